Context: an optimization exercise on an open-source flow, tuned for small area, a short achievable clock period and few clock cycles. The choices shown serve that exercise and are no tape-out recipe. The RTL was checked by simulation tests, not by an equivalence proof against the original design. Order is by start time. A run may have started before the one above it ended, and the first run may already hold edits. The series may have gaps, and a smaller design here may also do less where the tests do not look. Power and IR drop assume default switching activity.

==> design.v <==
module rv32 (clk,clrn,pc,inst,m_addr,d_f_mem,d_t_mem,write,
                                 io_rdn,io_wrn,rvram,wvram,read);
    input         clk, clrn;                                  
    input  [31:0] inst;                                       
    input  [31:0] d_f_mem;                                    
    output [31:0] pc;                                         
    output [31:0] m_addr;                                     
    output [31:0] d_t_mem;                                    
    output  [3:0] write;                                      
    output        read;                                       
    output  [3:0] wvram;                                      
    output        rvram;                                      
    output   reg  io_wrn;                                     
    output   reg  io_rdn;                                     
    reg           wreg;                                       
    reg     [3:0] wmem;                                       
    reg           rmem;                                       
    reg    [31:0] alu_out;                                    
    reg    [31:0] mem_out;                                    
    reg    [31:0] m_addr;                                     
    reg    [31:0] next_pc;                                    
    reg    [31:0] d_t_mem;
    wire   [31:0] pc_plus_4 = pc + 4;                         
    wire    [6:0] opcode = inst[6:0];   
    wire    [2:0] func3  = inst[14:12]; 
    wire    [6:0] func7  = inst[31:25]; 
    wire    [4:0] rd     = inst[11:7];  
    wire    [4:0] rs     = inst[19:15];  
    wire    [4:0] rt     = inst[24:20];  
    wire    [4:0] shamt  = inst[24:20];  
    wire          sign   = inst[31];
    wire   [11:0] imm    = inst[31:20];
    wire   [31:0] broffset  = {{19{sign}},inst[31],inst[7],inst[30:25],inst[11:8],1'b0};    
    wire   [31:0] simm      = {{20{sign}},inst[31:20]};                                     
    wire   [31:0] stimm     = {{20{sign}},inst[31:25],inst[11:7]};                          
    wire   [31:0] uimm      = {inst[31:12],12'h0};                                          
    wire   [31:0] jaloffset = {{11{sign}},inst[31],inst[19:12],inst[20],inst[30:21],1'b0};  
    wire i_auipc = (opcode == 7'b0010111);
    wire i_lui   = (opcode == 7'b0110111);
    wire i_jal   = (opcode == 7'b1101111);
    wire i_jalr  = (opcode == 7'b1100111) & (func3 == 3'b000);
    wire i_beq   = (opcode == 7'b1100011) & (func3 == 3'b000);
    wire i_bne   = (opcode == 7'b1100011) & (func3 == 3'b001);
    wire i_blt   = (opcode == 7'b1100011) & (func3 == 3'b100);
    wire i_bge   = (opcode == 7'b1100011) & (func3 == 3'b101);
    wire i_bltu  = (opcode == 7'b1100011) & (func3 == 3'b110);
    wire i_bgeu  = (opcode == 7'b1100011) & (func3 == 3'b111);
    wire i_lb    = (opcode == 7'b0000011) & (func3 == 3'b000);
    wire i_lh    = (opcode == 7'b0000011) & (func3 == 3'b001);
    wire i_lw    = (opcode == 7'b0000011) & (func3 == 3'b010);
    wire i_lbu   = (opcode == 7'b0000011) & (func3 == 3'b100);
    wire i_lhu   = (opcode == 7'b0000011) & (func3 == 3'b101);
    wire i_sb    = (opcode == 7'b0100011) & (func3 == 3'b000);
    wire i_sh    = (opcode == 7'b0100011) & (func3 == 3'b001);
    wire i_sw    = (opcode == 7'b0100011) & (func3 == 3'b010);
    wire i_addi  = (opcode == 7'b0010011) & (func3 == 3'b000);
    wire i_slti  = (opcode == 7'b0010011) & (func3 == 3'b010);
    wire i_sltiu = (opcode == 7'b0010011) & (func3 == 3'b011);
    wire i_xori  = (opcode == 7'b0010011) & (func3 == 3'b100);
    wire i_ori   = (opcode == 7'b0010011) & (func3 == 3'b110);
    wire i_andi  = (opcode == 7'b0010011) & (func3 == 3'b111);
    wire i_csrrw = (opcode == 7'b1110011) & (func3 == 3'b001);  
    wire i_slli  = (opcode == 7'b0010011) & (func3 == 3'b001) & (func7 == 7'b0000000);
    wire i_srli  = (opcode == 7'b0010011) & (func3 == 3'b101) & (func7 == 7'b0000000);
    wire i_srai  = (opcode == 7'b0010011) & (func3 == 3'b101) & (func7 == 7'b0100000);
    wire i_add   = (opcode == 7'b0110011) & (func3 == 3'b000) & (func7 == 7'b0000000);
    wire i_sub   = (opcode == 7'b0110011) & (func3 == 3'b000) & (func7 == 7'b0100000);
    wire i_sll   = (opcode == 7'b0110011) & (func3 == 3'b001) & (func7 == 7'b0000000);
    wire i_slt   = (opcode == 7'b0110011) & (func3 == 3'b010) & (func7 == 7'b0000000);
    wire i_sltu  = (opcode == 7'b0110011) & (func3 == 3'b011) & (func7 == 7'b0000000);
    wire i_xor   = (opcode == 7'b0110011) & (func3 == 3'b100) & (func7 == 7'b0000000);
    wire i_srl   = (opcode == 7'b0110011) & (func3 == 3'b101) & (func7 == 7'b0000000);
    wire i_sra   = (opcode == 7'b0110011) & (func3 == 3'b101) & (func7 == 7'b0100000);
    wire i_or    = (opcode == 7'b0110011) & (func3 == 3'b110) & (func7 == 7'b0000000);
    wire i_and   = (opcode == 7'b0110011) & (func3 == 3'b111) & (func7 == 7'b0000000);
    reg    [31:0]  pc;
    always @ (posedge clk or negedge clrn) begin
        if (!clrn) pc <= 0;
        else       pc <= next_pc;
    end
    wire        i_load = i_lw | i_lb | i_lbu | i_lh | i_lhu | i_csrrw;
    wire [31:0] data_2_rf = i_load ? mem_out : alu_out;
    reg    [31:0] regfile [1:31];                           
    wire   [31:0] a = (rs==0) ? 0 : regfile[rs];            
    wire   [31:0] b = (rt==0) ? 0 : regfile[rt];            
    always @ (posedge clk) begin
        if (wreg && (rd != 0)) begin
            regfile[rd] <= data_2_rf;                       
        end
    end
    wire  vr_space =                                        
          alu_out[31] &  
          alu_out[30] &  
         ~alu_out[29];   
    assign write   =    wmem & {4{~vr_space}};              
    assign read    =    rmem &    ~vr_space;                
    assign wvram   =    wmem & {4{vr_space}};               
    assign rvram   =    rmem & vr_space;                    
    always @(*) begin                                       
        alu_out = 0;                                        
        mem_out = 0;                                        
        m_addr  = 0;                                        
        wreg    = 0;                                        
        wmem    = 4'b0000;                                  
        rmem    = 0;                                        
        io_rdn  = 1;
        io_wrn  = 1;
        d_t_mem = b;
        next_pc = pc_plus_4;
        case (1'b1)
            i_add: begin                                    
                alu_out = a + b;
                wreg    = 1; end
            i_sub: begin                                    
                alu_out = a - b;
                wreg    = 1; end
            i_and: begin                                    
                alu_out = a & b;
                wreg    = 1; end
            i_or: begin                                     
                alu_out = a | b;
                wreg    = 1; end
            i_xor: begin                                    
                alu_out = a ^ b;
                wreg    = 1; end
            i_sll: begin                                    
                alu_out = a << b[4:0];
                wreg    = 1; end
            i_srl: begin                                    
                alu_out = a >> b[4:0];
                wreg    = 1; end
            i_sra: begin                                    
                alu_out = $signed(a) >>> b[4:0];
                wreg    = 1; end
            i_slli: begin                                   
                alu_out = a << shamt;
                wreg    = 1; end
            i_srli: begin                                   
                alu_out = a >> shamt;
                wreg    = 1; end
            i_srai: begin                                   
                alu_out = $signed(a) >>> shamt;
                wreg    = 1; end
            i_slt: begin                                    
                if ($signed(a) < $signed(b)) 
                  alu_out = 1;
                wreg    = 1; end
            i_sltu: begin                                   
                if ({1'b0,a} < {1'b0,b}) 
                  alu_out = 1;
                wreg    = 1; end
            i_addi: begin                                   
                alu_out = a + simm;
                wreg    = 1; end
            i_andi: begin                                   
                alu_out = a & simm;
                wreg    = 1; end
            i_ori: begin                                    
                alu_out = a | simm;
                wreg    = 1; end
            i_xori: begin                                   
                alu_out = a ^ simm;
                wreg    = 1; end
            i_slti: begin                                   
                if ($signed(a) < $signed(simm)) 
                  alu_out = 1;
                wreg    = 1; end
            i_sltiu: begin                                  
                if ({1'b0,a} < {1'b0,simm}) 
                  alu_out = 1;
                wreg    = 1; end
            i_lw: begin                                     
                alu_out = a + simm;
                m_addr  = {alu_out[31:2],2'b00};            
                rmem    = 1;
                mem_out = d_f_mem;
                wreg    = 1; end
            i_lbu: begin                                    
                alu_out = a + simm;
                m_addr  = alu_out;
                rmem    = 1;
                case(m_addr[1:0])
                  2'b00: mem_out = {24'h0,d_f_mem[ 7: 0]};
                  2'b01: mem_out = {24'h0,d_f_mem[15: 8]};
                  2'b10: mem_out = {24'h0,d_f_mem[23:16]};
                  2'b11: mem_out = {24'h0,d_f_mem[31:24]};
                endcase
                wreg    = 1; end
            i_lb: begin                                     
                alu_out = a + simm;
                m_addr  = alu_out;
                rmem    = 1;
                case(m_addr[1:0])
                  2'b00: mem_out = {{24{d_f_mem[ 7]}},d_f_mem[ 7: 0]};
                  2'b01: mem_out = {{24{d_f_mem[15]}},d_f_mem[15: 8]};
                  2'b10: mem_out = {{24{d_f_mem[23]}},d_f_mem[23:16]};
                  2'b11: mem_out = {{24{d_f_mem[31]}},d_f_mem[31:24]};
                endcase
                wreg    = 1; end
            i_lhu: begin                                    
                alu_out = a + simm;
                m_addr  = {alu_out[31:1],1'b0};             
                rmem    = 1;
                       case(m_addr[1])
                  1'b0: mem_out = {16'h0,d_f_mem[15: 0]};
                  1'b1: mem_out = {16'h0,d_f_mem[31:16]};
                endcase
                wreg    = 1; end
            i_lh: begin                                     
                alu_out = a + simm;
                m_addr  = {alu_out[31:1],1'b0};             
                rmem    = 1;
                case(m_addr[1])
                  1'b0: mem_out = {{16{d_f_mem[15]}},d_f_mem[15: 0]};
                  1'b1: mem_out = {{16{d_f_mem[31]}},d_f_mem[31:16]};
                endcase
                wreg    = 1; end
            i_sb: begin                                     
                alu_out = a + stimm;
                m_addr  = alu_out;
                wmem    = 4'b0001 << alu_out[1:0];
                d_t_mem = {4{b[7:0]}}; end
            i_sh: begin                                     
                alu_out = a + stimm;
                m_addr  = {alu_out[31:1],1'b0};             
                wmem    = 4'b0011 << {alu_out[1],1'b0};
                d_t_mem = {2{b[15:0]}}; end
            i_sw: begin                                     
                alu_out = a + stimm;
                m_addr  = {alu_out[31:2],2'b00};            
                wmem    = 4'b1111; end
            i_beq: begin                                    
                if (a == b) 
                  next_pc = pc + broffset; end
            i_bne: begin                                    
                if (a != b) 
                  next_pc = pc + broffset; end
            i_blt: begin                                    
                if ($signed(a) < $signed(b)) 
                  next_pc = pc + broffset; end
            i_bge: begin                                    
                if ($signed(a) >= $signed(b)) 
                  next_pc = pc + broffset; end
            i_bltu: begin                                   
                if ({1'b0,a} < {1'b0,b}) 
                  next_pc = pc + broffset; end
            i_bgeu: begin                                   
                if ({1'b0,a} >= {1'b0,b}) 
                  next_pc = pc + broffset; end
            i_auipc: begin                                  
                alu_out = pc + uimm;
                wreg    = 1; end
            i_lui: begin                                    
                alu_out = uimm;
                wreg    = 1; end
            i_jal: begin                                    
                alu_out = pc_plus_4;
                wreg    = 1;
                next_pc = pc + jaloffset; end
            i_jalr: begin                                   
                alu_out = pc_plus_4;
                wreg    = 1;
                next_pc = (a + simm) & 32'hfffffffe; end
            i_csrrw: begin                                  
                m_addr  = {20'h0,imm};
                if (rd != 0) begin
                    io_rdn  = 0;  
                    mem_out = d_f_mem;
                    wreg    = 1;
                end
                if (rs != 0) begin
                    io_wrn  = 0;  
                    d_t_mem = a;
                end
            end
            default: ;
        endcase
    end
endmodule
==> run.sh <==
#!/bin/bash
# synth_recipe.tcl (not shown) runs the flow's synth.tcl, then flattens the netlist and writes it again
# the make line also repeats each setting of config.mk as NAME=value (left out here)
make -C /OpenROAD-flow-scripts/flow DESIGN_CONFIG=/design/flow/config.mk WORK_HOME=/design/flow/orfs CLKGATE_MAP_FILE= SYNTH_SCRIPT=/design/flow/synth_recipe.tcl finish
==> config.mk <==
export PLATFORM = sky130hd
export DESIGN_NAME = rv32
export DESIGN_NICKNAME = rv32
export VERILOG_FILES = /design/flow/design.v
export SDC_FILE = /design/flow/constraint.sdc
export NUM_CORES = 4
export LEC_CHECK = 0
export CAP_MARGIN = 20
export CORE_MARGIN = 2
export CORE_UTILIZATION = 35
export SLEW_MARGIN = 20
==> constraint.sdc <==
create_clock -name core_clock -period 14.5 [get_ports {clk}]
set_input_delay 2.9000 -clock core_clock [delete_from_list [all_inputs] [get_ports {clk}]]
set_output_delay 2.9000 -clock core_clock [all_outputs]
set_load 0.01 [all_outputs]
==> reports/metrics.csv, run 1 <==
metric,value,unit
Seq cells post-synth,1023,
CP Capture Type,primary output,
remaining global-route overflow,0,
Worst path depth,24,
# clock sinks,1023,
initial antenna violation count,43,
max-capacitance violation count,0,
post-route clock period utilization,97.8,%
fmax,70.5,MHz
Worst-Skew Late Latency,780,ps
Most used DFF post-synth,edfxtp_1,
# port buffers,172,
asr flop ratio synth,3.03,%
Starting Density,35.1,%
full die area,219000,um2
Post-synth EDFFs,992,
Via density,6.99,
Post-route DRC,0,
Layout area overhead,14.7,%
final slew viol count,0,
Final Hold Fails,0,
Post-Synthesis Cells,7092,
"reg-to-reg slack, setup",5960,ps
# hold bufs at CTS,0,
final std cells w/o fill,10289,
layout cells sized above 1,16.7,%
sequential fraction of the synthesis area,40.6,%
final setup fails,0,
first-pass GRT wire length,598000,um
number of CTS-inserted buffers,107,
CP Launch Point,inst[15],
pin count of the biggest net entering global routing,87,
routability cong.,1.11,
leakage,31.0,nW
CTS HTree Levels,3,
WP data required,11600,ps
worst stage delay on the critical path,790,ps
Top Ports,174,
Clock Pin Slew Worst Setup and Hold Paths,60,ps
ANT nets after route,0,
CP endpoint,write[2],
worst reg2reg path startpoint,regfile[21][2],
crit-path leading delay family,simple AND/OR/NAND/NOR gates,
crit path max fanout,27,
total negative slack,0,ps
Post-CTS Setup Inserts,0,
Mapped Nets,7449,
Pwr Density,120,nW/um2
crit-path most repeated cell,buf_4,
Nets,7688,
Tmin final,14180,ps
status,finished clean,
startpoint type of the worst setup path,input pin,
core area,214000,um2
Post-Syn Area per Cell,10.6,um2
Starting DRT DRC Count,11321,
Placed Cells incl. Taps,10055,
CTS resizes,0,
vias in the first global route,67318,
clock root cell,clkbuf_16,
Yosys cell types,106,
Worst Path Arrival,11280,ps
post-synth design cell area,75400,um2
reg2reg path depth,20,
drt wl/cell,43.6,um
Pre-antenna DRT Iters,9,
Detail Placement HPWL,334000,um
Critical-path top delay cell,ha_1,
CTS tree,done,
Chip Height,468,um
VDD IR max,0.000106,V
Hold Path Class,reg2reg,
worst slew pin tran,1340,ps
YS warnings,1,
critical-path cell list,clkbuf_8 -> nand3b_2 -> buf_4 -> o221ai_1 -> nor4_1 -> nor3_1 -> nand2_1 -> ha_1 -> nand4_1 -> nor4_1 -> a21boi_0 -> or3_1 -> and3_1 -> o21ai_0 -> o2111a_1 -> nor3_1 -> buf_4 -> or2_1 -> nand3_1 -> buf_4 -> nor4_2 -> buf_4 -> nor2_1 -> clkdlybuf4s50_1,
vias,71910,
DIE WIDTH,468,um
Bufs and invs on worst path,6,
total track usage,39.8,%
Finished Core Util,40.3,%
CP Class,in2out,
total wire length,449000,um
RSZ-0062 raised after global routing,no,
num rows,170,
worst hold slack,747,ps
maximum root-to-sink buffer count,3,
headroom to the max-slew limit,10.7,%
RR Endpoint,regfile[11][20],
Max Clock Skew,79.3,ps
-- tightest hold or removal path: cells and delay by family (launching register included) --
family / cells / cell delay, ps
AO/OA/AOI/OAI: 2 / 200
flip-flops: 1 / 500
-- kinds of logic (layout without fill, tap and decap cells) --
group / after synthesis / in the layout / share of synthesized area (%)
fa+ha+maj: 291 / 291 / 4.90
xor+xnor: 174 / 174 / 2.02
buf+inv: 693 / 1024 / 4.13
compound gates: 2266 / 2266 / 19.9
flops: 1023 / 1023 / 40.6
other cells: 1 / 29 / 0.00498
simple gates: 1777 / 1777 / 10.9
mux: 867 / 867 / 17.5
-- cell usage after synthesis (45+ instances only) --
library cell / instances / share of area (%)
buf_1: 76 / 0.38
o221ai_1: 75 / 0.87
xor2_1: 67 / 0.78
inv_1: 152 / 0.76
clkbuf_1: 302 / 1.5
nor3_1: 135 / 0.90
nand2_1: 544 / 2.7
o211ai_1: 84 / 0.84
mux4_2: 337 / 10
mux2i_1: 472 / 6.3
o22ai_1: 69 / 0.57
nor4_1: 45 / 0.37
a221oi_1: 78 / 0.91
nor2_1: 544 / 2.7
a22oi_1: 205 / 2.0
o21ai_0: 392 / 2.6
nand3_1: 184 / 1.2
edfxtp_1: 992 / 40
a21o_1: 68 / 0.68
a31oi_1: 61 / 0.51
xnor2_1: 107 / 1.2
ha_1: 284 / 4.7
a21oi_1: 625 / 4.2
a211oi_1: 227 / 2.3
buf_2: 96 / 0.64
-- placed cells by master, fill, tap and decap left out, drive strengths merged, types with 43 or more instances in the layout --
cell type / Yosys / layout
a211oi: 239 / 239
a21o: 68 / 68
a21oi: 626 / 626
a221oi: 78 / 78
a22oi: 205 / 205
a31oi: 61 / 61
buf: 232 / 502
clkbuf: 303 / 128
clkdlybuf4s50: 0 / 160
clkinv: 3 / 54
edfxtp: 992 / 992
ha: 284 / 284
inv: 155 / 156
mux2i: 473 / 473
mux4: 353 / 353
nand2: 546 / 546
nand3: 186 / 186
nor2: 544 / 544
nor3: 136 / 136
nor4: 57 / 57
o211ai: 84 / 84
o21ai: 397 / 397
o21bai: 43 / 43
o221ai: 75 / 75
o22ai: 69 / 69
xnor2: 107 / 107
xor2: 67 / 67
-- layer usage --
metal  vias up  share of wire, %  track usage [%]
met1     36514                38             50.4
met5         -             0.033                0
met2      5588                43             59.1
met3      1309                11             10.8
met4        22               8.4             27.1
li1      28477                 -                -
-- flip-flops by register name (all words and copies together) (netlist names) --
| signal | count |
|---|---|
| regfile | 992 |
| pc | 31 |
-- final cells by class --
type	count	area [um2]
fillers	20685	128000
well taps	2838	3550
multi-input cells	5376	42300
diodes	28	70.1
flip-flops and latches	1023	30600
inverters	158	598
clock inverters	76	910
repair buffers	665	5650
clock buffers	125	2760
-- worst min-delay path by stage --
stage / startpoint / depth (start not counted) / endpoint / slack (ps)
after floorplan: pc[1] / 2 / pc[1] / 590
after global placement: pc[1] / 2 / pc[1] / 690
after detailed placement: pc[1] / 2 / pc[1] / 720
after CTS: pc[1] / 2 / pc[1] / 730
after global routing: pc[1] / 2 / pc[1] / 770
final: pc[1] / 2 / pc[1] / 750
-- where the power goes --
group	total, mW	leakage (nW)	internal, mW	switching, mW
Combinational	4.01	19.7	1.26	2.76
Clock	2.86	1.75	1.64	1.22
Sequential	3.48	9.56	3.36	0.123
Total	10.4	31.0	6.25	4.10
-- metrics by stage --
step	cell area (um2)	setup WS, ps	total power, mW
2_1_floorplan	75400	2200	5.61
3_3_place_gp	82500	427	7.35
3_5_place_dp	82600	673	7.34
4_1_cts	86200	652	10.2
5_1_grt	86400	151	10.6
6_report	86400	316	10.4
Testbench counts, summed over its fixed seeds: cycles 41,292.
==> inputs of run 2 (changes only) <==
==> design.v (replaced) <==
module rv32 (clk,clrn,pc,inst,m_addr,d_f_mem,d_t_mem,write,
                                 io_rdn,io_wrn,rvram,wvram,read);
    input         clk, clrn;                                  
    input  [31:0] inst;                                       
    input  [31:0] d_f_mem;                                    
    output [31:0] pc;                                         
    output [31:0] m_addr;                                     
    output [31:0] d_t_mem;                                    
    output  [3:0] write;                                      
    output        read;                                       
    output  [3:0] wvram;                                      
    output        rvram;                                      
    output        io_wrn;                                     
    output        io_rdn;                                     
    reg    [31:0] pc;                                         
    reg    [31:0] ir, ir_pc;                                  
    reg           ir_v;
    reg    [31:0] ex_a, ex_b, ex_i;                           
    reg     [4:0] ex_rd;
    reg           ex_wen, ex_ld, ex_st, ex_br, ex_jalr, ex_csr, ex_iow;
    reg           ex_fam, ex_faw, ex_fbm, ex_fbw;             
    reg           ex_useimm, ex_sub, ex_pred;
    reg           ex_add, ex_slt, ex_sll, ex_sr, ex_xor, ex_or, ex_and, ex_passi, ex_link;
    reg     [2:0] ex_f3;
    reg    [31:0] m_addr, d_t_mem;                            
    reg     [3:0] write, wvram;
    reg           read, rvram, io_wrn, io_rdn;
    reg     [4:0] m_rd;
    reg           m_wen, m_ld;
    reg     [2:0] m_f3;
    reg    [31:0] w_data;                                     
    reg     [4:0] w_rd;
    reg           w_wen, w_ld;
    reg     [2:0] w_f3;
    reg     [1:0] w_a;
    reg    [31:0] w_ldv;
    always @(*) begin
        case (w_f3[1:0])
            2'b00: begin                                        
                case (w_a)
                    2'b00: w_ldv[7:0] = w_data[ 7: 0];
                    2'b01: w_ldv[7:0] = w_data[15: 8];
                    2'b10: w_ldv[7:0] = w_data[23:16];
                    default: w_ldv[7:0] = w_data[31:24];
                endcase
                w_ldv[31:8] = {24{~w_f3[2] & w_ldv[7]}};
            end
            2'b01: begin                                        
                w_ldv[15:0] = w_a[1] ? w_data[31:16] : w_data[15:0];
                w_ldv[31:16] = {16{~w_f3[2] & w_ldv[15]}};
            end
            default: w_ldv = w_data;                            
        endcase
    end
    wire   [31:0] w_val = w_ld ? w_ldv : w_data;
    reg    [31:0] regfile [1:31];
    always @ (posedge clk) begin
        if (w_wen) regfile[w_rd] <= w_val;
    end
    wire    [6:0] opcode = ir[6:0];
    wire    [2:0] func3  = ir[14:12];
    wire    [4:0] rd     = ir[11:7];
    wire    [4:0] rs     = ir[19:15];
    wire    [4:0] rt     = ir[24:20];
    wire          sign   = ir[31];
    wire   [31:0] broffset  = {{19{sign}},ir[31],ir[7],ir[30:25],ir[11:8],1'b0};
    wire   [31:0] simm      = {{20{sign}},ir[31:20]};
    wire   [31:0] stimm     = {{20{sign}},ir[31:25],ir[11:7]};
    wire   [31:0] uimm      = {ir[31:12],12'h0};
    wire   [31:0] jaloffset = {{11{sign}},ir[31],ir[19:12],ir[20],ir[30:21],1'b0};
    wire d_lui   = (opcode == 7'b0110111);
    wire d_auipc = (opcode == 7'b0010111);
    wire d_jal   = (opcode == 7'b1101111);
    wire d_jalr  = (opcode == 7'b1100111);
    wire d_br    = (opcode == 7'b1100011);
    wire d_ld    = (opcode == 7'b0000011);
    wire d_st    = (opcode == 7'b0100011);
    wire d_opi   = (opcode == 7'b0010011);
    wire d_opr   = (opcode == 7'b0110011);
    wire d_csr   = (opcode == 7'b1110011) & (func3 == 3'b001);
    wire d_alu   = d_opi | d_opr;
    wire d_use1  = ~(d_lui | d_auipc | d_jal);
    wire d_use2  = d_opr | d_st | d_br;
    wire d_wr    = (d_lui | d_auipc | d_jal | d_jalr | d_ld | d_alu | d_csr) & (rd != 5'd0);
    wire d_rdm   = d_ld | d_csr;                                
    wire   [31:0] rf_a = (rs == 5'd0) ? 32'd0 : regfile[rs];
    wire   [31:0] rf_b = (rt == 5'd0) ? 32'd0 : regfile[rt];
    wire   [31:0] id_a = (w_wen && (w_rd == rs)) ? w_val : rf_a;
    wire   [31:0] id_b = (w_wen && (w_rd == rt)) ? w_val : rf_b;
    wire hz1 = d_use1 & (rs != 5'd0) & ((ex_ld & ex_wen & (ex_rd == rs)) | (m_ld & m_wen & (m_rd == rs)));
    wire hz2 = d_use2 & (rt != 5'd0) & ((ex_ld & ex_wen & (ex_rd == rt)) | (m_ld & m_wen & (m_rd == rt)));
    wire stall = ir_v & (hz1 | hz2);
    wire          d_pred   = d_br & sign;
    wire   [31:0] id_tgt   = ir_pc + (d_jal ? jaloffset : broffset);
    wire   [31:0] id_pc4   = ir_pc + 32'd4;
    wire   [31:0] fa = ex_fam ? m_addr : ex_faw ? w_data : ex_a;
    wire   [31:0] fb = ex_fbm ? m_addr : ex_fbw ? w_data : ex_b;
    wire   [31:0] op2 = ex_useimm ? ex_i : fb;
    wire   [32:0] sum = {1'b0, fa} + {1'b0, op2 ^ {32{ex_sub}}} + {32'd0, ex_sub};
    wire          ltu = ~sum[32];                               
    wire          lts = (fa[31] ^ op2[31]) ? fa[31] : sum[31];
    wire          lt  = ex_f3[0] ? ltu : lts;
    wire          eq  = (fa == fb);
    reg           cond;
    always @(*) begin
        case (ex_f3)
            3'b000: cond = eq;
            3'b001: cond = ~eq;
            3'b100: cond = lts;
            3'b101: cond = ~lts;
            3'b110: cond = ltu;
            default: cond = ~ltu;
        endcase
    end
    wire   [31:0] shl = fa << op2[4:0];
    wire   [31:0] shr = $signed({ex_f3[2] & ex_i[10] & fa[31], fa}) >>> op2[4:0];
    wire   [31:0] res = ({32{ex_add}}   & sum[31:0])
                      | ({32{ex_slt}}   & {31'd0, lt})
                      | ({32{ex_sll}}   & shl)
                      | ({32{ex_sr}}    & shr)
                      | ({32{ex_xor}}   & (fa ^ op2))
                      | ({32{ex_or}}    & (fa | op2))
                      | ({32{ex_and}}   & (fa & op2))
                      | ({32{ex_passi}} & ex_i)
                      | ({32{ex_link}}  & ex_b);
    wire ex_redirect = (ex_br & (cond ^ ex_pred)) | ex_jalr;
    wire [31:0] ex_tgt = ex_jalr ? {sum[31:1], 1'b0} : ex_i;
    wire vr_space = sum[31] & sum[30] & ~sum[29];
    reg   [3:0] be;
    always @(*) begin
        case (ex_f3[1:0])
            2'b00:   be = 4'b0001 << sum[1:0];
            2'b01:   be = sum[1] ? 4'b1100 : 4'b0011;
            default: be = 4'b1111;
        endcase
    end
    reg  [31:0] st_data;
    always @(*) begin
        case (ex_f3[1:0])
            2'b00:   st_data = {4{fb[7:0]}};
            2'b01:   st_data = {2{fb[15:0]}};
            default: st_data = fb;
        endcase
    end
    wire id_go   = ir_v & ~stall & ~ex_redirect;                
    wire id_jump = id_go & (d_jal | d_pred);
    always @ (posedge clk or negedge clrn) begin
        if (!clrn) begin
            pc      <= 0;
            ir_v    <= 0;
            ex_wen  <= 0; ex_ld <= 0; ex_st <= 0; ex_br <= 0; ex_jalr <= 0;
            ex_csr  <= 0; ex_iow <= 0;
            write   <= 0; wvram <= 0; read <= 0; rvram <= 0;
            io_wrn  <= 1; io_rdn <= 1;
            m_wen   <= 0; m_ld <= 0;
            w_wen   <= 0; w_ld <= 0;
        end else begin
            if (ex_redirect)      pc <= ex_tgt;
            else if (stall)       pc <= pc;
            else if (id_jump)     pc <= id_tgt;
            else                  pc <= pc + 32'd4;
            if (ex_redirect | id_jump) ir_v <= 0;
            else if (!stall)           ir_v <= 1;
            ex_wen  <= id_go & d_wr;
            ex_ld   <= id_go & d_rdm;
            ex_st   <= id_go & d_st;
            ex_br   <= id_go & d_br;
            ex_jalr <= id_go & d_jalr;
            ex_csr  <= id_go & d_csr;
            ex_iow  <= id_go & d_csr & (rs != 5'd0);
            write   <= {4{ex_st & ~vr_space}} & be;
            wvram   <= {4{ex_st &  vr_space}} & be;
            read    <= ex_ld & ~ex_csr & ~vr_space;
            rvram   <= ex_ld & ~ex_csr &  vr_space;
            io_rdn  <= ~(ex_csr & ex_wen);
            io_wrn  <= ~ex_iow;
            m_wen   <= ex_wen;
            m_ld    <= ex_ld;
            w_wen   <= m_wen;
            w_ld    <= m_ld;
        end
    end
    always @ (posedge clk) begin
        if (!stall) begin
            ir    <= inst;
            ir_pc <= pc;
        end
        ex_a      <= d_auipc ? ir_pc : id_a;
        ex_b      <= (d_jal | d_jalr) ? id_pc4 : id_b;
        ex_i      <= d_br  ? (d_pred ? id_pc4 : id_tgt) :
                     d_st  ? stimm :
                     (d_lui | d_auipc) ? uimm :
                     d_csr ? {20'd0, ir[31:20]} : simm;
        ex_rd     <= rd;
        ex_f3     <= d_csr ? 3'b010 : func3;
        ex_pred   <= d_pred;
        ex_fam    <= d_use1 & (rs != 5'd0) & ex_wen & (ex_rd == rs);
        ex_faw    <= d_use1 & (rs != 5'd0) & m_wen  & (m_rd  == rs);
        ex_fbm    <= d_use2 & (rt != 5'd0) & ex_wen & (ex_rd == rt);
        ex_fbw    <= d_use2 & (rt != 5'd0) & m_wen  & (m_rd  == rt);
        ex_useimm <= ~(d_opr | d_br);
        ex_sub    <= (d_opr & ir[30] & (func3 == 3'b000)) | d_br |
                     (d_alu & (func3[2:1] == 2'b01));
        ex_add    <= ((d_alu & (func3 == 3'b000)) | d_auipc | d_ld | d_st);
        ex_slt    <= d_alu & (func3[2:1] == 2'b01);
        ex_sll    <= d_alu & (func3 == 3'b001);
        ex_sr     <= d_alu & (func3 == 3'b101);
        ex_xor    <= d_alu & (func3 == 3'b100);
        ex_or     <= d_alu & (func3 == 3'b110);
        ex_and    <= d_alu & (func3 == 3'b111);
        ex_passi  <= d_lui | d_csr;
        ex_link   <= d_jal | d_jalr;
        m_addr    <= res;
        d_t_mem   <= ex_csr ? fa : st_data;
        m_rd      <= ex_rd;
        m_f3      <= ex_f3;
        w_data    <= m_ld ? d_f_mem : m_addr;
        w_rd      <= m_rd;
        w_f3      <= m_f3;
        w_a       <= m_addr[1:0];
    end
endmodule
==> run 2 against run 1 <==
Still clean. Count of clock-buffer cells in the layout is 66 higher. Global-route usage is 13 points lower. Clock skew is 29 ps lower. Critical path type is now reg2reg. Largest power group is now sequential cells. Highest routed layer unchanged.
==> reports/metrics.csv, run 2 <==
metric,value,unit
Synth area leader,edfxtp_1,
maximum root-to-sink buffer count,3,
overall power,10.9,mW
worst stage delay on the critical path,720,ps
startpoint type of the worst setup path,flop,
status,finished clean,
# clock sinks,1356,
Post-route DRC,0,
Bufs and invs on worst path,4,
leakage,27.6,nW
busiest grt layer,met2,
"commonest non-fill, non-tap cell in the layout",edfxtp_1,
total track usage,27.3,%
met1 usage,34.1,%
# port buffers,173,
core area,203000,um2
vias,50145,
Internal Power,7.41,mW
first-pass GRT wire length,398000,um
CP Class,reg2reg,
# hold bufs at CTS,0,
sequential fraction of the synthesis area,53.2,%
Clock Pin Slew Worst Setup and Hold Paths,60,ps
critical-path cell list,buf_4 -> mux2_1 -> mux2i_1 -> o21a_2 -> buf_4 -> xnor2_1 -> inv_1 -> fa_1 -> nor2b_1 -> o31ai_1 -> a211oi_1 -> nor3_1 -> o211ai_1 -> xnor2_1 -> o211ai_2 -> a211oi_4 -> mux2i_4 -> buf_4 -> or2_0 -> o221ai_1 -> a21o_1,
most instantiated cells after synthesis,"edfxtp_1, mux4_2, nor2_1",
Pre-antenna DRT Iters,6,
ANT nets after route,0,
full die area,208000,um2
Final Hold Fails,0,
routability cong.,0.997,
CP Capture Type,flop,
crit path max fanout,51,
Largest register FFs,992,
Post-Syn Area per Cell,13.7,um2
clock root cell,clkbuf_16,
pin count of the biggest net entering global routing,134,
Most used DFF post-synth,edfxtp_1,
final setup fails,0,
top-count cell post-synth,edfxtp_1,
Placed Cells incl. Taps,7840,
met3 Usage GRT,5.84,%
crit-path leading delay family,compound AO/OA/AOI/OAI gates,
Comb pwr share,20.5,%
Via density,6.17,
drt wl/cell,35.5,um
final std cells w/o fill,8130,
Finished Core Util,40.4,%
vias in the first global route,49678,
Seq cells post-synth,1356,
Max Clock Skew,50.1,ps
fmax,138,MHz
num rows,165,
Post-Synthesis Cells,5229,
crit-path most repeated cell,buf_4,
synth top area cells,"edfxtp_1, mux4_2, dfxtp_1",
layout cells sized above 1,21.2,%
Critical-path top delay cell,or2_0,
Sequential Power Share,43.5,%
Post-CTS Setup Inserts,0,
post-synth design cell area,71500,um2
Pwr Density,134,nW/um2
Starting DRT DRC Count,6933,
Net Switching,3.54,mW
post-route clock period utilization,50.0,%
Tmin final,7240,ps
Layout area overhead,14.4,%
Worst-Skew Late Latency,830,ps
Yosys cell types,95,
Detail Placement HPWL,194000,um
asr flop ratio synth,4.13,%
Worst Path Arrival,7950,ps
DIE WIDTH,456,um
CTS resizes,0,
headroom to the max-slew limit,14.5,%
worst hold slack,335,ps
Mapped Nets,5425,
remaining global-route overflow,0,
Switching Share,32.4,%
Chip Height,456,um
Post-synth EDFFs,1056,
Top reg by flops,regfile,
most frequent cells in the layout,"edfxtp_1, mux4_2, nor2_1",
total negative slack,0,ps
total wire length,289000,um
Starting Density,35.3,%
worst slew pin tran,1280,ps
Hold Path Class,reg2reg,
Nets,5522,
Top Ports,174,
WP data required,15200,ps
number of CTS-inserted buffers,155,
VDD IR max,0.000126,V
clock share of power,36.0,%
filler instances,18628,
RSZ-0062 raised after global routing,no,
YS warnings,1,
met2 usage,42.4,%
CTS tree,done,
initial antenna violation count,17,
Synth top area share,44.4,%
final slew viol count,0,
max-capacitance violation count,0,
CTS HTree Levels,4,
## run 2: changes by cell type after synthesis, sizes merged, moves of 68 or more
cell and delta:
a211oi -141, a21oi -302, a221oi -68, a22oi -182, buf -107, dfxtp +244
ha -156, mux2i -152, mux4 +200, nand2 -232, nand3 -105, nor2 -168
nor3 -76, o21ai -145
## run 2: power by group through the flow
stage          sequential [mW]  combinational, mW  clock [mW]
2_1_floorplan             4.57               1.24           0
3_3_place_gp              4.80               2.17           0
3_5_place_dp              4.79               2.17           0
4_1_cts                   4.72               2.18        3.99
5_1_grt                   4.75               2.33        4.14
6_report                  4.76               2.25        3.94
## run 2: per-layer routing
metal | vias up | wire length [um]
met2 | 2820 | 131000
met3 | 620 | 25300
met1 | 25886 | 109000
li1 | 20803 | -
met5 | - | 102
met4 | 16 | 22900
## run 2: final timing paths
| kind | startpoint | slack, ps | endpoint | cells after the start |
|---|---|---|---|---|
| max | ex_fbw | 7260 | pc[31] | 21 |
| min | m_f3[0] | 340 | w_f3[0] | 0 |
| max reg2reg | ex_fbw | 7260 | pc[31] | 21 |
| min reg2reg | m_f3[0] | 340 | w_f3[0] | 0 |
| max in group asynchronous | clrn | 11570 | ex_csr | 2 |
| min in group asynchronous | clrn | 2280 | pc[16] | 2 |
## run 2: kinds of logic (layout without fill, tap and decap cells)
logic type	Yosys count	after routing	share of synthesized area [%]
xor gates and xnor gates	193	193	2.37
adders and majority gates	130	130	2.30
muxes	978	978	23.7
other	0	7	0
DFF	1356	1356	53.2
buffers and inverters	517	739	2.83
AOI/OAI and AO/OA	1053	1053	9.42
and+or+nand+nor	1002	1002	6.26
## run 2: through the flow
| step | instance area (um2) | setup WS (ps) |
|---|---|---|
| after floorplan | 71500 | 8740 |
| after global placement | 76600 | 7470 |
| after detailed placement | 76600 | 7390 |
| after CTS | 81700 | 7390 |
| after global routing | 81700 | 6880 |
| final | 81700 | 7260 |
## run 2: cell type report
| cell class | instances | area [um2] | area share, % |
|---|---|---|---|
| flip-flops and latches | 1356 | 38000 | 46.5 |
| inverters | 132 | 495 | 0.606 |
| repair buffers | 325 | 2910 | 3.56 |
| diodes | 7 | 17.5 | 0.0214 |
| multi-input cells | 3356 | 31800 | 39.0 |
| well taps | 2672 | 3340 | 4.09 |
| clock inverters | 91 | 955 | 1.17 |
| clock buffers | 191 | 4130 | 5.05 |
Testbench counts for the RTL of run 2, summed over its fixed seeds: cycles 50,141.
==> inputs of run 3 (changes only) <==
==> design.v (replaced) <==
module rv32 (clk,clrn,pc,inst,m_addr,d_f_mem,d_t_mem,write,
                                 io_rdn,io_wrn,rvram,wvram,read);
    input         clk, clrn;                                  
    input  [31:0] inst;                                       
    input  [31:0] d_f_mem;                                    
    output [31:0] pc;                                         
    output [31:0] m_addr;                                     
    output [31:0] d_t_mem;                                    
    output  [3:0] write;                                      
    output        read;                                       
    output  [3:0] wvram;                                      
    output        rvram;                                      
    output        io_wrn;                                     
    output        io_rdn;                                     
    reg    [31:0] pc;                                         
    reg    [31:0] ex_a, ex_b, ex_i;                           
    reg    [31:0] ex_c;                                       
    reg           ex_fc;
    reg     [4:0] ex_rd;
    reg           ex_wen, ex_ld, ex_st, ex_jalr, ex_csr, ex_iow;
    reg     [5:0] ex_rb;                                    
    reg           ex_fa, ex_fb;                               
    reg           ex_sub;
    reg           ex_si, ex_smp, ex_smn, ex_sbp, ex_sbn;      
    reg           ex_add, ex_slt, ex_sll, ex_sr, ex_xor, ex_or, ex_and, ex_passi, ex_link;
    reg     [2:0] ex_f3;
    reg    [31:0] m_addr, d_t_mem;                            
    reg     [3:0] write, wvram;
    reg           read, rvram, io_wrn, io_rdn;
    reg     [4:0] m_rd;
    reg           m_wen, m_ld;
    reg     [2:0] m_f3;
    reg    [31:0] w_val;                                      
    reg     [4:0] w_rd;
    reg           w_wen;
    reg    [31:0] m_ldv;
    always @(*) begin
        case (m_f3[1:0])
            2'b00: begin                                        
                case (m_addr[1:0])
                    2'b00: m_ldv[7:0] = d_f_mem[ 7: 0];
                    2'b01: m_ldv[7:0] = d_f_mem[15: 8];
                    2'b10: m_ldv[7:0] = d_f_mem[23:16];
                    default: m_ldv[7:0] = d_f_mem[31:24];
                endcase
                m_ldv[31:8] = {24{~m_f3[2] & m_ldv[7]}};
            end
            2'b01: begin                                        
                m_ldv[15:0] = m_addr[1] ? d_f_mem[31:16] : d_f_mem[15:0];
                m_ldv[31:16] = {16{~m_f3[2] & m_ldv[15]}};
            end
            default: m_ldv = d_f_mem;                           
        endcase
    end
    wire   [31:0] m_val = m_ld ? m_ldv : m_addr;
    reg    [31:0] regfile [1:31];
    always @ (posedge clk) begin
        if (w_wen) regfile[w_rd] <= w_val;
    end
    wire    [6:0] opcode = inst[6:0];
    wire    [2:0] func3  = inst[14:12];
    wire    [4:0] rd     = inst[11:7];
    wire    [4:0] rs     = inst[19:15];
    wire    [4:0] rt     = inst[24:20];
    wire          sign   = inst[31];
    wire   [31:0] broffset  = {{19{sign}},inst[31],inst[7],inst[30:25],inst[11:8],1'b0};
    wire   [31:0] simm      = {{20{sign}},inst[31:20]};
    wire   [31:0] stimm     = {{20{sign}},inst[31:25],inst[11:7]};
    wire   [31:0] uimm      = {inst[31:12],12'h0};
    wire   [31:0] jaloffset = {{11{sign}},inst[31],inst[19:12],inst[20],inst[30:21],1'b0};
    wire d_lui   = (opcode == 7'b0110111);
    wire d_auipc = (opcode == 7'b0010111);
    wire d_jal   = (opcode == 7'b1101111);
    wire d_jalr  = (opcode == 7'b1100111);
    wire d_br    = (opcode == 7'b1100011);
    wire d_ld    = (opcode == 7'b0000011);
    wire d_st    = (opcode == 7'b0100011);
    wire d_opi   = (opcode == 7'b0010011);
    wire d_opr   = (opcode == 7'b0110011);
    wire d_csr   = (opcode == 7'b1110011) & (func3 == 3'b001);
    wire d_alu   = d_opi | d_opr;
    wire d_use1  = ~(d_lui | d_auipc | d_jal);
    wire d_use2  = d_opr | d_st | d_br;
    wire d_wr    = (d_lui | d_auipc | d_jal | d_jalr | d_ld | d_alu | d_csr) & (rd != 5'd0);
    wire d_rdm   = d_ld | d_csr;                                
    reg    [31:0] rf_a, rf_b;
    integer k;
    always @(*) begin
        rf_a = 32'd0;
        rf_b = 32'd0;
        for (k = 1; k < 32; k = k + 1) begin
            rf_a = rf_a | ({32{rs == k}} & regfile[k]);
            rf_b = rf_b | ({32{rt == k}} & regfile[k]);
        end
    end
    wire   [31:0] fd_a = (m_wen && (m_rd == rs)) ? m_val : (w_wen && (w_rd == rs)) ? w_val : rf_a;
    wire   [31:0] fd_b = (m_wen && (m_rd == rt)) ? m_val : (w_wen && (w_rd == rt)) ? w_val : rf_b;
    wire hz1 = d_use1 & ex_ld & ex_wen & (ex_rd == rs);
    wire hz2 = d_use2 & ex_ld & ex_wen & (ex_rd == rt);
    wire stall = hz1 | hz2;
    wire   [14:0] lo_b     = {1'b0, pc[13:0]} + {1'b0, broffset[13:0]};
    wire   [14:0] lo_j     = {1'b0, pc[13:0]} + {1'b0, jaloffset[13:0]};
    wire          dz_b     = (lo_b[14] == sign);
    wire          dz_j     = lo_j[14] ? (&{inst[31], inst[19:14]}) : ~(|{inst[31], inst[19:14]});
    wire          d_pred   = d_br & sign & dz_b;
    wire          fd_jump  = (d_jal & dz_j) | d_pred;
    wire   [13:0] fd_tgt   = ({14{d_jal}} & lo_j[13:0]) | ({14{~d_jal}} & lo_b[13:0]);
    wire   [31:0] pc4      = pc + 32'd4;
    wire   [31:0] fa = ex_fa ? m_addr : ex_a;
    wire   [31:0] fb = ex_fb ? m_addr : ex_b;
    wire   [31:0] op2 = ({32{ex_si}}  & ex_i)   |
                        ({32{ex_smp}} & m_addr) | ({32{ex_smn}} & ~m_addr) |
                        ({32{ex_sbp}} & ex_b)   | ({32{ex_sbn}} & ~ex_b);
    wire   [33:0] sum_c = {1'b0, fa, 1'b1} + {1'b0, op2, ex_sub};
    wire   [32:0] sum = sum_c[33:1];
    wire          ltu = ~sum[32];                               
    wire          lts = (fa[31] ^ ~op2[31]) ? fa[31] : sum[31];
    wire          lt  = ex_f3[0] ? ltu : lts;
    wire   [31:0] fc   = ex_fc ? m_addr : ex_c;
    wire          eq   = (fc == fb);
    wire          bltu = fc < fb;
    wire          blts = (fc[31] ^ fb[31]) ? fc[31] : bltu;
    wire    [4:0] shamt = ex_si ? ex_i[4:0] : fb[4:0];
    wire   [31:0] shl = fa << shamt;
    wire   [31:0] shr = $signed({ex_f3[2] & ex_i[10] & fa[31], fa}) >>> shamt;
    wire   [31:0] res = ({32{ex_add}}   & sum[31:0])
                      | ({32{ex_slt}}   & {31'd0, lt})
                      | ({32{ex_sll}}   & shl)
                      | ({32{ex_sr}}    & shr)
                      | ({32{ex_xor}}   & (fa ^ op2))
                      | ({32{ex_or}}    & (fa | op2))
                      | ({32{ex_and}}   & (fa & op2))
                      | ({32{ex_passi}} & ex_i)
                      | ({32{ex_link}}  & ex_b);
    wire ex_redirect = (ex_rb[0] & eq)   | (ex_rb[1] & ~eq)  |
                       (ex_rb[2] & blts) | (ex_rb[3] & ~blts) |
                       (ex_rb[4] & bltu) | (ex_rb[5] & ~bltu) | ex_jalr;
    wire [31:0] ex_tgt = {sum[31:1], 1'b0};
    wire vr_space = sum[31] & sum[30] & ~sum[29];
    reg   [3:0] be;
    always @(*) begin
        case (ex_f3[1:0])
            2'b00:   be = 4'b0001 << sum[1:0];
            2'b01:   be = sum[1] ? 4'b1100 : 4'b0011;
            default: be = 4'b1111;
        endcase
    end
    reg  [31:0] st_data;
    always @(*) begin
        case (ex_f3[1:0])
            2'b00:   st_data = {4{fb[7:0]}};
            2'b01:   st_data = {2{fb[15:0]}};
            default: st_data = fb;
        endcase
    end
    wire fwd_b   = d_use2 & (rt != 5'd0) & ex_wen & (ex_rd == rt);
    wire d_sub   = (d_opr & inst[30] & (func3 == 3'b000)) | (d_alu & (func3[2:1] == 2'b01));
    wire fd_go   = ~stall & ~ex_redirect;                       
    always @ (posedge clk or negedge clrn) begin
        if (!clrn) begin
            pc      <= 0;
            ex_wen  <= 0; ex_ld <= 0; ex_st <= 0; ex_rb <= 0; ex_jalr <= 0;
            ex_csr  <= 0; ex_iow <= 0;
            write   <= 0; wvram <= 0; read <= 0; rvram <= 0;
            io_wrn  <= 1; io_rdn <= 1;
            m_wen   <= 0; m_ld <= 0;
            w_wen   <= 0;
        end else begin
            if (ex_redirect)      pc <= ex_tgt;
            else if (stall)       pc <= pc;
            else if (fd_jump)     pc <= {pc[31:14], fd_tgt};
            else                  pc <= pc4;
            ex_wen  <= fd_go & d_wr;
            ex_ld   <= fd_go & d_rdm;
            ex_st   <= fd_go & d_st;
            ex_rb   <= {6{fd_go & d_br}} & (
                       (func3 == 3'b000) ? (d_pred ? 6'b000010 : 6'b000001) :
                       (func3 == 3'b001) ? (d_pred ? 6'b000001 : 6'b000010) :
                       (func3 == 3'b100) ? (d_pred ? 6'b001000 : 6'b000100) :
                       (func3 == 3'b101) ? (d_pred ? 6'b000100 : 6'b001000) :
                       (func3 == 3'b110) ? (d_pred ? 6'b100000 : 6'b010000) :
                       (func3 == 3'b111) ? (d_pred ? 6'b010000 : 6'b100000) : 6'b000000);
            ex_jalr <= fd_go & (d_jalr | (d_jal & ~dz_j));
            ex_csr  <= fd_go & d_csr;
            ex_iow  <= fd_go & d_csr & (rs != 5'd0);
            write   <= {4{ex_st & ~vr_space}} & be;
            wvram   <= {4{ex_st &  vr_space}} & be;
            read    <= ex_ld & ~ex_csr & ~vr_space;
            rvram   <= ex_ld & ~ex_csr &  vr_space;
            io_rdn  <= ~(ex_csr & ex_wen);
            io_wrn  <= ~ex_iow;
            m_wen   <= ex_wen;
            m_ld    <= ex_ld;
            w_wen   <= m_wen;
        end
    end
    always @ (posedge clk) begin
        ex_a      <= (d_auipc | d_jal | d_br) ? pc : fd_a;
        ex_c      <= fd_a;
        ex_fc     <= d_br & (rs != 5'd0) & ex_wen & (ex_rd == rs);
        ex_b      <= (d_jal | d_jalr) ? pc4 : fd_b;
        ex_i      <= d_br  ? (d_pred ? 32'd4 : broffset) :
                     d_jal ? jaloffset :
                     d_st  ? stimm :
                     (d_lui | d_auipc) ? uimm :
                     d_csr ? {20'd0, inst[31:20]} :
                     (d_opi & (func3[2:1] == 2'b01)) ? ~simm : simm;
        ex_rd     <= rd;
        ex_f3     <= d_csr ? 3'b010 : func3;
        ex_fa     <= d_use1 & ~d_br & (rs != 5'd0) & ex_wen & (ex_rd == rs);
        ex_fb     <= fwd_b;
        ex_sub    <= d_sub;
        ex_si     <= ~d_opr;
        ex_smp    <= d_opr &  fwd_b & ~d_sub;
        ex_smn    <= d_opr &  fwd_b &  d_sub;
        ex_sbp    <= d_opr & ~fwd_b & ~d_sub;
        ex_sbn    <= d_opr & ~fwd_b &  d_sub;
        ex_add    <= ((d_alu & (func3 == 3'b000)) | d_auipc | d_ld | d_st);
        ex_slt    <= d_alu & (func3[2:1] == 2'b01);
        ex_sll    <= d_alu & (func3 == 3'b001);
        ex_sr     <= d_alu & (func3 == 3'b101);
        ex_xor    <= d_alu & (func3 == 3'b100);
        ex_or     <= d_alu & (func3 == 3'b110);
        ex_and    <= d_alu & (func3 == 3'b111);
        ex_passi  <= d_lui | d_csr;
        ex_link   <= d_jal | d_jalr;
        m_addr    <= res;
        d_t_mem   <= ex_csr ? fa : st_data;
        m_rd      <= ex_rd;
        m_f3      <= ex_f3;
        w_val     <= m_val;
        w_rd      <= m_rd;
    end
endmodule
==> flow/run.sh (new file) <==
#!/bin/bash
set -uo pipefail
M=$(cat flow/margin.txt)
B="BUFFER_PORTS_ARGS=-buffer_cell sky130_fd_sc_hd__buf_4"
bash standard.sh synth > synth.log 2>&1 || exit 1
for step in floorplan place cts; do
  bash standard.sh SETUP_SLACK_MARGIN=$M "$B" $step > $step.log 2>&1 || exit 1
done
for step in route finish; do
  bash standard.sh SETUP_SLACK_MARGIN=0 "$B" $step > $step.log 2>&1 || exit 1
done
==> flow/margin.txt (new file) <==
10.2
==> standard.sh (new file) <==
#!/bin/bash
# synth_recipe.tcl (not shown) runs the flow's synth.tcl, then flattens the netlist and writes it again
# the make line also repeats each setting of config.mk as NAME=value (left out here)
make -C /OpenROAD-flow-scripts/flow DESIGN_CONFIG=/design/flow/config.mk WORK_HOME=/design/flow/orfs CLKGATE_MAP_FILE= SYNTH_SCRIPT=/design/flow/synth_recipe.tcl "${@:-finish}"
--- a/config.mk
+++ b/config.mk
@@ -6,6 +6,8 @@
 export NUM_CORES = 4
 export LEC_CHECK = 0
 export CAP_MARGIN = 20
+export CELL_PAD_IN_SITES_DETAIL_PLACEMENT = 1
 export CORE_MARGIN = 2
 export CORE_UTILIZATION = 35
 export SLEW_MARGIN = 20
+export TNS_END_PERCENT = 5
removed: run.sh
==> run 3 against run 2 <==
Synthesized cell count increased by 13%. Global-route usage increased by 11 points. Worst setup slack improved by 2100 ps. Count of clock-buffer cells in the layout decreased by 3. Register-to-register slack improved by 2400 ps. Sequential share of layout area decreased by 0.45 points. Maximum frequency increased by 40%. Flip-flop and latch count decreased by 42.
==> reports/metrics.csv, run 3 <==
metric,value,unit
Pwr Density,130,nW/um2
# port buffers,173,
ANT nets after route,0,
Worst Hold Launch,ex_iow,
initial antenna violation count,37,
Nets,6286,
max-capacitance violation count,0,
worst stage delay on the critical path,710,ps
routability cong.,1.07,
Yosys cell types,92,
reg2reg path depth,15,
sequential fraction of the synthesis area,55.5,%
num rows,159,
simple-gate share of the synthesized area,12.2,%
CP Class,in2reg,
Layout area overhead,20.7,%
core area,187000,um2
RR Endpoint,m_addr[31],
vias,64583,
final setup fails,0,
CP Launch Point,inst[20],
clock share of power,38.1,%
asr flop ratio synth,4.49,%
Sequential Power Share,42.9,%
worst slew pin tran,1390,ps
status,finished clean,
VDD IR max,0.000125,V
"commonest non-fill, non-tap cell in the layout",edfxtp_1,
Hold Path Class,reg2reg,
Top Ports,174,
Bufs and invs on worst path,2,
leakage,29.2,nW
number of CTS-inserted buffers,144,
most frequent cells in the layout,"edfxtp_1, a22oi_1, nand2_1",
Synth top area share,45.3,%
layout cells sized above 1,19.8,%
WHS Endpoint,io_wrn,
fmax,193,MHz
clock root cell,clkbuf_16,
Post-Synthesis Cells,5903,
headroom to the max-slew limit,6.11,%
remaining global-route overflow,0,
Most used DFF post-synth,edfxtp_1,
DP Area,70500,um2
combinational family with the most area after synthesis,compound AO/OA/AOI/OAI gates,
Worst-Skew Late Latency,850,ps
Synth area leader,edfxtp_1,
post-route clock period utilization,35.8,%
Hold Path Cell Cnt,1,
Detail Placement HPWL,222000,um
post-synth design cell area,65800,um2
Post-Syn Area per Cell,11.1,um2
crit-path leading delay family,compound AO/OA/AOI/OAI gates,
filler instances,19803,
YS warnings,1,
Seq cells post-synth,1314,
critical-path cell list,buf_6 -> xnor2_4 -> nand3_4 -> buf_4 -> a31oi_1 -> mux2i_1 -> o21ai_0,
Compound-Gate Fraction of Synth Area,19.1,%
worst hold slack,366,ps
Top reg by flops,regfile,
CP Capture Type,flop,
pre-CTS setup slack,7900,ps
startpoint type of the worst setup path,input pin,
final slew viol count,0,
Worst Path Arrival,5920,ps
"Design Area, Final",79400,um2
synth top area cells,"edfxtp_1, a22oi_1, dfxtp_1",
worst reg2reg path startpoint,ex_b[14],
Final Hold Fails,0,
Max Clock Skew,73.4,ps
CTS HTree Levels,4,
top-count cell post-synth,edfxtp_1,
full die area,191000,um2
most instantiated cells after synthesis,"edfxtp_1, a22oi_1, nand2_1",
xor and xnor area share after synthesis,1.50,%
CTS tree,done,
"reg-to-reg slack, setup",9680,ps
RSZ-0062 raised after global routing,no,
worst setup margin,9310,ps
Pre-antenna DRT Iters,13,
Tmin final,5190,ps
Post-route DRC,0,
Post-synth EDFFs,992,
Mapped Nets,6090,
total wire length,381000,um
Internal Power,7.08,mW
multiplexer area fraction after synthesis,5.92,%
vias in the first global route,62315,
Starting DRT DRC Count,15827,
DIE WIDTH,438,um
# clock sinks,1314,
WP data required,15240,ps
total track usage,38.5,%
Starting Density,35.1,%
Largest register FFs,992,
adder-cell share of the synthesized area,2.35,%
maximum root-to-sink buffer count,3,
total negative slack,0,ps
Via density,7.38,
Switching Share,31.4,%
Critical-path top delay cell,xnor2_4,
Clock Pin Slew Worst Setup and Hold Paths,60,ps
drt wl/cell,43.5,um
Net Switching,3.24,mW
first-pass GRT wire length,514000,um
pin count of the biggest net entering global routing,66,
crit path max fanout,32,
Comb pwr share,19.0,%
Chip Height,438,um
-- run 3: cell families after synthesis --
family / Yosys count
AO/OA/AOI/OAI: 1750
adder cells (fa/ha/maj): 121
XOR/XNOR: 113
multiplexers: 355
AND/OR/NAND/NOR: 1693
buffers and inverters: 557
flip-flops: 1314
-- run 3: layout make-up --
cell class | count | area, um2 | area share [%]
Antenna cell | 33 | 82.6 | 0.104
Clock buffer | 188 | 3970 | 5.01
Clock inverter | 78 | 1020 | 1.29
Tap cell | 2495 | 3120 | 3.93
Timing Repair Buffer | 490 | 4950 | 6.24
Inverter | 115 | 432 | 0.544
Multi-Input combinational cell | 4034 | 29200 | 36.8
Sequential cell | 1314 | 36600 | 46.1
-- run 3: power by group through the flow --
stage	combinational, mW	sequential (mW)	clock [mW]
floorplan	0.967	4.36	0
global placement	1.69	4.47	0
detailed placement	1.72	4.47	0
CTS	1.85	4.40	3.91
global route	2.01	4.42	4.05
finish	1.96	4.42	3.93
-- run 3: what timing repair did --
item | CTS | global route
hold buffers | 0 | 0
resized for setup | 533 | 0
buffers inserted | 114 | 0
setup endpoints to repair | 276 | 0
-- run 3: per-stage QoR --
stage | cells | utilization (%) | power (mW)
2_1_floorplan | 5903 | - | 5.33
3_3_place_gp | 8314 | 37.7 | 6.15
3_5_place_dp | 8314 | 37.7 | 6.19
4_1_cts | 8713 | 42.3 | 10.2
5_1_grt | 8722 | 42.4 | 10.5
6_report | 8747 | 42.4 | 10.3
-- run 3: how the worst max path moves through the flow --
stage / depth (start not counted) / slack, ps / end
2_1_floorplan: 10 / 9360 / pc[28]
3_3_place_gp: 8 / 7750 / ex_i[21]
3_5_place_dp: 11 / 7900 / ex_a[23]
4_1_cts: 11 / 9880 / pc[30]
5_1_grt: 7 / 9390 / ex_b[25]
6_report: 7 / 9310 / ex_b[25]
-- run 3: metal layers --
metal / track usage (%) / part of all wire [%] / vias up
met5: 1.89 / 0.10 / -
met4: 32.8 / 12 / 22
met3: 18.6 / 16 / 2648
met2: 53.8 / 40 / 7374
met1: 43.6 / 32 / 31091
li1: - / - / 23448
-- run 3: worst reg2reg max path, delay by kind of cell (launching register included) --
kind	cells	cell delay, ps
flip-flops	1	880
AO/OA/AOI/OAI	6	1470
multiplexers	1	280
adder cells (fa/ha/maj)	2	1030
AND/OR/NAND/NOR	5	890
buffers and inverters	1	100
Testbench counts for the RTL of run 3, summed over its fixed seeds: cycles 44,528.
==> inputs of run 4 (changes only) <==
==> run.sh (new file) <==
#!/bin/bash
# synth_recipe.tcl (not shown) runs the flow's synth.tcl, then flattens the netlist and writes it again
# the make line also repeats each setting of config.mk as NAME=value (left out here)
make -C /OpenROAD-flow-scripts/flow DESIGN_CONFIG=/design/flow/config.mk WORK_HOME=/design/flow/orfs CLKGATE_MAP_FILE= SYNTH_SCRIPT=/design/flow/synth_recipe.tcl finish
--- a/config.mk
+++ b/config.mk
@@ -6,8 +6,6 @@
 export NUM_CORES = 4
 export LEC_CHECK = 0
 export CAP_MARGIN = 20
-export CELL_PAD_IN_SITES_DETAIL_PLACEMENT = 1
 export CORE_MARGIN = 2
 export CORE_UTILIZATION = 35
 export SLEW_MARGIN = 20
-export TNS_END_PERCENT = 5
removed: flow/run.sh
removed: flow/margin.txt
removed: standard.sh
==> run 4 against run 3 <==
Final cell count is 1.6% lower. Maximum frequency is 27% lower. Largest power group unchanged. Critical path type unchanged. Flip-flop and latch count stayed put. Highest routed layer unchanged. Non-clock buffer count is 118 lower. Clock skew is 28 ps lower. Area after synthesis stayed put.
==> reports/metrics.csv, run 4 <==
metric,value,unit
Hold Path Class,reg2reg,
vias in the first global route,55472,
Max Clock Skew,45.7,ps
synth top area cells,"edfxtp_1, a22oi_1, dfxtp_1",
Yosys cell types,92,
CTS tree,done,
Detail Placement HPWL,215000,um
drt wl/cell,40.4,um
Finished Core Util,40.4,%
clock root cell,clkbuf_16,
Post-route DRC,0,
core area,187000,um2
Clock Pin Slew Worst Setup and Hold Paths,60,ps
filler instances,17685,
Seq cells post-synth,1314,
RSZ-0062 raised after global routing,no,
asr flop ratio synth,4.49,%
headroom to the max-slew limit,19.5,%
total wire length,348000,um
CP Capture Type,flop,
Top Ports,174,
routability cong.,1.01,
Internal Power,6.92,mW
most frequent cells in the layout,"edfxtp_1, a22oi_1, nand2_1",
Top reg by flops,regfile,
Synth area leader,edfxtp_1,
total negative slack,0,ps
Post-CTS Setup Inserts,0,
overall power,9.97,mW
Starting Density,35.1,%
final setup fails,0,
initial antenna violation count,22,
Worst Path Arrival,7880,ps
maximum root-to-sink buffer count,3,
top-count cell post-synth,edfxtp_1,
DIE WIDTH,438,um
"commonest non-fill, non-tap cell in the layout",edfxtp_1,
max-capacitance violation count,0,
num rows,159,
Largest register FFs,992,
reg2reg path depth,16,
CTS resizes,0,
final slew viol count,0,
Nets,6163,
crit path max fanout,18,
CP Class,in2reg,
first-pass GRT wire length,465000,um
leakage,27.5,nW
Via density,7.00,
# hold bufs at CTS,0,
Comb pwr share,17.8,%
Post-Synthesis Cells,5903,
CTS HTree Levels,4,
Chip Height,438,um
total track usage,34.9,%
ANT nets after route,0,
sequential fraction of the synthesis area,55.5,%
Mapped Nets,6090,
Post-Syn Area per Cell,11.1,um2
post-route clock period utilization,49.2,%
Starting DRT DRC Count,13812,
fmax,140,MHz
vias,60247,
Final Hold Fails,0,
Sequential Power Share,44.2,%
post-synth design cell area,65800,um2
number of CTS-inserted buffers,141,
Pwr Density,132,nW/um2
clock share of power,38.0,%
layout cells sized above 1,11.8,%
register area,36600,um2
# clock sinks,1314,
startpoint type of the worst setup path,input pin,
most instantiated cells after synthesis,"edfxtp_1, a22oi_1, nand2_1",
YS warnings,1,
Pre-antenna DRT Iters,13,
Switching Share,30.6,%
Most used DFF post-synth,edfxtp_1,
Synth top area share,45.3,%
Net Switching,3.06,mW
Hold Path Cell Cnt,1,
worst slew pin tran,1200,ps
multi-input logic area,27500,um2
VDD IR max,0.0000928,V
Tmin final,7130,ps
# port buffers,173,
status,finished clean,
pin count of the biggest net entering global routing,59,
WP data required,15250,ps
Worst-Skew Late Latency,830,ps
full die area,191000,um2
remaining global-route overflow,0,
Layout area overhead,15.1,%
Post-synth EDFFs,992,
-- run 4: cell counts after synthesis --
Identical to the previous run, type by type.
-- run 4: worst max-delay path, stage by stage --
cell and delay [ps]:
clkdlybuf4s50_1 1010, nor3b_2 290, buf_4 480, and2_2 830, buf_4 500, a22oi_1 180
nand3_1 150, nor4_1 80, a31o_2 250, o21ai_0 830, mux2_2 310
-- run 4: area by class of cell --
cell class	count	area share [%]
clock inverter	80	1.28
timing repair buffer	372	4.26
multi-input combinational	4032	36.4
tap	2495	4.12
clock buffer	180	5.08
antenna	19	0.0628
inverter	115	0.570
sequential	1314	48.3
-- run 4: cells by family (layout without fill, tap and decap cells) --
group	after synthesis	after routing	share of synthesized area, %
AO/OA/AOI/OAI	1750	1750	19.1
XOR/XNOR	113	113	1.50
adder cells (fa/ha/maj)	121	121	2.35
buffers and inverters	557	747	3.44
flip-flops	1314	1314	55.5
multiplexers	355	355	5.92
other	0	19	0
AND/OR/NAND/NOR	1693	1693	12.2
-- run 4: layer usage --
layer / part of all wire (%) / GRT usage [%] / vias up
met5: 0.013 / 0 / -
met4: 9.6 / 25.4 / 8
met3: 15 / 13.2 / 1797
met2: 42 / 51.7 / 6392
met1: 33 / 41.3 / 28871
li1: - / - / 23179
-- run 4: final timing paths --
path	startpoint	slack, ps	to
worst max register to register	ex_fa	8050	m_addr[0]
worst min register to register	ex_iow	360	io_wrn
worst max-delay path	inst[19]	7370	ex_a[31]
max in group asynchronous	clrn	11450	pc[23]
worst min-delay path	ex_iow	360	io_wrn
min in group asynchronous	clrn	1940	write[3]
-- run 4: stage by stage --
stage	instance area [um2]	setup WS (ps)	instances	hold slack, ps
2_1_floorplan	65800	9020	5903	329
3_3_place_gp	70800	6830	8328	354
3_5_place_dp	70800	6870	8328	358
4_1_cts	75700	7680	8588	367
5_1_grt	75700	7570	8589	374
6_report	75700	7370	8607	360
-- run 4: power by group through the flow --
| stage | logic (mW) | clock network (mW) | registers, mW |
|---|---|---|---|
| after detailed placement | 1.69 | 0 | 4.47 |
| after global placement | 1.69 | 0 | 4.47 |
| after global routing | 1.84 | 3.94 | 4.40 |
| after CTS | 1.70 | 3.79 | 4.39 |
| final | 1.78 | 3.79 | 4.40 |
| after floorplan | 0.931 | 0 | 4.36 |
==> inputs of run 5 (changes only) <==
--- a/design.v
+++ b/design.v
@@ -30,9 +30,6 @@
     reg     [4:0] m_rd;
     reg           m_wen, m_ld;
     reg     [2:0] m_f3;
-    reg    [31:0] w_val;                                      
-    reg     [4:0] w_rd;
-    reg           w_wen;
     reg    [31:0] m_ldv;
     always @(*) begin
         case (m_f3[1:0])
@@ -55,7 +52,7 @@
     wire   [31:0] m_val = m_ld ? m_ldv : m_addr;
     reg    [31:0] regfile [1:31];
     always @ (posedge clk) begin
-        if (w_wen) regfile[w_rd] <= w_val;
+        if (m_wen) regfile[m_rd] <= m_val;
     end
     wire    [6:0] opcode = inst[6:0];
     wire    [2:0] func3  = inst[14:12];
@@ -93,8 +90,8 @@
             rf_b = rf_b | ({32{rt == k}} & regfile[k]);
         end
     end
-    wire   [31:0] fd_a = (m_wen && (m_rd == rs)) ? m_val : (w_wen && (w_rd == rs)) ? w_val : rf_a;
-    wire   [31:0] fd_b = (m_wen && (m_rd == rt)) ? m_val : (w_wen && (w_rd == rt)) ? w_val : rf_b;
+    wire   [31:0] fd_a = (m_wen && (m_rd == rs)) ? m_val : rf_a;
+    wire   [31:0] fd_b = (m_wen && (m_rd == rt)) ? m_val : rf_b;
     wire hz1 = d_use1 & ex_ld & ex_wen & (ex_rd == rs);
     wire hz2 = d_use2 & ex_ld & ex_wen & (ex_rd == rt);
     wire stall = hz1 | hz2;
@@ -164,7 +161,6 @@
             write   <= 0; wvram <= 0; read <= 0; rvram <= 0;
             io_wrn  <= 1; io_rdn <= 1;
             m_wen   <= 0; m_ld <= 0;
-            w_wen   <= 0;
         end else begin
             if (ex_redirect)      pc <= ex_tgt;
             else if (stall)       pc <= pc;
@@ -191,7 +187,6 @@
             io_wrn  <= ~ex_iow;
             m_wen   <= ex_wen;
             m_ld    <= ex_ld;
-            w_wen   <= m_wen;
         end
     end
     always @ (posedge clk) begin
@@ -228,7 +223,5 @@
         d_t_mem   <= ex_csr ? fa : st_data;
         m_rd      <= ex_rd;
         m_f3      <= ex_f3;
-        w_val     <= m_val;
-        w_rd      <= m_rd;
     end
 endmodule
==> flow/run.sh (new file) <==
#!/bin/bash
set -uo pipefail
M=$(cat flow/margin.txt)
MR=$(cat flow/margin_route.txt)
B="BUFFER_PORTS_ARGS=-buffer_cell sky130_fd_sc_hd__buf_4"
bash standard.sh synth > synth.log 2>&1 || exit 1
for step in floorplan place cts; do
  bash standard.sh SETUP_SLACK_MARGIN=$M "$B" $step > $step.log 2>&1 || exit 1
done
for step in route finish; do
  bash standard.sh SETUP_SLACK_MARGIN=$MR "$B" $step > $step.log 2>&1 || exit 1
done
==> flow/margin.txt (new file) <==
10.2
==> flow/margin_route.txt (new file) <==
9.7
==> standard.sh (new file) <==
#!/bin/bash
# synth_recipe.tcl (not shown) runs the flow's synth.tcl, then flattens the netlist and writes it again
# the make line also repeats each setting of config.mk as NAME=value (left out here)
make -C /OpenROAD-flow-scripts/flow DESIGN_CONFIG=/design/flow/config.mk WORK_HOME=/design/flow/orfs CLKGATE_MAP_FILE= SYNTH_SCRIPT=/design/flow/synth_recipe.tcl "${@:-finish}"
--- a/config.mk
+++ b/config.mk
@@ -6,6 +6,8 @@
 export NUM_CORES = 4
 export LEC_CHECK = 0
 export CAP_MARGIN = 20
+export CELL_PAD_IN_SITES_DETAIL_PLACEMENT = 1
 export CORE_MARGIN = 2
 export CORE_UTILIZATION = 35
 export SLEW_MARGIN = 20
+export TNS_END_PERCENT = 5
removed: run.sh
==> run 5 against run 4 <==
Largest power group unchanged. Worst setup slack improved by 2300 ps. Register-to-register slack improved by 1800 ps. Non-clock buffer count increased by 179. Sequential power decreased by 2%. Global-route usage increased by 5.2 points. Via count increased by 4.7%. Largest cell class unchanged. Hold slack improved by 14 ps. Still clean on timing, DRC and antenna. Highest routed layer unchanged. Combinational power increased by 44%. Wire length increased by 11%. Critical endpoint is now ex_a[3].
==> reports/metrics.csv, run 5 <==
metric,value,unit
status,finished clean,
post-route clock period utilization,33.3,%
met2 wire len,152000,um
"commonest non-fill, non-tap cell in the layout",edfxtp_1,
layout cells sized above 1,22.0,%
CP Launch Point,inst[16],
Via density,7.49,
leakage,27.6,nW
# clock sinks,1276,
worst setup margin,9670,ps
sequential fraction of the synthesis area,56.2,%
Max Clock Skew,91.5,ps
crit-path leading delay family,simple AND/OR/NAND/NOR gates,
initial antenna violation count,34,
num rows,156,
worst stage delay on the critical path,430,ps
Top Ports,174,
CTS HTree Levels,4,
Worst-Skew Late Latency,870,ps
WP data required,15210,ps
Layout area overhead,22.0,%
Pwr Density,138,nW/um2
pre-CTS setup slack,7970,ps
clock root cell,clkbuf_16,
Detail Placement HPWL,225000,um
total negative slack,0,ps
# port buffers,173,
Post-route DRC,0,
headroom to the max-slew limit,17.3,%
startpoint type of the worst setup path,input pin,
Mapped Nets,5801,
Synth top area share,46.8,%
Placed Cells incl. Taps,7952,
Chip Height,431,um
YS warnings,1,
max-capacitance violation count,0,
DIE WIDTH,431,um
synth top area cells,"edfxtp_1, a22oi_1, dfxtp_1",
crit path max fanout,14,
maximum root-to-sink buffer count,3,
RSZ-0062 raised after global routing,yes,
fmax,207,MHz
Hold Path Class,reg2reg,
Nets,6098,
critical-path cell list,buf_4 -> or2_4 -> buf_4 -> nor2_4 -> buf_4 -> a222oi_1 -> nand4_1 -> nor3_4 -> a21oi_1 -> mux2_2,
total track usage,40.1,%
Post-Synthesis Cells,5614,
Seq cells post-synth,1276,
remaining global-route overflow,0,
DP Area,69000,um2
Post-synth EDFFs,992,
crit-path most repeated cell,buf_4,
Most used DFF post-synth,edfxtp_1,
CP Capture Type,flop,
Post-Route M1 WL,123000,um
Starting DRT DRC Count,13943,
pin count of the biggest net entering global routing,65,
number of CTS-inserted buffers,141,
drt wl/cell,45.7,um
worst reg2reg path startpoint,ex_fb,
worst hold slack,374,ps
routability cong.,1.02,
final setup fails,0,
vias in the first global route,60991,
post-synth design cell area,63700,um2
CTS tree,done,
most instantiated cells after synthesis,"edfxtp_1, a22oi_1, nand2_1",
Worst Hold Launch,ex_iow,
Post-Syn Area per Cell,11.3,um2
Critical-path top delay cell,nor3_4,
Starting Density,35.2,%
Tmin final,4830,ps
Clock Pin Slew Worst Setup and Hold Paths,60,ps
Top reg by flops,regfile,
# hold bufs at CTS,0,
first-pass GRT wire length,515000,um
vias,63062,
final std cells w/o fill,8424,
met3 wire length,64100,um
Bufs and invs on worst path,3,
full die area,185000,um2
worst slew pin tran,1240,ps
Yosys cell types,98,
total wire length,385000,um
"Design Area, Final",77700,um2
Pre-antenna DRT Iters,17,
core area,181000,um2
Final Hold Fails,0,
top-count cell post-synth,edfxtp_1,
Finished Core Util,43.0,%
ANT nets after route,0,
DR top layer,met5,
final slew viol count,0,
Largest register FFs,992,
Worst Path Arrival,5540,ps
asr flop ratio synth,4.55,%
CP Class,in2reg,
VDD IR max,0.000108,V
most frequent cells in the layout,"edfxtp_1, a22oi_1, nand2_1",
Synth area leader,edfxtp_1,
overall power,10.7,mW
run 5: kinds of logic (layout without fill, tap and decap cells):
group | count (synthesis) | after routing | share of synthesized area (%)
AND/OR/NAND/NOR | 1510 | 1525 | 11.1
adder cells (fa/ha/maj) | 121 | 121 | 2.42
multiplexers | 317 | 319 | 5.52
other | 0 | 24 | 0
buffers and inverters | 530 | 927 | 3.41
AO/OA/AOI/OAI | 1753 | 1755 | 19.9
flip-flops | 1276 | 1276 | 56.2
XOR/XNOR | 107 | 107 | 1.47
run 5: path summary, 6_finish.rpt:
check / depth (start not counted) / slack, ps / endpoint
worst max-delay path: 10 / 9670 / ex_a[3]
worst min-delay path: 1 / 370 / io_wrn
worst max register to register: 13 / 9800 / ex_rb[4]
worst min register to register: 1 / 370 / io_wrn
max in group asynchronous: 1 / 11550 / pc[3]
min in group asynchronous: 1 / 2180 / write[0]
run 5: where the power goes:
group | total, mW | internal, mW | switching (mW)
logic | 2.56 | 0.866 | 1.70
clock network | 3.86 | 2.18 | 1.68
registers | 4.29 | 4.07 | 0.226
total | 10.7 | 7.12 | 3.60
run 5: layout make-up:
cell class                 count  area [um2]
clock buffer                 172        3750
timing repair inverter         1        7.51
tap                         2370        2970
multi-input combinational   3827       28400
inverter                     113         443
clock inverter                90        1160
sequential                  1276       35900
antenna                       24        60.1
fill                       19028      103000
timing repair buffer         551        5040
run 5: metal layers:
metal / up-vias / global-route usage [%]
li1: 22782 / -
met2: 7115 / 56.1
met3: 2604 / 19.8
met4: 52 / 34.1
met5: - / 3.77
met1: 30509 / 45.2
run 5: worst register-to-register path: stages, from the launching register on:
cell	delay [ps]
dfxtp_2	340
buf_8	330
mux2i_2	780
ha_1	310
nand4_1	230
nor4_4	310
buf_4	200
nand4_1	540
mux2i_1	350
nand2_1	150
a21oi_4	220
buf_6	280
nand3_1	270
nor3_1	300
run 5: repair_timing:
| action | CTS | global route |
|---|---|---|
| pin swaps | 114 | 1 |
| resized for setup | 497 | 2 |
| cloned | 29 | 0 |
| endpoints found under the setup margin | 743 | 4 |
| setup buffers | 157 | 0 |
Testbench counts for the RTL of run 5, summed over its fixed seeds: cycles 44,528.
==> inputs of run 6 (changes only) <==
--- a/design.v
+++ b/design.v
@@ -30,6 +30,9 @@
     reg     [4:0] m_rd;
     reg           m_wen, m_ld;
     reg     [2:0] m_f3;
+    reg    [31:0] w_val;                                      
+    reg     [4:0] w_rd;
+    reg           w_wen;
     reg    [31:0] m_ldv;
     always @(*) begin
         case (m_f3[1:0])
@@ -52,7 +55,7 @@
     wire   [31:0] m_val = m_ld ? m_ldv : m_addr;
     reg    [31:0] regfile [1:31];
     always @ (posedge clk) begin
-        if (m_wen) regfile[m_rd] <= m_val;
+        if (w_wen) regfile[w_rd] <= w_val;
     end
     wire    [6:0] opcode = inst[6:0];
     wire    [2:0] func3  = inst[14:12];
@@ -90,8 +93,8 @@
             rf_b = rf_b | ({32{rt == k}} & regfile[k]);
         end
     end
-    wire   [31:0] fd_a = (m_wen && (m_rd == rs)) ? m_val : rf_a;
-    wire   [31:0] fd_b = (m_wen && (m_rd == rt)) ? m_val : rf_b;
+    wire   [31:0] fd_a = (m_wen && (m_rd == rs)) ? m_val : (w_wen && (w_rd == rs)) ? w_val : rf_a;
+    wire   [31:0] fd_b = (m_wen && (m_rd == rt)) ? m_val : (w_wen && (w_rd == rt)) ? w_val : rf_b;
     wire hz1 = d_use1 & ex_ld & ex_wen & (ex_rd == rs);
     wire hz2 = d_use2 & ex_ld & ex_wen & (ex_rd == rt);
     wire stall = hz1 | hz2;
@@ -161,6 +164,7 @@
             write   <= 0; wvram <= 0; read <= 0; rvram <= 0;
             io_wrn  <= 1; io_rdn <= 1;
             m_wen   <= 0; m_ld <= 0;
+            w_wen   <= 0;
         end else begin
             if (ex_redirect)      pc <= ex_tgt;
             else if (stall)       pc <= pc;
@@ -187,6 +191,7 @@
             io_wrn  <= ~ex_iow;
             m_wen   <= ex_wen;
             m_ld    <= ex_ld;
+            w_wen   <= m_wen;
         end
     end
     always @ (posedge clk) begin
@@ -223,5 +228,7 @@
         d_t_mem   <= ex_csr ? fa : st_data;
         m_rd      <= ex_rd;
         m_f3      <= ex_f3;
+        w_val     <= m_val;
+        w_rd      <= m_rd;
     end
 endmodule
==> run 6 against run 5 <==
Synthesized cell count grew 5.1%. Flip-flop and latch count grew 38. Critical path depth is the same. Non-clock buffer count shrank 59. Die area grew 3.2%. Hold slack lost 7.9 ps. Power shrank 3.8%. Largest cell class unchanged. Maximum frequency shrank 5.8%. Combinational power shrank 23%.
==> reports/metrics.csv, run 6 <==
metric,value,unit
status,finished clean,
crit path max fanout,31,
Synth top area share,45.3,%
startpoint type of the worst setup path,input pin,
top-count cell post-synth,edfxtp_1,
synth top area cells,"edfxtp_1, a22oi_1, dfxtp_1",
Top Ports,174,
final setup fails,0,
VDD IR max,0.000125,V
vias in the first global route,62315,
leakage,29.2,nW
# port buffers,173,
Mapped Nets,6090,
WP data required,15230,ps
Nets,6288,
drt wl/cell,43.5,um
clock root cell,clkbuf_16,
routability cong.,1.07,
Hold Path Class,reg2reg,
num rows,159,
Post-route DRC,0,
layout cells sized above 1,19.8,%
CTS HTree Levels,4,
Chip Height,438,um
YS warnings,1,
sequential fraction of the synthesis area,55.5,%
reg2reg path depth,15,
CP endpoint,ex_b[25],
multi-input logic area,29200,um2
Pwr Density,130,nW/um2
Pre-antenna DRT Iters,13,
Tmin final,5130,ps
number of CTS-inserted buffers,144,
post-synth design cell area,65800,um2
clock share of power,38.1,%
"commonest non-fill, non-tap cell in the layout",edfxtp_1,
first-pass GRT wire length,514000,um
CP Launch Point,inst[23],
Largest register FFs,992,
max-capacitance violation count,0,
initial antenna violation count,37,
asr flop ratio synth,4.49,%
worst slew pin tran,1300,ps
Net Switching,3.23,mW
Switching Share,31.4,%
Worst-Skew Late Latency,850,ps
Max Clock Skew,72.7,ps
Post-Synthesis Cells,5903,
maximum root-to-sink buffer count,3,
Detail Placement HPWL,222000,um
# clock sinks,1314,
most frequent cells in the layout,"edfxtp_1, a22oi_1, nand2_1",
Sequential Power Share,42.9,%
"reg-to-reg slack, setup",9680,ps
ANT nets after route,0,
most instantiated cells after synthesis,"edfxtp_1, a22oi_1, nand2_1",
Synth area leader,edfxtp_1,
Seq cells post-synth,1314,
DIE WIDTH,438,um
core area,187000,um2
Layout area overhead,20.7,%
worst reg2reg path startpoint,ex_b[14],
overall power,10.3,mW
final slew viol count,0,
total wire length,381000,um
Via density,7.40,
Starting Density,35.1,%
Comb pwr share,19.0,%
CTS tree,done,
CP Capture Type,flop,
remaining global-route overflow,0,
headroom to the max-slew limit,12.1,%
filler instances,19789,
total negative slack,0,ps
Post-Syn Area per Cell,11.1,um2
Final Hold Fails,0,
fmax,195,MHz
total track usage,38.5,%
pin count of the biggest net entering global routing,66,
RR Endpoint,m_addr[31],
Post-synth EDFFs,992,
Starting DRT DRC Count,15410,
RSZ-0062 raised after global routing,yes,
CP Class,in2reg,
register area,36600,um2
vias,64779,
Yosys cell types,92,
post-route clock period utilization,35.4,%
Most used DFF post-synth,edfxtp_1,
Worst Path Arrival,5860,ps
Internal Power,7.08,mW
Top reg by flops,regfile,
full die area,191000,um2
Clock Pin Slew Worst Setup and Hold Paths,60,ps
run 6: power groups by stage:
| stage | clock, mW | sequential, mW | combinational (mW) |
|---|---|---|---|
| 2_1_floorplan | 0 | 4.36 | 0.967 |
| 3_3_place_gp | 0 | 4.47 | 1.69 |
| 3_5_place_dp | 0 | 4.47 | 1.72 |
| 4_1_cts | 3.91 | 4.40 | 1.85 |
| 5_1_grt | 4.05 | 4.42 | 2.01 |
| 6_report | 3.93 | 4.42 | 1.96 |
run 6: logic make-up after synthesis:
group | Yosys count | synth area share (%)
AO/OA/AOI/OAI | 1750 | 19.1
AND/OR/NAND/NOR | 1693 | 12.2
flip-flops | 1314 | 55.5
buffers and inverters | 557 | 3.44
multiplexers | 355 | 5.92
adder cells (fa/ha/maj) | 121 | 2.35
XOR/XNOR | 113 | 1.50
run 6: layout make-up:
class                      count  area share (%)
tap                         2495            3.93
clock buffer                 188            5.00
antenna                       35           0.110
timing repair buffer         492            6.27
clock inverter                78            1.29
multi-input combinational   4034            36.8
sequential                  1314            46.1
inverter                     115           0.544
run 6: worst min path at each step:
stage	start	end	slack, ps	depth (start not counted)
final	ex_iow	io_wrn	370	1
after global routing	ex_f3[0]	m_f3[0]	370	0
after CTS	ex_f3[0]	m_f3[0]	360	0
after detailed placement	ex_iow	io_wrn	370	1
after global placement	ex_iow	io_wrn	350	1
after floorplan	ex_f3[1]	m_f3[1]	330	0
run 6: routing by layer:
metal	up-vias	share of wire, %	GRT usage, %
met2	7396	40	53.8
met3	2591	16	18.6
li1	23484	-	-
met4	26	11	32.8
met5	-	0.14	1.89
met1	31282	32	43.6
run 6: repair_timing:
item	CTS	global route
pin swaps	104	2
hold buffers	0	0
gates resized for setup	533	3
buffers inserted	114	2
setup endpoints to repair	276	52
gates cloned	19	0
run 6: through the flow:
| stage | instance area, um2 | hold WS [ps] | cells | setup WS [ps] | utilization [%] |
|---|---|---|---|---|---|
| 3_5_place_dp | 70500 | 366 | 8314 | 7900 | 37.7 |
| 4_1_cts | 79300 | 362 | 8713 | 9880 | 42.3 |
| 2_1_floorplan | 66000 | 329 | 5903 | 9360 | - |
| 6_report | 79400 | 366 | 8751 | 9370 | 42.4 |
| 3_3_place_gp | 70500 | 349 | 8314 | 7750 | 37.7 |
| 5_1_grt | 79300 | 374 | 8722 | 9590 | 42.4 |
run 6: worst max-delay path, stage by stage:
cell and delay, ps:
buf_8 150, or3_1 560, nor2_4 170, buf_6 540
a22oi_1 250, nand3_1 160, nor2_1 60, a31oi_1 630
mux2i_1 160, o21ai_0 160
Testbench counts for the RTL of run 6, summed over its fixed seeds: cycles 44,528.

## re-timing with driven ports
Ports are ideal in the flow. The routed layouts listed here were re-timed in OpenROAD.
Step 1, drivers: a clkbuf_16 drives clk and a buf_2 each remaining input, both assumed.
Step 2 times the ports against the registers' clock, not the clock port: input delays grow and output delays shrink by t, the midpoint of the rising clock arrivals with the driver on.
a / b / c = ideal ports / drivers / drivers and shift; a / b = the first two.
| run | t, ns | setup WS [ns] | clock arrival spread, ns |
|---|---|---|---|
| run 1 | 0.822 | 0.316 / 0.234 / 0.234 | 0.079 / 0.080 |
| run 2 | 0.885 | 7.256 / 7.256 / 7.256 | 0.059 / 0.060 |
| run 3 | 0.899 | 9.313 / 9.366 / 8.467 | 0.078 / 0.077 |
| run 4 | 0.885 | 7.368 / 7.427 / 6.543 | 0.049 / 0.049 |
| run 5 | 0.912 | 9.668 / 9.726 / 8.814 | 0.093 / 0.093 |
| run 6 | 0.899 | 9.371 / 9.404 / 8.505 | 0.076 / 0.076 |
After both steps setup and hold are still met in every run listed. The setup slack of run 6, which loses most, moves by +0.033 ns with the drivers and by -0.866 ns with both steps.
